What follows belongs to an exercise in optimizing a design on an open flow for a short achievable clock period and few clock cycles; a production flow would make more cautious choices. Where RTL was checked, it was by simulation tests only, not by an equivalence proof against the original. The runs stand in the order in which they began. Some may have run side by side, so a run need not build on the results above it, and the first need not be the original design. Not every run is shown, and edits may drop behaviour that the tests do not exercise. No functional check of the RTL was part of run 1. Power and IR drop assume default switching activity.

**design/flow/run.sh**
```bash
#!/bin/bash
# synth_recipe.tcl (not shown) runs the flow's synth.tcl, then flattens the netlist and writes it again
# the make line also repeats each setting of config.mk as NAME=value (left out here)
make -C /OpenROAD-flow-scripts/flow DESIGN_CONFIG=/design/flow/config.mk WORK_HOME=/design/flow/orfs CLKGATE_MAP_FILE= SYNTH_SCRIPT=/design/flow/synth_recipe.tcl finish
```
**design/flow/config.mk**
```make
export PLATFORM = sky130hd
export DESIGN_NAME = Pipeline_CPU
export DESIGN_NICKNAME = Pipeline_CPU
export VERILOG_FILES = /design/flow/design.v
export SDC_FILE = /design/flow/constraint.sdc
export NUM_CORES = 4
export LEC_CHECK = 0
export ABC_CLOCK_PERIOD_IN_PS = 2500
export CAP_MARGIN = 30
export CORE_MARGIN = 2
export CORE_UTILIZATION = 40
export SETUP_SLACK_MARGIN = 5
export SLEW_MARGIN = 30
```
**design/flow/constraint.sdc**
```tcl
create_clock -name core_clock -period 8.0 [get_ports {clk}]
set_input_delay 1.6000 -clock core_clock [delete_from_list [all_inputs] [get_ports {clk}]]
set_output_delay 1.6000 -clock core_clock [all_outputs]
set_load 0.01 [all_outputs]
```
**design/flow/design.v**
```verilog
`timescale 1ns / 1ps
module Pred_static(
    input  [31:0] inst,
    output        taken,
    output        is_br,
    output [31:0] off
    );
    wire [4:0] op   = inst[6:2];
    wire       jal  = (op == 5'b11011);
    wire       jalr = (op == 5'b11001);
    wire       beq  = (op == 5'b11000) && (inst[14:12] == 3'b000);
    wire       bne  = (op == 5'b11000) && (inst[14:12] == 3'b001);
    wire       same = (inst[19:15] == inst[24:20]);
    wire [31:0] immI = {{20{inst[31]}}, inst[31:20]};
    wire [31:0] immB = {{19{inst[31]}}, inst[31], inst[7], inst[30:25], inst[11:8], 1'b0};
    wire [31:0] immJ = {{11{inst[31]}}, inst[31], inst[19:12], inst[20], inst[30:21], 1'b0};
    assign is_br = beq | bne;
    assign taken = jal | jalr | (beq & (same | inst[31])) | (bne & ~same);
    assign off   = jal ? immJ : jalr ? immI : immB;
endmodule
module Pipeline_CPU(
    input [31:0] Data_in,
    input clk,
    input rst,
    input [31:0] inst_IF,
    output [31:0] PC_out_IF,
    output [31:0] Addr_out,
    output [31:0] Data_out,
    output MemRW_Mem
    );
    reg  [9:0]  fa;           
    reg  [31:0] pc_redir;     
    reg         d_valid;
    reg  [31:0] ir;
    reg  [31:0] pc_d;
    reg         x_valid;
    reg  [31:0] x_a, x_b, x_sd;
    reg  [4:0]  x_rd;
    reg         x_w, x_load, x_store, x_br, x_bne, x_pred;
    reg  [31:0] x_alt;
    reg         x_add, x_sub, x_and, x_or, x_xor, x_sll, x_srl, x_sra, x_slt, x_sltu;
    reg  [31:0] m_res, m_sd;
    reg  [4:0]  m_rd;
    reg         m_w, m_load, m_store;
    reg  [31:0] rf [1:31];
    wire        x_cmp   = x_sub | x_slt | x_sltu;
    wire [31:0] x_sum   = x_a + (x_cmp ? ~x_b : x_b) + {31'd0, x_cmp};
    wire        x_lt_s  = (x_a[31] ^ x_b[31]) ? x_a[31] : x_sum[31];
    wire        x_lt_u  = (x_a[31] ^ x_b[31]) ? x_b[31] : x_sum[31];
    wire [31:0] x_shl   = x_a << x_b[4:0];
    wire [31:0] x_shr   = $signed({x_sra & x_a[31], x_a}) >>> x_b[4:0];
    wire [31:0] x_res   = ({32{x_add | x_sub}} & x_sum)
                        | ({32{x_and}} & (x_a & x_b))
                        | ({32{x_or}}  & (x_a | x_b))
                        | ({32{x_xor}} & (x_a ^ x_b))
                        | ({32{x_sll}} & x_shl)
                        | ({32{x_srl | x_sra}} & x_shr)
                        | {31'd0, (x_slt & x_lt_s) | (x_sltu & x_lt_u)};
    wire        x_eq     = (x_a == x_b);
    wire        x_taken  = x_eq ^ x_bne;
    wire        redirect = x_valid & x_br & (x_taken ^ x_pred);
    wire [31:0] m_val = m_load ? Data_in : m_res;
    assign Addr_out  = m_res;
    assign Data_out  = m_sd;
    assign MemRW_Mem = m_store;
    wire [4:0] d_op  = ir[6:2];
    wire [2:0] d_f3  = ir[14:12];
    wire       d_f7  = ir[30];
    wire [4:0] d_rd  = ir[11:7];
    wire [4:0] d_rs1 = ir[19:15];
    wire [4:0] d_rs2 = ir[24:20];
    wire d_opr  = (d_op == 5'b01100);
    wire d_opi  = (d_op == 5'b00100);
    wire d_ld   = (d_op == 5'b00000);
    wire d_st   = (d_op == 5'b01000);
    wire d_jal  = (d_op == 5'b11011);
    wire d_jalr = (d_op == 5'b11001);
    wire d_lui  = (d_op == 5'b01101);
    wire d_link = d_jal | d_jalr | d_lui;
    wire        d_pred, d_isbr;
    wire [31:0] d_off;
    Pred_static pred_d(.inst(ir), .taken(d_pred), .is_br(d_isbr), .off(d_off));
    wire [31:0] d_pc4   = pc_d + 32'd4;
    wire [31:0] d_pcoff = pc_d + d_off;
    wire [31:0] d_next  = d_pred ? d_pcoff : d_pc4;     
    wire d_use1 = d_opr | d_opi | d_ld | d_st | d_isbr;
    wire d_use2 = d_opr | d_st | d_isbr;
    wire d_wr   = (d_opr | d_opi | d_ld | d_link) & (d_rd != 5'd0);
    wire [31:0] immI = {{20{ir[31]}}, ir[31:20]};
    wire [31:0] immS = {{20{ir[31]}}, ir[31:25], ir[11:7]};
    wire [31:0] rf1 = (d_rs1 == 5'd0) ? 32'd0 : rf[d_rs1];
    wire [31:0] rf2 = (d_rs2 == 5'd0) ? 32'd0 : rf[d_rs2];
    wire by1x = x_valid & x_w & (x_rd == d_rs1);
    wire by2x = x_valid & x_w & (x_rd == d_rs2);
    wire by1m = m_w & (m_rd == d_rs1);
    wire by2m = m_w & (m_rd == d_rs2);
    wire [31:0] rs1v = by1x ? x_res : by1m ? m_val : rf1;
    wire [31:0] rs2v = by2x ? x_res : by2m ? m_val : rf2;
    wire stall = d_valid & x_valid & x_load & x_w &
                 ((d_use1 & (x_rd == d_rs1)) | (d_use2 & (x_rd == d_rs2)));
    wire [3:0] fn   = {d_f3, d_f7};
    wire r_sub  = d_opr & (fn == 4'b0001);
    wire r_and  = d_opr & (fn == 4'b1110);
    wire r_or   = d_opr & (fn == 4'b1100);
    wire r_xor  = d_opr & (fn == 4'b1000);
    wire r_sll  = d_opr & (fn == 4'b0010);
    wire r_srl  = d_opr & (fn == 4'b1010);
    wire r_sra  = d_opr & (fn == 4'b1011);
    wire r_slt  = d_opr & (fn == 4'b0100);
    wire r_sltu = d_opr & (fn == 4'b0110);
    wire i_and  = d_opi & (d_f3 == 3'b111);
    wire i_or   = d_opi & (d_f3 == 3'b110);
    wire i_xor  = d_opi & (d_f3 == 3'b100);
    wire i_sll  = d_opi & (d_f3 == 3'b001);
    wire i_srl  = d_opi & (d_f3 == 3'b101) & ~d_f7;
    wire i_sra  = d_opi & (d_f3 == 3'b101) & d_f7;
    wire i_slt  = d_opi & (d_f3 == 3'b010);
    wire i_sltu = d_opi & (d_f3 == 3'b011);
    wire a_and  = r_and | i_and;
    wire a_or   = r_or  | i_or;
    wire a_xor  = r_xor | i_xor;
    wire a_sll  = r_sll | i_sll;
    wire a_srl  = r_srl | i_srl;
    wire a_sra  = r_sra | i_sra;
    wire a_slt  = r_slt | i_slt;
    wire a_sltu = r_sltu | i_sltu;
    wire a_sub  = r_sub;
    wire a_add  = ~(a_and | a_or | a_xor | a_sll | a_srl | a_sra | a_slt | a_sltu | a_sub);
    wire [31:0] d_a = d_link ? 32'd0 : rs1v;
    wire [31:0] d_b = d_link ? d_pc4 : (d_opi | d_ld) ? immI : d_st ? immS : rs2v;
    wire        f_pred, f_isbr;
    wire [31:0] f_off;
    Pred_static pred_f(.inst(inst_IF), .taken(f_pred), .is_br(f_isbr), .off(f_off));
    wire [9:0]  f_next = fa + (f_pred ? f_off[11:2] : 10'd1);
    assign PC_out_IF = {20'd0, fa, 2'b00};
    always @(posedge clk or posedge rst) begin
        if (rst) begin
            fa       <= 10'd0;
            pc_redir <= 32'd0;
            d_valid  <= 1'b0;
            ir       <= 32'd0;
            pc_d     <= 32'd0;
        end else if (redirect) begin
            fa       <= x_alt[11:2];
            pc_redir <= x_alt;
            d_valid  <= 1'b0;
        end else if (!stall) begin
            fa       <= f_next;
            d_valid  <= 1'b1;
            ir       <= inst_IF;
            pc_d     <= d_valid ? d_next : pc_redir;
        end
    end
    always @(posedge clk or posedge rst) begin
        if (rst) begin
            x_valid <= 1'b0;
            x_w     <= 1'b0;
            x_load  <= 1'b0;
            x_store <= 1'b0;
            x_br    <= 1'b0;
            x_bne   <= 1'b0;
            x_pred  <= 1'b0;
            x_rd    <= 5'd0;
            x_a     <= 32'd0;
            x_b     <= 32'd0;
            x_sd    <= 32'd0;
            x_alt   <= 32'd0;
            x_add   <= 1'b0;
            x_sub   <= 1'b0;
            x_and   <= 1'b0;
            x_or    <= 1'b0;
            x_xor   <= 1'b0;
            x_sll   <= 1'b0;
            x_srl   <= 1'b0;
            x_sra   <= 1'b0;
            x_slt   <= 1'b0;
            x_sltu  <= 1'b0;
        end else begin
            x_valid <= d_valid & ~stall & ~redirect;
            x_w     <= d_wr;
            x_load  <= d_ld;
            x_store <= d_st;
            x_br    <= d_isbr;
            x_bne   <= d_f3[0];
            x_pred  <= d_pred;
            x_rd    <= d_rd;
            x_a     <= d_a;
            x_b     <= d_b;
            x_sd    <= rs2v;
            x_alt   <= d_pred ? d_pc4 : d_pcoff;
            x_add   <= a_add;
            x_sub   <= a_sub;
            x_and   <= a_and;
            x_or    <= a_or;
            x_xor   <= a_xor;
            x_sll   <= a_sll;
            x_srl   <= a_srl;
            x_sra   <= a_sra;
            x_slt   <= a_slt;
            x_sltu  <= a_sltu;
        end
    end
    always @(posedge clk or posedge rst) begin
        if (rst) begin
            m_res   <= 32'd0;
            m_sd    <= 32'd0;
            m_rd    <= 5'd0;
            m_w     <= 1'b0;
            m_load  <= 1'b0;
            m_store <= 1'b0;
        end else begin
            m_res   <= x_res;
            m_sd    <= x_sd;
            m_rd    <= x_rd;
            m_w     <= x_valid & x_w;
            m_load  <= x_valid & x_load;
            m_store <= x_valid & x_store;
        end
    end
    integer i;
    always @(posedge clk or posedge rst) begin
        if (rst) begin
            for (i = 1; i < 32; i = i + 1)
                rf[i] <= 32'd0;
        end else if (m_w) begin
            rf[m_rd] <= m_val;
        end
    end
endmodule
```
==> summary.md, run 1 <==
| Metric | Value |
|---|---|
| Status | timing/DRC/antenna clean |
| RSZ-0062 raised after global routing | true |
| Worst slew margin | 30.1% |
| Antenna Nets Post-Route | 0 |
| CTS Buf Count | 146 |
| I/O pins | 163 |
| Chip width | 426 um |
| Vias in the first global route | 69900 |
| Fillers | 15800 |
| Hold crit path type | flip-flop to flip-flop |
| First-pass GRT wire length | 545000 um |
| Routed vias/inst | 6.95 |
| Initial antenna violation count | 33 |
| CTS root buffer | clkbuf_16 |
| CTS tree | yes |
| Final worst-path cycle share | 48.0% |
| H-tree depth | 4 |
| Synth async-reset ratio | 100% |
| Initial Util | 40.4% |
| DRC violations left | 0 |
| Mean area per synthesized cell | 8.99 um2 |
| Max Freq | 260 MHz |
| Crit path kind | input pin to flip-flop |
| Via count | 75300 |
| Synth warnings | 2 |
| Post-synth EDFFs | 0 |
| Leak pwr | 38.0 nW |
| Max-slew violations | 0 |
| Worst IR drop on VDD | 207 uV |
| CP endpoint kind | flip-flop |
| Critical Path Fanout Max | 5 |
| Cell Rows | 154 |
| Top-area cell type share of the netlist area | 46.3% |
| Biggest area consumer among synthesized cells | dfrtp_1 |
| Largest net degree at the start of global routing | 179 |
| Clock Latency Late Sink | 0.85 ns |
| Clock Sinks | 1319 |
| Port Buf Inserts | 138 |
| GRT Total Usage | 42.5% |
| Commonest register cell after synthesis | dfrtp_1 |
| MaxCap Viol Count | 0 |
| Initial detailed-routing violation count | 16100 |
| Share of post-route cells with drive strength above 1 | 24.7% |
| Total Power | 0.0286 W |
| Routability cong. | 0.981 |
| Top cells by area, synth | dfrtp_1 46%, a22oi_1 7.6%, a21oi_1 6.3%, nor2_1 5.0%, o21ai_0 4.1% |
| Routed length per placed instance | 36.7 um |
| Post-DP HPWL | 228000 um |
| Die Y | 426 um |
| Post-synth top cells | 1319 x dfrtp_1, 944 x nor2_1, 896 x a21oi_1, 758 x nand2_1, 720 x a22oi_1 |
| Setup violators final | 0 |
| Clk_skew | 0.0465 ns |
| Setup TNS Final | 0 ns |
| DRT Pass-1 Iters | 14 |
| Unique masters post-synth | 88 |
| Final Hold Viols | 0 |
| Post-synthesis sequential area ratio | 46.3% |
| Worst EP arrival | 4.55 ns |
| Tmin final | 3.84 ns |
| Worst slew pin tran | 1.05 ns |
| #FFs+latches synth | 1319 |
| Layout Nets | 8556 |
| Die area | 0.181 mm2 |
| Finished Core Util | 52.2% |
| Hold buffer count at cts | 0 |
| Area delta synth->final | 29.4% |
| Crit start category | input pin |
| Critical path data required time | 8.71 ns |
| Fin worst setup slack | 4.16 ns |
| GRT overflow | 0 |
| Maximum clock path buffer count | 3 |
| Core Box Area | 0.176 mm2 |
| DP Worst Slack | 2.34 ns |
| WL final | 397000 um |
| Post-synthesis instance area | 0.0712 mm2 |
| Pwr dens | 310 mW/mm2 |
| Mapped Cells | 7922 |
| Cell Area, Placed | 0.0760 mm2 |
| Count leader, synth | dfrtp_1 |
| Clock transition at path regs | 0.06 ns |
| Final Cell Area | 0.0921 mm2 |
-- power by group --
part | leakage [nW] | internal, W | switching, W
sequential | 13.5 | 0.00820 | 0.00165
clock | 2.50 | 0.00421 | 0.00303
combinational | 22.0 | 0.00476 | 0.00675
-- area by class of cell --
class	count	area, um2	share of cell area, %
clock inverter	64	838	0.910
multi-input combinational	5783	40400	43.9
clock buffer	202	4210	4.56
timing repair inverter	2	15.0	0.0163
tap	2340	2930	3.18
antenna	21	52.6	0.0570
sequential	1319	33100	35.9
inverter	123	508	0.551
timing repair buffer	969	10100	11.0
-- cells in the final DEF, fill, tap and decap left out, types with 31 or more instances in the layout --
master,n
a21o_1,46
a21oi_1,810
a21oi_2,62
a221oi_1,35
a222oi_1,43
a22o_1,39
a22oi_1,710
and2_4,53
and3_1,171
buf_12,73
buf_16,31
buf_2,67
buf_4,488
buf_6,206
buf_8,35
clkbuf_16,154
clkbuf_8,33
clkdlybuf4s50_1,48
clkinv_2,32
dfrtp_1,1282
ha_1,96
ha_4,40
inv_1,100
mux2_2,31
mux2i_1,53
mux2i_4,32
mux4_2,74
nand2_1,678
nand2_2,42
nand2_4,31
nand3_1,139
nand4_1,166
nor2_1,881
nor2_4,47
nor3_1,61
o211ai_1,37
o21ai_0,517
o21ai_1,36
xnor2_1,52
xor2_1,41
-- critical path: stages --
cell	delay, ns
clkdlybuf4s50_1	0.46
nor4_2	0.23
and4_4	0.30
a22oi_2	0.07
inv_1	0.06
ha_1	0.22
a21o_1	0.21
a21oi_4	0.20
buf_4	0.14
buf_6	0.08
buf_6	0.08
buf_6	0.08
buf_6	0.08
buf_6	0.08
buf_6	0.09
buf_6	0.08
xor2_1	0.19
nor2_1	0.06
a21oi_1	0.13
a21oi_1	0.09
-- final timing paths --
path | from | end | slack (ns) | cells past startpoint
max | inst_IF[13] | fa[3] | 4.16 | 20
min in group asynchronous | rst | rf[4][12] | 1.28 | 3
max reg2reg | ir[17] | x_a[20] | 4.24 | 11
max in group asynchronous | rst | fa[6] | 5.36 | 5
min | x_sd[10] | m_sd[10] | 0.35 | 0
min reg2reg | x_sd[10] | m_sd[10] | 0.35 | 0
-- routing by layer --
| layer | share of wire (%) | vias up | GRT usage (%) |
|---|---|---|---|
| li1 | - | 29800 | - |
| met1 | 35 | 36500 | 53.1 |
| met2 | 39 | 6793 | 57.9 |
| met3 | 16 | 2222 | 19.0 |
| met4 | 9.8 | 38 | 30.0 |
| met5 | 0.099 | - | 0.926 |
-- stage by stage --
step                      hold WS [ns]  std cells
after floorplan                  0.331       7943
after global placement           0.336       9938
after detailed placement         0.335       9955
after CTS                        0.350      10600
after global routing             0.356      10800
final                            0.350      10800
-- registers in the layout, summed over array words and instances, names as in the netlist, 5 cells and up --
name	count
rf	992
m_res	32
m_sd	32
pc_d	32
pc_redir	32
x_a	32
x_alt	32
x_b	32
x_sd	32
ir	30
fa	10
m_rd	5
x_rd	5
-- cell families (layout without fill, tap and decap cells) --
group           count (synthesis)  in the layout  synth area share [%]
compound gates               2714           2714                  24.0
fa+ha+maj                     146            146                  2.60
mux                           217            217                  4.45
simple gates                 2540           2550                  16.1
flops                        1319           1319                  46.3
xor+xnor                      134            134                  1.67
buf+inv                       851           1360                  4.80
other cells                     1             43               0.00527
-- repair_timing --
| item | CTS | global route |
|---|---|---|
| cloned | 31 | 9 |
| pin swaps | 338 | 237 |
| gates resized for setup | 1349 | 374 |
| setup buffers | 396 | 139 |
| setup endpoints to repair | 575 | 558 |
==> inputs of run 2 (changes only) <==
==> design/flow/design.v (replaced) <==
`timescale 1ns / 1ps
module Pred_static(
    input  [31:0] inst,
    output        taken,
    output [31:0] off
    );
    wire [4:0] op   = inst[6:2];
    wire       jal  = (op == 5'b11011);
    wire       jalr = (op == 5'b11001);
    wire       beq  = (op == 5'b11000) && (inst[14:12] == 3'b000);
    wire       bne  = (op == 5'b11000) && (inst[14:12] == 3'b001);
    wire       same = (inst[19:15] == inst[24:20]);
    wire [31:0] immI = {{20{inst[31]}}, inst[31:20]};
    wire [31:0] immB = {{19{inst[31]}}, inst[31], inst[7], inst[30:25], inst[11:8], 1'b0};
    wire [31:0] immJ = {{11{inst[31]}}, inst[31], inst[19:12], inst[20], inst[30:21], 1'b0};
    assign taken = jal | jalr | (beq & (same | inst[31])) | (bne & ~same);
    assign off   = jal ? immJ : jalr ? immI : immB;
endmodule
module Pipeline_CPU(
    input [31:0] Data_in,
    input clk,
    input rst,
    input [31:0] inst_IF,
    output [31:0] PC_out_IF,
    output [31:0] Addr_out,
    output [31:0] Data_out,
    output MemRW_Mem
    );
    reg  [9:0]  fa;           
    reg  [31:0] pc_redir;     
    reg         d_valid;
    reg  [31:0] ir;
    reg  [31:0] pc_d;
    reg         d_pred;       
    reg  [31:0] d_off;        
    reg  [31:0] d_sel1, d_sel2;    
    reg         x_valid;
    reg  [31:0] x_aa, x_ab;   
    reg  [31:0] x_dbn;        
    reg  [31:0] x_la, x_lb;   
    reg  [31:0] x_san;        
    reg  [4:0]  x_sh;         
    reg  [31:0] x_ca, x_cb;   
    reg  [31:0] x_sd;         
    reg  [4:0]  x_rd;
    reg         x_late;       
    reg         x_w, x_load, x_store, x_br, x_bne, x_pred;
    reg  [31:0] x_alt;
    reg         x_add, x_sub, x_and, x_or, x_xor, x_sll, x_srl, x_sra, x_slt, x_sltu;
    reg  [31:0] m_res, m_addr, m_sd;
    reg  [4:0]  m_rd;
    reg         m_w, m_load, m_store;
    reg  [31:0] rf [1:31];
    wire [31:0] x_sum   = x_aa + x_ab;
    wire [31:0] x_dif   = x_aa + x_dbn + 32'd1;
    wire [31:0] x_sa    = ~x_san;
    wire        x_lt_s  = (x_la[31] ^ x_lb[31]) ? x_la[31] : x_dif[31];
    wire        x_lt_u  = (x_la[31] ^ x_lb[31]) ? x_lb[31] : x_dif[31];
    wire        x_fill = x_sra & x_sa[31];
    wire [31:0] l0 = x_sh[0] ? {x_sa[30:0], 1'b0}  : x_sa;
    wire [31:0] l1 = x_sh[1] ? {l0[29:0], 2'b0}    : l0;
    wire [31:0] l2 = x_sh[2] ? {l1[27:0], 4'b0}    : l1;
    wire [31:0] l3 = x_sh[3] ? {l2[23:0], 8'b0}    : l2;
    wire [31:0] x_shl = x_sh[4] ? {l3[15:0], 16'b0} : l3;
    wire [31:0] r0 = x_sh[0] ? {x_fill, x_sa[31:1]}     : x_sa;
    wire [31:0] r1 = x_sh[1] ? {{2{x_fill}}, r0[31:2]}  : r0;
    wire [31:0] r2 = x_sh[2] ? {{4{x_fill}}, r1[31:4]}  : r1;
    wire [31:0] r3 = x_sh[3] ? {{8{x_fill}}, r2[31:8]}  : r2;
    wire [31:0] x_shr = x_sh[4] ? {{16{x_fill}}, r3[31:16]} : r3;
    wire [31:0] x_fast  = ({32{x_add}} & x_sum) | ({32{x_sub}} & x_dif)
                        | ({32{x_and}} & (x_la & x_lb))
                        | ({32{x_or}}  & (x_la | x_lb))
                        | ({32{x_xor}} & (x_la ^ x_lb));
    wire [31:0] x_slow  = ({32{x_sll}} & x_shl)
                        | ({32{x_srl | x_sra}} & x_shr)
                        | {31'd0, (x_slt & x_lt_s) | (x_sltu & x_lt_u)};
    wire [31:0] x_res   = x_fast | x_slow;
    wire        x_eq     = (x_ca == x_cb);
    wire        x_taken  = x_eq ^ x_bne;
    wire        redirect = x_valid & x_br & (x_taken ^ x_pred);
    wire [31:0] m_val = m_load ? Data_in : m_res;
    assign Addr_out  = m_addr;
    assign Data_out  = m_sd;
    assign MemRW_Mem = m_store;
    wire [4:0] d_op  = ir[6:2];
    wire [2:0] d_f3  = ir[14:12];
    wire       d_f7  = ir[30];
    wire [4:0] d_rd  = ir[11:7];
    wire [4:0] d_rs1 = ir[19:15];
    wire [4:0] d_rs2 = ir[24:20];
    wire d_opr  = (d_op == 5'b01100);
    wire d_opi  = (d_op == 5'b00100);
    wire d_ld   = (d_op == 5'b00000);
    wire d_st   = (d_op == 5'b01000);
    wire d_jal  = (d_op == 5'b11011);
    wire d_jalr = (d_op == 5'b11001);
    wire d_lui  = (d_op == 5'b01101);
    wire d_link = d_jal | d_jalr | d_lui;
    wire d_isbr = (d_op == 5'b11000) && (d_f3[2:1] == 2'b00);
    wire [31:0] d_pc4   = pc_d + 32'd4;
    wire [31:0] d_pcoff = pc_d + d_off;
    wire [31:0] d_next  = d_pred ? d_pcoff : d_pc4;     
    wire d_use1 = d_opr | d_opi | d_ld | d_st | d_isbr;
    wire d_use2 = d_opr | d_st | d_isbr;
    wire d_wr   = (d_opr | d_opi | d_ld | d_link) & (d_rd != 5'd0);
    wire [31:0] immI = {{20{ir[31]}}, ir[31:20]};
    wire [31:0] immS = {{20{ir[31]}}, ir[31:25], ir[11:7]};
    reg  [31:0] rf1, rf2;
    integer k;
    always @(*) begin
        rf1 = 32'd0;
        rf2 = 32'd0;
        for (k = 1; k < 32; k = k + 1) begin
            rf1 = rf1 | ({32{d_sel1[k]}} & rf[k]);
            rf2 = rf2 | ({32{d_sel2[k]}} & rf[k]);
        end
    end
    wire by1x = x_valid & x_w & (x_rd == d_rs1);
    wire by2x = x_valid & x_w & (x_rd == d_rs2);
    wire by1m = m_w & (m_rd == d_rs1);
    wire by2m = m_w & (m_rd == d_rs2);
    wire [31:0] rs1e = by1m ? m_val : rf1;       
    wire [31:0] rs2e = by2m ? m_val : rf2;
    wire [31:0] rs1v = by1x ? x_fast : rs1e;
    wire [31:0] rs2v = by2x ? x_fast : rs2e;
    wire stall = d_valid & x_valid & x_late & x_w &
                 ((d_use1 & (x_rd == d_rs1)) | (d_use2 & (x_rd == d_rs2)));
    wire [3:0] fn   = {d_f3, d_f7};
    wire a_and  = (d_opr & (fn == 4'b1110)) | (d_opi & (d_f3 == 3'b111));
    wire a_or   = (d_opr & (fn == 4'b1100)) | (d_opi & (d_f3 == 3'b110));
    wire a_xor  = (d_opr & (fn == 4'b1000)) | (d_opi & (d_f3 == 3'b100));
    wire a_sll  = (d_opr & (fn == 4'b0010)) | (d_opi & (d_f3 == 3'b001));
    wire a_srl  = (d_opr & (fn == 4'b1010)) | (d_opi & (d_f3 == 3'b101) & ~d_f7);
    wire a_sra  = (d_opr & (fn == 4'b1011)) | (d_opi & (d_f3 == 3'b101) & d_f7);
    wire a_slt  = (d_opr & (fn == 4'b0100)) | (d_opi & (d_f3 == 3'b010));
    wire a_sltu = (d_opr & (fn == 4'b0110)) | (d_opi & (d_f3 == 3'b011));
    wire a_sub  = d_opr & (fn == 4'b0001);
    wire a_add  = ~(a_and | a_or | a_xor | a_sll | a_srl | a_sra | a_slt | a_sltu | a_sub);
    wire        sel_ax = by1x & ~d_link;
    wire [31:0] d_a_e  = d_link ? 32'd0 : rs1e;
    wire [31:0] d_a    = sel_ax ? x_fast : d_a_e;
    wire        b_imm  = d_link | d_opi | d_ld | d_st;
    wire        sel_bx = by2x & ~b_imm;
    wire [31:0] b_con  = d_link ? d_pc4 : (d_opi | d_ld) ? immI : immS;
    wire [31:0] d_b_e  = b_imm ? b_con : rs2e;
    wire [31:0] d_b    = sel_bx ? x_fast : d_b_e;
    wire        f_pred;
    wire [31:0] f_off;
    Pred_static pred_f(.inst(inst_IF), .taken(f_pred), .off(f_off));
    wire [4:0]  f_op   = inst_IF[6:2];
    wire        f_jal  = (f_op == 5'b11011);
    wire        f_jalr = (f_op == 5'b11001);
    wire [9:0]  f_tj   = fa + {inst_IF[20], inst_IF[30:22]};
    wire [9:0]  f_ti   = fa + inst_IF[31:22];
    wire [9:0]  f_tb   = fa + {inst_IF[7], inst_IF[30:25], inst_IF[11:9]};
    wire [9:0]  f_t4   = fa + 10'd1;
    wire        f_selb = f_pred & ~f_jal & ~f_jalr;
    wire [9:0]  f_next = ({10{f_jal}} & f_tj) | ({10{f_jalr}} & f_ti) |
                         ({10{f_selb}} & f_tb) | ({10{~f_pred}} & f_t4);
    wire [31:0] f_sel1 = 32'd1 << inst_IF[19:15];
    wire [31:0] f_sel2 = 32'd1 << inst_IF[24:20];
    assign PC_out_IF = {20'd0, fa, 2'b00};
    always @(posedge clk or posedge rst) begin
        if (rst) begin
            fa       <= 10'd0;
            pc_redir <= 32'd0;
            d_valid  <= 1'b0;
            ir       <= 32'd0;
            pc_d     <= 32'd0;
            d_pred   <= 1'b0;
            d_off    <= 32'd0;
            d_sel1   <= 32'd0;
            d_sel2   <= 32'd0;
        end else if (redirect) begin
            fa       <= x_alt[11:2];
            pc_redir <= x_alt;
            d_valid  <= 1'b0;
        end else if (!stall) begin
            fa       <= f_next;
            d_valid  <= 1'b1;
            ir       <= inst_IF;
            d_pred   <= f_pred;
            d_off    <= f_off;
            d_sel1   <= f_sel1;
            d_sel2   <= f_sel2;
            pc_d     <= d_valid ? d_next : pc_redir;
        end
    end
    always @(posedge clk or posedge rst) begin
        if (rst) begin
            x_valid <= 1'b0;
            x_w     <= 1'b0;
            x_load  <= 1'b0;
            x_late  <= 1'b0;
            x_store <= 1'b0;
            x_br    <= 1'b0;
            x_bne   <= 1'b0;
            x_pred  <= 1'b0;
            x_rd    <= 5'd0;
            x_aa    <= 32'd0;
            x_ab    <= 32'd0;
            x_dbn   <= 32'd0;
            x_la    <= 32'hffffffff;
            x_lb    <= 32'hffffffff;
            x_san   <= 32'd0;
            x_sh    <= 5'h1f;
            x_ca    <= 32'd0;
            x_cb    <= 32'd0;
            x_sd    <= 32'hffffffff;
            x_alt   <= 32'd0;
            x_add   <= 1'b0;
            x_sub   <= 1'b0;
            x_and   <= 1'b0;
            x_or    <= 1'b0;
            x_xor   <= 1'b0;
            x_sll   <= 1'b0;
            x_srl   <= 1'b0;
            x_sra   <= 1'b0;
            x_slt   <= 1'b0;
            x_sltu  <= 1'b0;
        end else begin
            x_valid <= d_valid & ~stall & ~redirect;
            x_w     <= d_wr;
            x_load  <= d_ld;
            x_late  <= d_ld | a_sll | a_srl | a_sra | a_slt | a_sltu;
            x_store <= d_st;
            x_br    <= d_isbr;
            x_bne   <= d_f3[0];
            x_pred  <= d_pred;
            x_rd    <= d_rd;
            x_aa    <= d_a;
            x_ab    <= d_b;
            x_dbn   <= ~d_b;
            x_la    <= d_a;
            x_lb    <= d_b;
            x_san   <= ~d_a;
            x_sh    <= d_b[4:0];
            x_ca    <= rs1v;
            x_cb    <= rs2v;
            x_sd    <= rs2v;
            x_alt   <= d_pred ? d_pc4 : d_pcoff;
            x_add   <= a_add;
            x_sub   <= a_sub;
            x_and   <= a_and;
            x_or    <= a_or;
            x_xor   <= a_xor;
            x_sll   <= a_sll;
            x_srl   <= a_srl;
            x_sra   <= a_sra;
            x_slt   <= a_slt;
            x_sltu  <= a_sltu;
        end
    end
    always @(posedge clk or posedge rst) begin
        if (rst) begin
            m_res   <= 32'd0;
            m_addr  <= 32'hffffffff;
            m_sd    <= 32'd0;
            m_rd    <= 5'd0;
            m_w     <= 1'b0;
            m_load  <= 1'b0;
            m_store <= 1'b0;
        end else begin
            m_res   <= x_res;
            m_addr  <= x_res;
            m_sd    <= x_sd;
            m_rd    <= x_rd;
            m_w     <= x_valid & x_w;
            m_load  <= x_valid & x_load;
            m_store <= x_valid & x_store;
        end
    end
    integer i;
    always @(posedge clk or posedge rst) begin
        if (rst) begin
            for (i = 1; i < 32; i = i + 1)
                rf[i] <= 32'd0;
        end else if (m_w) begin
            rf[m_rd] <= m_val;
        end
    end
endmodule
==> design/flow/config.mk (replaced) <==
export PLATFORM = sky130hd
export DESIGN_NAME = Pipeline_CPU
export DESIGN_NICKNAME = Pipeline_CPU
export VERILOG_FILES = /design/flow/design.v
export SDC_FILE = /design/flow/constraint.sdc
export NUM_CORES = 4
export LEC_CHECK = 0
export CAP_MARGIN = 30
export CORE_MARGIN = 2
export CORE_UTILIZATION = 30
export SETUP_SLACK_MARGIN = 5
export SLEW_MARGIN = 30
==> summary.md, run 2 <==
| Metric | Value |
|---|---|
| Status | timing/DRC/antenna clean |
| Synth Area in XOR/XNOR | 1.87% |
| Post-synth top cells | 1493 x dfrtp_1, 868 x nand2_1, 856 x nor2_1, 798 x a21oi_1, 669 x o21ai_0 |
| Fin worst setup slack | 4.72 ns |
| Post-Synth Simple-Gate Area | 12.6% |
| Crit path kind | flip-flop to flip-flop |
| Max Freq | 304 MHz |
| DRT Pass-1 Iters | 14 |
| Via count | 76800 |
| Final Hold Viols | 0 |
| Synth async-reset ratio | 100% |
| CTS tree | yes |
| Worst slew pin tran | 1.20 ns |
| Die area | 0.271 mm2 |
| Commonest non-fill, non-tap cell in the layout | dfrtp_1 |
| Stages on the worst setup path | 9 |
| GRT Total Usage | 27.9% |
| Cell Area, Placed | 0.0860 mm2 |
| Unique masters post-synth | 100 |
| Clock Latency Late Sink | 0.90 ns |
| Chip width | 521 um |
| Largest family of logic cells by synthesized area | compound AO/OA/AOI/OAI gates |
| CP most frequent cell | buf_4 |
| Antenna Nets Post-Route | 0 |
| Worst EP arrival | 4.04 ns |
| Port Buf Inserts | 138 |
| Commonest register cell after synthesis | dfrtp_1 |
| Worst IR drop on VDD | 182 uV |
| Compound-Gate Fraction of Synth Area | 24.2% |
| Core Box Area | 0.265 mm2 |
| Mapped Cells | 8334 |
| Area delta synth->final | 24.5% |
| Placed cells | 11500 |
| H-tree depth | 4 |
| Clk_skew | 0.0820 ns |
| Post-synthesis sequential area ratio | 50.9% |
| Mean area per synthesized cell | 9.60 um2 |
| Tmin final | 3.28 ns |
| Count leader, synth | dfrtp_1 |
| Critical Path Fanout Max | 18 |
| Max-slew violations | 0 |
| Synth warnings | 2 |
| Most frequent cells in the layout | 1404 x dfrtp_1, 823 x nor2_1, 821 x nand2_1 |
| Setup violators final | 0 |
| Cell Rows | 189 |
| Routed vias/inst | 6.31 |
| Initial detailed-routing violation count | 14100 |
| GRT overflow | 0 |
| Crit start category | flip-flop |
| Critical path data required time | 8.76 ns |
| Synthesized-area fraction occupied by adder cells | 2.80% |
| Die Y | 521 um |
| Largest Register | rf |
| DP Worst Slack | 3.22 ns |
| Setup TNS Final | 0 ns |
| Hold crit path type | flip-flop to flip-flop |
| Layout Nets | 8715 |
| Initial Util | 30.2% |
| Worst slew margin | 20.2% |
| Leak pwr | 40.1 nW |
| Bufs and invs on worst path | 2 |
| Clock transition at path regs | 0.06 ns |
| Top cells by area, synth | dfrtp_1 47%, a21oi_1 5.0%, dfstp_2 4.2%, o21ai_0 4.2%, nand2_1 4.1% |
| Crit-path cells | buf_4 -> buf_4 -> a22o_1 -> a221oi_1 -> nand4_1 -> nor3_2 -> mux2i_2 -> nor2_1 -> a211oi_4 |
| Clock Sinks | 1621 |
| First-pass GRT wire length | 547000 um |
| Maximum clock path buffer count | 3 |
| CP endpoint kind | flip-flop |
| RSZ-0062 raised after global routing | true |
| Mux cell area share after synthesis | 3.52% |
| Final worst-path cycle share | 41.1% |
| Top-area cell type share of the netlist area | 46.7% |
| Routed length per placed instance | 32.5 um |
| CTS Buf Count | 178 |
| MaxCap Viol Count | 0 |
| Initial antenna violation count | 25 |
| Reg2Reg Depth | 9 |
| Post-DP HPWL | 232000 um |
| Pwr dens | 319 mW/mm2 |
| Largest delay share family, worst path | buffers and inverters |
| I/O pins | 163 |
| Worst path max stage delay | 0.62 ns |
| Slowest CP cell | mux2i_2 |
| Post-Layout Cell Count | 12200 |
| Final Cell Area | 0.0997 mm2 |
| Worst Hold Depth | 0 |
| Largest net degree at the start of global routing | 171 |
| Vias in the first global route | 71900 |
| Share of post-route cells with drive strength above 1 | 20.4% |
| Biggest area consumer among synthesized cells | dfrtp_1 |
| WL final | 396000 um |
| Post-synth EDFFs | 0 |
| Post-synthesis instance area | 0.0800 mm2 |
| #FFs+latches synth | 1621 |
| Min Hold Slack | 0.352 ns |
| DRC violations left | 0 |
| CTS root buffer | clkbuf_16 |
| Routability cong. | 0.975 |
| Max FFs per register | 992 |
## run 2: changes by cell type after synthesis, moves of 47 or more
cell       change
a22o_1       +237
a22oi_1      -333
a2111oi_0     -49
and3_1       -160
nand2_1      +110
o21ai_0       +92
a221oi_1     +237
mux2i_1      +101
mux4_2        -58
clkbuf_1      +47
nor2_1        -88
dfrtp_1      +174
dfstp_2      +128
a21oi_1       -98
## run 2: layer usage
layer  track usage, %  part of all wire, %
met1             36.3                   38
met2             37.9                   39
met3             11.8                   15
met4             17.5                  7.8
met5            0.386                0.064
## run 2: worst reg2reg max path: cells and delay by family, from the launching register on
| family | cells | cell delay [ns] |
|---|---|---|
| buffers and inverters | 2 | 1.12 |
| AOI/OAI and AO/OA | 3 | 0.57 |
| and+or+nand+nor | 3 | 0.55 |
| DFF | 1 | 0.35 |
| muxes | 1 | 0.62 |
## run 2: final cells by class
cell class | instances | area, um2
Clock inverter | 80 | 1080
Fill cell | 25900 | 166000
Inverter | 140 | 541
Clock buffer | 253 | 5080
Timing Repair Buffer | 632 | 6900
Tap cell | 3533 | 4420
Multi-Input combinational cell | 5900 | 40700
Antenna cell | 11 | 27.5
Sequential cell | 1621 | 40900
## run 2: cells by family after synthesis
family,count (synthesis)
adders and majority gates,176
and+or+nand+nor,2328
xor gates and xnor gates,171
muxes,255
AOI/OAI and AO/OA,2935
buffers and inverters,847
other,1
DFF,1621
## run 2: final timing paths
path,startpoint,end,slack [ns]
min in group asynchronous,rst,rf[6][20],1.10
hold / removal,x_sd[3],m_sd[3],0.35
setup reg to reg,d_sel1[31],x_aa[24],4.72
max in group asynchronous,rst,x_aa[22],5.33
hold reg to reg,x_sd[3],m_sd[3],0.35
setup / recovery,d_sel1[31],x_aa[24],4.72
## run 2: what timing repair did
item / 4_1_cts / 5_1_grt
buffers inserted: 141 / 106
pin swaps: 127 / 152
endpoints found under the setup margin: 835 / 1196
hold buffers: 0 / 0
gates resized for setup: 971 / 467
hold endpoints to repair: 0 / 0
gates cloned: 16 / 12
## run 2: power by group
group	leakage, nW	internal [W]	switching, W
Combinational	20.4	0.00449	0.00682
Clock	2.99	0.00488	0.00380
Sequential	16.8	0.0101	0.00164
Total	40.1	0.0195	0.0123
## run 2: through the flow
step	util, %	power [W]
after floorplan	-	0.0168
after global placement	32.2	0.0202
after detailed placement	32.4	0.0205
after CTS	36.3	0.0306
after global routing	37.6	0.0329
final	37.6	0.0318
Testbench counts for the RTL of run 2, summed over its fixed seeds: cycles 18,357.
==> inputs of run 3 (changes only) <==
--- a/design/flow/design.v
+++ b/design/flow/design.v
@@ -67,11 +67,12 @@
     wire [31:0] r2 = x_sh[2] ? {{4{x_fill}}, r1[31:4]}  : r1;
     wire [31:0] r3 = x_sh[3] ? {{8{x_fill}}, r2[31:8]}  : r2;
     wire [31:0] x_shr = x_sh[4] ? {{16{x_fill}}, r3[31:16]} : r3;
-    wire [31:0] x_fast  = ({32{x_add}} & x_sum) | ({32{x_sub}} & x_dif)
-                        | ({32{x_and}} & (x_la & x_lb))
+    wire [31:0] x_log   = ({32{x_and}} & (x_la & x_lb))
                         | ({32{x_or}}  & (x_la | x_lb))
                         | ({32{x_xor}} & (x_la ^ x_lb));
-    wire [31:0] x_slow  = ({32{x_sll}} & x_shl)
+    wire [31:0] x_fast  = ({32{x_add}} & x_sum) | x_log;
+    wire [31:0] x_slow  = ({32{x_sub}} & x_dif)
+                        | ({32{x_sll}} & x_shl)
                         | ({32{x_srl | x_sra}} & x_shr)
                         | {31'd0, (x_slt & x_lt_s) | (x_sltu & x_lt_u)};
     wire [31:0] x_res   = x_fast | x_slow;
@@ -138,12 +139,14 @@
     wire a_add  = ~(a_and | a_or | a_xor | a_sll | a_srl | a_sra | a_slt | a_sltu | a_sub);
     wire        sel_ax = by1x & ~d_link;
     wire [31:0] d_a_e  = d_link ? 32'd0 : rs1e;
-    wire [31:0] d_a    = sel_ax ? x_fast : d_a_e;
+    wire [31:0] d_a    = ({32{sel_ax & x_add}} & x_sum) | ({32{sel_ax}} & x_log)
+                       | ({32{~sel_ax}} & d_a_e);
     wire        b_imm  = d_link | d_opi | d_ld | d_st;
     wire        sel_bx = by2x & ~b_imm;
     wire [31:0] b_con  = d_link ? d_pc4 : (d_opi | d_ld) ? immI : immS;
     wire [31:0] d_b_e  = b_imm ? b_con : rs2e;
-    wire [31:0] d_b    = sel_bx ? x_fast : d_b_e;
+    wire [31:0] d_b    = ({32{sel_bx & x_add}} & x_sum) | ({32{sel_bx}} & x_log)
+                       | ({32{~sel_bx}} & d_b_e);
     wire        f_pred;
     wire [31:0] f_off;
     Pred_static pred_f(.inst(inst_IF), .taken(f_pred), .off(f_off));
@@ -197,16 +200,11 @@
             x_bne   <= 1'b0;
             x_pred  <= 1'b0;
             x_rd    <= 5'd0;
-            x_aa    <= 32'd0;
-            x_ab    <= 32'd0;
-            x_dbn   <= 32'd0;
-            x_la    <= 32'hffffffff;
-            x_lb    <= 32'hffffffff;
-            x_san   <= 32'd0;
+            x_la    <= 32'd0;
+            x_lb    <= 32'd0;
             x_sh    <= 5'h1f;
             x_ca    <= 32'd0;
             x_cb    <= 32'd0;
-            x_sd    <= 32'hffffffff;
             x_alt   <= 32'd0;
             x_add   <= 1'b0;
             x_sub   <= 1'b0;
@@ -222,22 +220,17 @@
             x_valid <= d_valid & ~stall & ~redirect;
             x_w     <= d_wr;
             x_load  <= d_ld;
-            x_late  <= d_ld | a_sll | a_srl | a_sra | a_slt | a_sltu;
+            x_late  <= d_ld | a_sub | a_sll | a_srl | a_sra | a_slt | a_sltu;
             x_store <= d_st;
             x_br    <= d_isbr;
             x_bne   <= d_f3[0];
             x_pred  <= d_pred;
             x_rd    <= d_rd;
-            x_aa    <= d_a;
-            x_ab    <= d_b;
-            x_dbn   <= ~d_b;
             x_la    <= d_a;
             x_lb    <= d_b;
-            x_san   <= ~d_a;
             x_sh    <= d_b[4:0];
             x_ca    <= rs1v;
             x_cb    <= rs2v;
-            x_sd    <= rs2v;
             x_alt   <= d_pred ? d_pc4 : d_pcoff;
             x_add   <= a_add;
             x_sub   <= a_sub;
@@ -254,22 +247,27 @@
     always @(posedge clk or posedge rst) begin
         if (rst) begin
             m_res   <= 32'd0;
-            m_addr  <= 32'hffffffff;
-            m_sd    <= 32'd0;
             m_rd    <= 5'd0;
             m_w     <= 1'b0;
             m_load  <= 1'b0;
             m_store <= 1'b0;
         end else begin
             m_res   <= x_res;
-            m_addr  <= x_res;
-            m_sd    <= x_sd;
             m_rd    <= x_rd;
             m_w     <= x_valid & x_w;
             m_load  <= x_valid & x_load;
             m_store <= x_valid & x_store;
         end
     end
+    always @(posedge clk) begin
+        x_aa    <= d_a;
+        x_ab    <= d_b;
+        x_dbn   <= ~d_b;
+        x_san   <= ~d_a;
+        x_sd    <= rs2v;
+        m_addr  <= x_res;
+        m_sd    <= x_sd;
+    end
     integer i;
     always @(posedge clk or posedge rst) begin
         if (rst) begin
==> summary.md, run 3 <==
| Metric | Value |
|---|---|
| Critical path data required time | 8.72 ns |
| Vias in the first global route | 70200 |
| Post-DP HPWL | 224000 um |
| Post-synth EDFFs | 0 |
| Most frequent cells in the layout | 1315 x dfrtp_1, 833 x nor2_1, 788 x nand2_1 |
| Final worst-path cycle share | 40.5% |
| Routability cong. | 0.970 |
| Max Freq | 308 MHz |
| Post-Layout Cell Count | 11900 |
| Via count | 75700 |
| Layout Nets | 8591 |
| Worst EP arrival | 3.97 ns |
| #FFs+latches synth | 1626 |
| Largest Register | rf |
| Fillers | 25500 |
| GRT overflow | 0 |
| WL final | 386000 um |
| Chip width | 515 um |
| Top-area cell type share of the netlist area | 44.6% |
| Biggest area consumer among synthesized cells | dfrtp_1 |
| RSZ-0062 raised after global routing | true |
| Routed vias/inst | 6.35 |
| MaxCap Viol Count | 0 |
| Worst slew pin tran | 1.14 ns |
| Mapped Cells | 8256 |
| Flop-to-flop setup slack | 4.76 ns |
| CP endpoint kind | flip-flop |
| Max FFs per register | 992 |
| Hold crit path type | flip-flop to flip-flop |
| Clk_skew | 0.0465 ns |
| Final Hold Viols | 0 |
| Post-synthesis instance area | 0.0783 mm2 |
| Worst IR drop on VDD | 279 uV |
| Commonest non-fill, non-tap cell in the layout | dfrtp_1 |
| I/O pins | 163 |
| Mean area per synthesized cell | 9.49 um2 |
| DRC violations left | 0 |
| Setup violators final | 0 |
| Slowest CP cell | nor3_4 |
| First-pass GRT wire length | 532000 um |
| Hold buffer count at cts | 0 |
| Clock Latency Late Sink | 0.88 ns |
| Antenna Nets Post-Route | 0 |
| Pwr dens | 320 mW/mm2 |
| Cell Rows | 187 |
| Post-synthesis sequential area ratio | 50.5% |
| Post-synth top cells | 1397 x dfrtp_1, 859 x nor2_1, 815 x nand2_1, 795 x a21oi_1, 665 x o21ai_0 |
| CTS tree | yes |
| Commonest register cell after synthesis | dfrtp_1 |
| Sequential Area | 0.0398 mm2 |
| Share of post-route cells with drive strength above 1 | 17.4% |
| Initial detailed-routing violation count | 14500 |
| Worst Hold Depth | 0 |
| Crit-path cells | buf_4 -> buf_6 -> a22o_1 -> a221oi_1 -> nand4_1 -> nor3_4 -> mux2i_2 -> nand2_1 -> o21ai_1 -> nand2_2 -> inv_1 |
| Synth async-reset ratio | 86.2% |
| Worst slew margin | 24.0% |
| Top cells by area, synth | dfrtp_1 45%, dfxtp_1 5.7%, a21oi_1 5.1%, o21ai_0 4.2%, nor2_1 4.1% |
| Critical Path Fanout Max | 19 |
| Maximum clock path buffer count | 3 |
| Crit start category | flip-flop |
| Clock transition at path regs | 0.06 ns |
| Multi-input combinational cell area | 0.0388 mm2 |
| Max-slew violations | 0 |
| CTS root buffer | clkbuf_16 |
| Port Buf Inserts | 138 |
| Initial antenna violation count | 34 |
| Tmin final | 3.24 ns |
| Area delta synth->final | 22.1% |
| Reg2Reg Depth | 11 |
| Die Y | 515 um |
| Bufs and invs on worst path | 3 |
| Die area | 0.265 mm2 |
| Count leader, synth | dfrtp_1 |
| Synth warnings | 2 |
| Largest delay share family, worst path | simple AND/OR/NAND/NOR gates |
| Crit path kind | flip-flop to flip-flop |
| Core Box Area | 0.260 mm2 |
| Initial Util | 30.2% |
| Leak pwr | 38.8 nW |
| Routed length per placed instance | 32.3 um |
| Placed cells | 11300 |
| Stages on the worst setup path | 11 |
| Status | timing/DRC/antenna clean |
| H-tree depth | 4 |
| Setup TNS Final | 0 ns |
| Unique masters post-synth | 89 |
| Clock Sinks | 1626 |
| GRT Total Usage | 27.9% |
| DRT Pass-1 Iters | 17 |
| CTS Buf Count | 173 |
| Largest net degree at the start of global routing | 168 |
| Worst path max stage delay | 0.47 ns |
==> run 3: cell families after synthesis <==
family | synth area share (%)
AOI/OAI and AO/OA | 24.2
xor gates and xnor gates | 1.98
adders and majority gates | 2.86
buffers and inverters | 4.29
DFF | 50.5
muxes | 3.87
other | 0.00479
and+or+nand+nor | 12.2
==> run 3: timing repair <==
item,in CTS,in global routing
resized for setup,834,293
setup buffers,166,64
pin swaps,105,106
setup endpoints to repair,1054,942
cloned,14,3
==> run 3: through the flow <==
| stage | hold WS, ns | setup WS (ns) | total power (W) | utilization [%] | area, um2 |
|---|---|---|---|---|---|
| after floorplan | 0.310 | -13.00 | 0.0164 | - | 78400 |
| final | 0.324 | 4.76 | 0.0307 | 36.8 | 95700 |
| after global placement | 0.316 | 3.29 | 0.0197 | 32.2 | 83600 |
| after CTS | 0.320 | 4.80 | 0.0296 | 36.1 | 93700 |
| after detailed placement | 0.314 | 3.30 | 0.0200 | 32.4 | 84100 |
| after global routing | 0.337 | 4.72 | 0.0317 | 36.8 | 95600 |
==> run 3: cell type report <==
class                           instances  area share (%)
Clock buffer                          258            5.41
Tap cell                             3402            4.45
Inverter                              161           0.636
Antenna cell                           33          0.0863
Timing Repair inverter                  1         0.00523
Sequential cell                      1626            41.6
Clock inverter                         63           0.842
Timing Repair Buffer                  599            6.34
Multi-Input combinational cell       5787            40.6
==> run 3: worst paths after layout <==
kind / startpoint / endpoint
max in group asynchronous: rst / x_lb[13]
min in group asynchronous: rst / rf[19][30]
hold reg to reg: x_sd[17] / m_sd[17]
setup / recovery: d_sel1[13] / x_la[14]
setup reg to reg: d_sel1[13] / x_la[14]
hold / removal: x_sd[17] / m_sd[17]
==> run 3: report_power, final <==
part | internal, W | total, W | leakage (nW) | switching (W)
registers | 0.0100 | 0.0116 | 16.2 | 0.00164
logic | 0.00407 | 0.0104 | 19.7 | 0.00638
clock network | 0.00494 | 0.00856 | 2.93 | 0.00362
total | 0.0190 | 0.0307 | 38.8 | 0.0116
==> run 3: routing by layer <==
| metal | track usage, % | vias to the layer above | share of wire, % |
|---|---|---|---|
| met5 | 0.311 | - | 0.078 |
| met4 | 20.0 | 26 | 9.2 |
| met3 | 12.2 | 2022 | 15 |
| met2 | 38.8 | 6720 | 40 |
| met1 | 34.2 | 36700 | 36 |
| li1 | - | 30300 | - |
==> run 3: worst reg2reg max path: stages (launching register included) <==
cell and delay (ns):
dfrtp_2 0.39, buf_4 0.33, buf_6 0.31, a22o_1 0.34
a221oi_1 0.21, nand4_1 0.19, nor3_4 0.47, mux2i_2 0.27
nand2_1 0.13, o21ai_1 0.16, nand2_2 0.20, inv_1 0.07
Testbench counts for the RTL of run 3, summed over its fixed seeds: cycles 18,367.
==> inputs of run 4 (changes only) <==
--- a/design/flow/design.v
+++ b/design/flow/design.v
@@ -16,6 +16,16 @@
     assign taken = jal | jalr | (beq & (same | inst[31])) | (bne & ~same);
     assign off   = jal ? immJ : jalr ? immI : immB;
 endmodule
+module Sum_eq(
+    input  [31:0] a,
+    input  [31:0] b,
+    input  [31:0] c,
+    output        eq
+    );
+    wire [31:0] h  = a ^ b;
+    wire [31:0] co = (a & b) | (h & ~c);
+    assign eq = ((h ^ c) == {co[30:0], 1'b0});
+endmodule
 module Pipeline_CPU(
     input [31:0] Data_in,
     input clk,
@@ -27,33 +37,39 @@
     output MemRW_Mem
     );
     reg  [9:0]  fa;           
+    reg  [9:0]  fa_n;         
     reg  [31:0] pc_redir;     
     reg         d_valid;
     reg  [31:0] ir;
     reg  [31:0] pc_d;
     reg         d_pred;       
     reg  [31:0] d_off;        
-    reg  [31:0] d_sel1, d_sel2;    
+    reg  [31:0] d_r1, d_r2;   
+    reg         by1x, by2x;   
+    reg         by1m, by2m;   
+    reg         d_same;       
+    reg         d_z1, d_z2;   
     reg         x_valid;
     reg  [31:0] x_aa, x_ab;   
     reg  [31:0] x_dbn;        
     reg  [31:0] x_la, x_lb;   
     reg  [31:0] x_san;        
-    reg  [4:0]  x_sh;         
-    reg  [31:0] x_ca, x_cb;   
+    reg  [4:0]  x_shn;        
     reg  [31:0] x_sd;         
     reg  [4:0]  x_rd;
     reg         x_late;       
-    reg         x_w, x_load, x_store, x_br, x_bne, x_pred;
-    reg  [31:0] x_alt;
+    reg         x_w, x_load, x_store;
     reg         x_add, x_sub, x_and, x_or, x_xor, x_sll, x_srl, x_sra, x_slt, x_sltu;
     reg  [31:0] m_res, m_addr, m_sd;
     reg  [4:0]  m_rd;
+    reg  [31:1] m_we;         
     reg         m_w, m_load, m_store;
     reg  [31:0] rf [1:31];
     wire [31:0] x_sum   = x_aa + x_ab;
-    wire [31:0] x_dif   = x_aa + x_dbn + 32'd1;
+    wire [32:0] x_dif1  = {x_aa, 1'b1} + {x_dbn, 1'b1};
+    wire [31:0] x_dif   = x_dif1[32:1];
     wire [31:0] x_sa    = ~x_san;
+    wire [4:0]  x_sh    = ~x_shn;
     wire        x_lt_s  = (x_la[31] ^ x_lb[31]) ? x_la[31] : x_dif[31];
     wire        x_lt_u  = (x_la[31] ^ x_lb[31]) ? x_lb[31] : x_dif[31];
     wire        x_fill = x_sra & x_sa[31];
@@ -76,9 +92,6 @@
                         | ({32{x_srl | x_sra}} & x_shr)
                         | {31'd0, (x_slt & x_lt_s) | (x_sltu & x_lt_u)};
     wire [31:0] x_res   = x_fast | x_slow;
-    wire        x_eq     = (x_ca == x_cb);
-    wire        x_taken  = x_eq ^ x_bne;
-    wire        redirect = x_valid & x_br & (x_taken ^ x_pred);
     wire [31:0] m_val = m_load ? Data_in : m_res;
     assign Addr_out  = m_addr;
     assign Data_out  = m_sd;
@@ -106,26 +119,28 @@
     wire d_wr   = (d_opr | d_opi | d_ld | d_link) & (d_rd != 5'd0);
     wire [31:0] immI = {{20{ir[31]}}, ir[31:20]};
     wire [31:0] immS = {{20{ir[31]}}, ir[31:25], ir[11:7]};
-    reg  [31:0] rf1, rf2;
-    integer k;
-    always @(*) begin
-        rf1 = 32'd0;
-        rf2 = 32'd0;
-        for (k = 1; k < 32; k = k + 1) begin
-            rf1 = rf1 | ({32{d_sel1[k]}} & rf[k]);
-            rf2 = rf2 | ({32{d_sel2[k]}} & rf[k]);
-        end
-    end
-    wire by1x = x_valid & x_w & (x_rd == d_rs1);
-    wire by2x = x_valid & x_w & (x_rd == d_rs2);
-    wire by1m = m_w & (m_rd == d_rs1);
-    wire by2m = m_w & (m_rd == d_rs2);
-    wire [31:0] rs1e = by1m ? m_val : rf1;       
-    wire [31:0] rs2e = by2m ? m_val : rf2;
+    wire [31:0] rs1e = by1m ? m_val : d_r1;      
+    wire [31:0] rs2e = by2m ? m_val : d_r2;
     wire [31:0] rs1v = by1x ? x_fast : rs1e;
     wire [31:0] rs2v = by2x ? x_fast : rs2e;
-    wire stall = d_valid & x_valid & x_late & x_w &
-                 ((d_use1 & (x_rd == d_rs1)) | (d_use2 & (x_rd == d_rs2)));
+    wire stall_x = x_late & ((d_use1 & by1x) | (d_use2 & by2x));
+    wire stall_m = d_isbr & m_load & (by1m | by2m);
+    wire [31:0] rs1b = by1m ? m_res : d_r1;
+    wire [31:0] rs2b = by2m ? m_res : d_r2;
+    wire        eq_e = (rs1b == rs2b);
+    wire        sz;                              
+    Sum_eq se_z(.a(x_la), .b(x_lb), .c(32'd0), .eq(sz));
+    wire        eqz_x = (x_add & sz) | (x_xor & (x_la == x_lb))
+                      | (x_and & ((x_la & x_lb) == 32'd0))
+                      | (x_or  & ((x_la | x_lb) == 32'd0));
+    wire        bx     = by1x | by2x;
+    wire        d_resd = d_same | ~bx | (by1x & d_z2) | (by2x & d_z1);
+    wire        d_eq   = d_same | (bx ? eqz_x : eq_e);
+    wire        d_taken = d_eq ^ d_f3[0];
+    wire [31:0] d_alt  = d_pred ? d_pc4 : d_pcoff;     
+    wire stall_b = d_isbr & ~d_resd;
+    wire stall   = d_valid & (stall_x | stall_m | stall_b);
+    wire redir_d = d_valid & ~stall & d_isbr & (d_taken ^ d_pred);
     wire [3:0] fn   = {d_f3, d_f7};
     wire a_and  = (d_opr & (fn == 4'b1110)) | (d_opi & (d_f3 == 3'b111));
     wire a_or   = (d_opr & (fn == 4'b1100)) | (d_opi & (d_f3 == 3'b110));
@@ -153,15 +168,30 @@
     wire [4:0]  f_op   = inst_IF[6:2];
     wire        f_jal  = (f_op == 5'b11011);
     wire        f_jalr = (f_op == 5'b11001);
-    wire [9:0]  f_tj   = fa + {inst_IF[20], inst_IF[30:22]};
-    wire [9:0]  f_ti   = fa + inst_IF[31:22];
-    wire [9:0]  f_tb   = fa + {inst_IF[7], inst_IF[30:25], inst_IF[11:9]};
-    wire [9:0]  f_t4   = fa + 10'd1;
+    wire [9:0]  fa_i   = ~fa_n;
+    wire [9:0]  f_tj   = fa_i + {inst_IF[20], inst_IF[30:22]};
+    wire [9:0]  f_ti   = fa_i + inst_IF[31:22];
+    wire [9:0]  f_tb   = fa_i + {inst_IF[7], inst_IF[30:25], inst_IF[11:9]};
+    wire [9:0]  f_t4   = fa_i + 10'd1;
     wire        f_selb = f_pred & ~f_jal & ~f_jalr;
     wire [9:0]  f_next = ({10{f_jal}} & f_tj) | ({10{f_jalr}} & f_ti) |
                          ({10{f_selb}} & f_tb) | ({10{~f_pred}} & f_t4);
+    wire [4:0]  f_rs1  = inst_IF[19:15];
+    wire [4:0]  f_rs2  = inst_IF[24:20];
+    wire        f_m1   = m_w & (m_rd == f_rs1);
+    wire        f_m2   = m_w & (m_rd == f_rs2);
     wire [31:0] f_sel1 = 32'd1 << inst_IF[19:15];
     wire [31:0] f_sel2 = 32'd1 << inst_IF[24:20];
+    reg  [31:0] f_r1, f_r2;
+    integer k;
+    always @(*) begin
+        f_r1 = 32'd0;
+        f_r2 = 32'd0;
+        for (k = 1; k < 32; k = k + 1) begin
+            f_r1 = f_r1 | ({32{f_sel1[k]}} & rf[k]);
+            f_r2 = f_r2 | ({32{f_sel2[k]}} & rf[k]);
+        end
+    end
     assign PC_out_IF = {20'd0, fa, 2'b00};
     always @(posedge clk or posedge rst) begin
         if (rst) begin
@@ -172,20 +202,40 @@
             pc_d     <= 32'd0;
             d_pred   <= 1'b0;
             d_off    <= 32'd0;
-            d_sel1   <= 32'd0;
-            d_sel2   <= 32'd0;
-        end else if (redirect) begin
-            fa       <= x_alt[11:2];
-            pc_redir <= x_alt;
-            d_valid  <= 1'b0;
-        end else if (!stall) begin
-            fa       <= f_next;
-            d_valid  <= 1'b1;
+            d_r1     <= 32'd0;
+            d_r2     <= 32'd0;
+            by1x     <= 1'b0;
+            by2x     <= 1'b0;
+            by1m     <= 1'b0;
+            by2m     <= 1'b0;
+            d_same   <= 1'b0;
+            d_z1     <= 1'b0;
+            d_z2     <= 1'b0;
+            fa_n     <= 10'h3ff;
+        end else if (stall) begin
+            d_r1     <= rs1e;
+            d_r2     <= rs2e;
+            by1x     <= 1'b0;
+            by2x     <= 1'b0;
+            by1m     <= by1x;
+            by2m     <= by2x;
+        end else begin
+            fa       <= redir_d ? d_alt[11:2] : f_next;
+            fa_n     <= ~(redir_d ? d_alt[11:2] : f_next);
+            pc_redir <= d_alt;       
+            d_valid  <= ~redir_d;
             ir       <= inst_IF;
             d_pred   <= f_pred;
             d_off    <= f_off;
-            d_sel1   <= f_sel1;
-            d_sel2   <= f_sel2;
+            d_r1     <= f_m1 ? m_val : f_r1;
+            d_r2     <= f_m2 ? m_val : f_r2;
+            by1x     <= d_valid & d_wr & (d_rd == f_rs1);
+            by2x     <= d_valid & d_wr & (d_rd == f_rs2);
+            by1m     <= x_valid & x_w & (x_rd == f_rs1);
+            by2m     <= x_valid & x_w & (x_rd == f_rs2);
+            d_same   <= (f_rs1 == f_rs2);
+            d_z1     <= (f_rs1 == 5'd0);
+            d_z2     <= (f_rs2 == 5'd0);
             pc_d     <= d_valid ? d_next : pc_redir;
         end
     end
@@ -196,16 +246,10 @@
             x_load  <= 1'b0;
             x_late  <= 1'b0;
             x_store <= 1'b0;
-            x_br    <= 1'b0;
-            x_bne   <= 1'b0;
-            x_pred  <= 1'b0;
             x_rd    <= 5'd0;
             x_la    <= 32'd0;
             x_lb    <= 32'd0;
-            x_sh    <= 5'h1f;
-            x_ca    <= 32'd0;
-            x_cb    <= 32'd0;
-            x_alt   <= 32'd0;
+            x_shn   <= 5'h1f;
             x_add   <= 1'b0;
             x_sub   <= 1'b0;
             x_and   <= 1'b0;
@@ -217,21 +261,15 @@
             x_slt   <= 1'b0;
             x_sltu  <= 1'b0;
         end else begin
-            x_valid <= d_valid & ~stall & ~redirect;
+            x_valid <= d_valid & ~stall;
             x_w     <= d_wr;
             x_load  <= d_ld;
             x_late  <= d_ld | a_sub | a_sll | a_srl | a_sra | a_slt | a_sltu;
             x_store <= d_st;
-            x_br    <= d_isbr;
-            x_bne   <= d_f3[0];
-            x_pred  <= d_pred;
             x_rd    <= d_rd;
             x_la    <= d_a;
             x_lb    <= d_b;
-            x_sh    <= d_b[4:0];
-            x_ca    <= rs1v;
-            x_cb    <= rs2v;
-            x_alt   <= d_pred ? d_pc4 : d_pcoff;
+            x_shn   <= ~d_b[4:0];
             x_add   <= a_add;
             x_sub   <= a_sub;
             x_and   <= a_and;
@@ -248,12 +286,14 @@
         if (rst) begin
             m_res   <= 32'd0;
             m_rd    <= 5'd0;
+            m_we    <= 31'd0;
             m_w     <= 1'b0;
             m_load  <= 1'b0;
             m_store <= 1'b0;
         end else begin
             m_res   <= x_res;
             m_rd    <= x_rd;
+            m_we    <= (x_valid & x_w) ? (32'd1 << x_rd) >> 1 : 31'd0;
             m_w     <= x_valid & x_w;
             m_load  <= x_valid & x_load;
             m_store <= x_valid & x_store;
@@ -273,8 +313,10 @@
         if (rst) begin
             for (i = 1; i < 32; i = i + 1)
                 rf[i] <= 32'd0;
-        end else if (m_w) begin
-            rf[m_rd] <= m_val;
+        end else begin
+            for (i = 1; i < 32; i = i + 1)
+                if (m_we[i])
+                    rf[i] <= m_val;
         end
     end
 endmodule
==> summary.md, run 4 <==
| Metric | Value |
|---|---|
| Layout Nets | 9244 |
| Post-DP HPWL | 260000 um |
| Post-synth top cells | 1438 x nor2_1, 1333 x dfrtp_1, 1256 x a21oi_1, 598 x clkbuf_1, 420 x nand2_1 |
| Most frequent cells in the layout | 1365 x nor2_1, 1282 x dfrtp_1, 1210 x a21oi_1 |
| Worst path max stage delay | 0.52 ns |
| Routed length per placed instance | 33.1 um |
| Worst IR drop on VDD | 270 uV |
| Post-synthesis instance area | 0.0798 mm2 |
| Routability cong. | 1.04 |
| Synth warnings | 2 |
| DRC violations left | 0 |
| H-tree depth | 4 |
| Setup violators final | 0 |
| RSZ-0062 raised after global routing | true |
| Pwr dens | 306 mW/mm2 |
| Setup TNS Final | 0 ns |
| Critical Path Fanout Max | 9 |
| Initial Util | 30.1% |
| Post-synth EDFFs | 0 |
| CTS root buffer | clkbuf_16 |
| MaxCap Viol Count | 0 |
| GRT Total Usage | 29.3% |
| P_sw | 0.0125 W |
| Clock Latency Late Sink | 0.88 ns |
| I/O pins | 163 |
| Crit start category | flip-flop |
| GRT overflow | 0 |
| Final worst-path cycle share | 41.4% |
| Total Power | 0.0313 W |
| CTS Buf Count | 170 |
| Sw frac | 39.9% |
| Part of the power in registers | 37.1% |
| Clock Sinks | 1572 |
| Synth async-reset ratio | 85.8% |
| Cell Rows | 189 |
| Largest delay share family, worst path | compound AO/OA/AOI/OAI gates |
| Antenna Nets Post-Route | 0 |
| Bufs and invs on worst path | 5 |
| Vias in the first global route | 75200 |
| Largest Register | rf |
| Max Freq | 302 MHz |
| Worst slew margin | 30.0% |
| Worst slew pin tran | 1.05 ns |
| DRT Pass-1 Iters | 17 |
| Status | timing/DRC/antenna clean |
| Port Buf Inserts | 138 |
| Critical path data required time | 8.77 ns |
| CP endpoint kind | flip-flop |
| Worst EP arrival | 4.09 ns |
| Leak pwr | 39.9 nW |
| Largest net degree at the start of global routing | 175 |
| Initial detailed-routing violation count | 16300 |
| Tmin final | 3.32 ns |
| Crit path kind | flip-flop to flip-flop |
| Pint | 0.0188 W |
| CTS tree | yes |
| Area delta synth->final | 28.5% |
| Share of post-route cells with drive strength above 1 | 21.3% |
| Die Y | 520 um |
| Clock transition at path regs | 0.06 ns |
| Core Box Area | 0.265 mm2 |
| Count leader, synth | nor2_1 |
| Maximum clock path buffer count | 3 |
| Initial antenna violation count | 24 |
| Slowest CP cell | dfrtp_4 |
| Mapped Cells | 8658 |
| Finished Core Util | 38.7% |
| Clk network pwr share | 27.2% |
| Routed vias/inst | 6.44 |
| WL final | 420000 um |
| Hold crit path type | flip-flop to flip-flop |
| Power share of the combinational group | 35.6% |
| Max-slew violations | 0 |
| Commonest register cell after synthesis | dfrtp_1 |
| Unique masters post-synth | 98 |
| First-pass GRT wire length | 573000 um |
| Chip width | 520 um |
| Die area | 0.270 mm2 |
| Clk_skew | 0.0484 ns |
| Max FFs per register | 992 |
| Top-area cell type share of the netlist area | 41.8% |
| Biggest area consumer among synthesized cells | dfrtp_1 |
| Mean area per synthesized cell | 9.22 um2 |
| Via count | 81700 |
| Top cells by area, synth | dfrtp_1 42%, a21oi_1 7.9%, nor2_1 6.8%, dfxtp_1 5.6%, a221oi_1 4.3% |
| #FFs+latches synth | 1572 |
| Crit-path cells | buf_6 -> buf_6 -> mux2i_4 -> xnor2_4 -> nor4_4 -> o2111ai_2 -> a211oi_2 -> a211oi_4 -> buf_12 -> xnor2_4 -> buf_12 -> nor2_4 -> inv_4 -> a211o_1 |
| Post-synthesis sequential area ratio | 47.9% |
| Commonest non-fill, non-tap cell in the layout | nor2_1 |
| Final Hold Viols | 0 |
## run 4: logic make-up (layout without fill, tap and decap cells)
| kind of cell | after synthesis | count (layout) | share of synthesized area, % |
|---|---|---|---|
| xor+xnor | 241 | 241 | 2.65 |
| flops | 1572 | 1572 | 47.9 |
| other cells | 1 | 40 | 0.00470 |
| fa+ha+maj | 176 | 176 | 2.81 |
| compound gates | 3080 | 3082 | 25.7 |
| simple gates | 2478 | 2480 | 13.5 |
| buf+inv | 919 | 1376 | 4.54 |
| mux | 191 | 192 | 2.89 |
## run 4: timing repair
| action | 4_1_cts | 5_1_grt |
|---|---|---|
| hold buffers | 0 | 0 |
| setup buffers | 218 | 217 |
| resized for setup | 944 | 561 |
| cloned | 19 | 15 |
| pin swaps | 179 | 259 |
| endpoints found under the setup margin | 480 | 739 |
## run 4: path summary, 6_finish.rpt
kind | from | cells past startpoint | slack, ns | endpoint
hold / removal | x_sd[21] | 0 | 0.33 | m_sd[21]
setup reg to reg | by1m | 14 | 4.68 | fa_n[5]
hold reg to reg | x_sd[21] | 0 | 0.33 | m_sd[21]
min in group asynchronous | rst | 2 | 1.15 | rf[4][5]
max in group asynchronous | rst | 4 | 5.16 | rf[9][12]
setup / recovery | by1m | 14 | 4.68 | fa_n[5]
## run 4: layout make-up
type / instances / area, um2
well taps: 3533 / 4420
flip-flops and latches: 1572 / 38400
repair buffers: 891 / 10100
clock buffers: 234 / 4920
multi-input cells: 6193 / 43000
inverters: 174 / 678
fillers: 25700 / 162000
clock inverters: 77 / 1040
diodes: 18 / 45.0
## run 4: layer usage
layer  part of all wire [%]  vias up  track usage [%]
met5                   0.31        -            0.737
met4                    9.6       41             20.4
met3                     15     2385             12.2
met2                     40     7145             41.5
met1                     35    39600             35.8
li1                       -    32500                -
## run 4: stage by stage
stage	setup WS, ns	hold slack [ns]	cell area (um2)	cells
5_1_grt	4.66	0.327	103000	12700
3_5_place_dp	2.17	0.312	86700	11900
6_report	4.68	0.326	103000	12700
4_1_cts	4.76	0.324	97500	12400
2_1_floorplan	-12.23	0.310	79900	8679
3_3_place_gp	2.13	0.311	86000	11900
## run 4: power by group through the flow
stage | registers (W) | logic, W | clock network [W]
6_report | 0.0116 | 0.0112 | 0.00854
5_1_grt | 0.0117 | 0.0118 | 0.00889
4_1_cts | 0.0114 | 0.00994 | 0.00855
3_5_place_dp | 0.0116 | 0.00917 | 0
3_3_place_gp | 0.0115 | 0.00891 | 0
2_1_floorplan | 0.0109 | 0.00583 | 0
Testbench counts for the RTL of run 4, summed over its fixed seeds: cycles 17,936.

==> static timing again, ports no longer ideal <==
How much do the figures lean on ideal ports? The routed layouts below were timed once more, with nothing changed but the port constraints. Step 1: set_driving_cell puts a clkbuf_16 on clk and a buf_2 on each other input, an assumption about the parent block. Step 2 adds t to the input delays and takes it off the output delays; t is the mean of the earliest and latest rising clock arrival at the registers after step 1. Input paths then give back, and output paths get back, about the clock's delay inside the block. Slacks: no drivers / after step 1 / after step 2; pairs: no drivers / after step 1.
run | shift t [ns] | setup WS [ns] | worst data-port slew with drivers (ns)
run 1 | 0.925 | 4.157 / 4.224 / 3.299 | 0.13
run 2 | 0.938 | 4.715 / 4.715 / 4.151 | 0.22
run 3 | 0.938 | 4.757 / 4.757 / 3.981 | 0.09
run 4 | 0.947 | 4.685 / 4.685 / 3.836 | 0.17
After both steps every run listed still meets setup and hold. The setup slack of run 1, which loses most, moves by +0.067 ns with the drivers and by -0.858 ns with both steps.
